Source: an optimization exercise on an open RTL-to-GDS flow (aim: small area). Production flows keep margins and buffers that such runs may drop.
At most, simulation tests tie the RTL to the original design; equivalence was not proved.
Order is by start time. A run may have started before the one above it ended, and the first run may already hold edits.
Not every run is shown, and edits may drop behaviour that the tests do not exercise.
Only the layout flow was run in run 14; the RTL was not checked for function there.

**flow/design.v**
```verilog
`timescale 1ns / 1ps
module spi_master #(parameter DATA_WIDTH = 16, parameter ADDRESS_WIDTH = 15)
(
    input   wire                                    clock,
    input   wire                                    reset_n,
    input   wire    [DATA_WIDTH-1:0]                data,
    input   wire    [ADDRESS_WIDTH-1:0]             address,
    input   wire                                    read_write,
    input   wire                                    enable,
    input   wire                                    burst_enable,
    input   wire    [15:0]                          burst_count,
    input   wire    [15:0]                          divider,
    input   wire                                    clock_phase,
    input   wire                                    clock_polarity,
    input   wire                                    master_in_slave_out,
    output  logic                                   serial_clock,
    output  reg     [DATA_WIDTH-1:0]                read_data,
    output  reg                                     busy,
    output  reg                                     slave_select,
    output  reg                                     master_out_slave_in,
    output  reg     [DATA_WIDTH+ADDRESS_WIDTH:0]    read_long_data,
    output  reg                                     read_data_valid,
    output  reg                                     burst_data_ready
);
typedef enum
{
    S_IDLE,
    S_SET_SS,
    S_TRANSMIT_ADDRESS,
    S_TRANSMIT_DATA,
    S_UPDATE_TABLE,
    S_READ_DATA,
    S_STOP
} state_type;
state_type                                      _state;
state_type                                      state;
reg                                             internal_serial_clock;
logic                                           _internal_serial_clock;
logic       [DATA_WIDTH-1:0]                    _read_data;
logic                                           _busy;
logic                                           _slave_select;
logic                                           _master_out_slave_in;
logic       [DATA_WIDTH+ADDRESS_WIDTH:0]        _read_long_data;
logic                                           _read_data_valid;
logic                                           _burst_data_ready;
reg         [7:0]                               process_counter;
logic       [7:0]                               _process_counter;
reg         [7:0]                               bit_counter;
logic       [7:0]                               _bit_counter;
reg                                             saved_clock_phase;
logic                                           _saved_clock_phase;
reg                                             saved_clock_polarity;
logic                                           _saved_clock_polarity;
reg                                             saved_read_write;
logic                                           _saved_read_write;
reg         [15:0]                              saved_burst_count;
logic       [15:0]                              _saved_burst_count;
reg         [15:0]                              divider_counter;
logic       [15:0]                              _divider_counter;
logic                                           divider_tick;
reg         [ADDRESS_WIDTH-1:0]                 saved_address;
logic       [ADDRESS_WIDTH-1:0]                 _saved_address;
reg         [DATA_WIDTH-1:0]                    saved_data;
logic       [DATA_WIDTH-1:0]                    _saved_data;
reg                                             saved_burst_enable;
logic                                           _saved_burst_enable;
reg         [DATA_WIDTH+ADDRESS_WIDTH:0]        write_shift_register;
logic       [DATA_WIDTH+ADDRESS_WIDTH:0]        _write_shift_register;
reg         [DATA_WIDTH+ADDRESS_WIDTH:0]        read_shift_register;
logic       [DATA_WIDTH+ADDRESS_WIDTH:0]        _read_shift_register;
reg                                             end_of_burst_word;
logic                                           _end_of_burst_word;
always_comb begin
    _state                  =   state;
    _process_counter        =   process_counter;
    _internal_serial_clock  =   internal_serial_clock;
    _read_data              =   read_data;
    _busy                   =   busy;
    _slave_select           =   slave_select;
    _master_out_slave_in    =   master_out_slave_in;
    _bit_counter            =   bit_counter;
    _saved_clock_phase      =   saved_clock_phase;
    _saved_clock_polarity   =   saved_clock_polarity;
    _saved_read_write       =   saved_read_write;
    _saved_burst_count      =   saved_burst_count;
    _divider_counter        =   divider_counter;
    _saved_address          =   saved_address;
    _saved_data             =   saved_data;
    _saved_burst_enable     =   saved_burst_enable;
    _write_shift_register   =   write_shift_register;
    _read_shift_register    =   read_shift_register;
    _read_long_data         =   read_long_data;
    _burst_data_ready       =   burst_data_ready;
    _end_of_burst_word      =   end_of_burst_word;
    _read_data_valid        =   0;
    if (saved_clock_polarity == 0) begin
        serial_clock    =   internal_serial_clock;
    end
    else begin
        serial_clock    =   !internal_serial_clock;
    end
    if (divider_counter == divider) begin
        _divider_counter    =   0;
        divider_tick        =   1;
    end
    else begin
        _divider_counter    =   divider_counter + 1;
        divider_tick        =   0;
    end
    case (state)
        S_IDLE: begin
            _saved_clock_phase      =   clock_phase;
            _saved_clock_polarity   =   clock_polarity;
            _saved_read_write       =   read_write;
            _saved_burst_count      =   burst_count;
            _saved_burst_enable     =   burst_enable;
            _saved_address          =   address;
            _saved_data             =   data;
            _busy                   =   busy;
            _internal_serial_clock  =   0;
            _bit_counter            =   0;
            _write_shift_register   =   0;
            _read_shift_register    =   0;
            _process_counter        =   0;
            _end_of_burst_word      =   0;
            if (enable) begin
                _busy   =   1;
                _state  =   S_SET_SS;
            end
        end
        S_SET_SS: begin
            if (divider_tick) begin
                _slave_select           =   0;
                _write_shift_register   =   {saved_address, saved_read_write, saved_data};
                _state                  =   S_TRANSMIT_ADDRESS;
                if (saved_clock_phase == 0) begin
                    _master_out_slave_in    =   saved_address[ADDRESS_WIDTH-1];
                    _write_shift_register   =   {saved_address[ADDRESS_WIDTH-2:0], saved_read_write, saved_data, 1'b0};
                end
            end
        end
        S_TRANSMIT_ADDRESS: begin
            if (divider_tick) begin
                case (process_counter)
                    0: begin
                        _process_counter    =   1;
                        if (saved_clock_phase == 1 && bit_counter != 0) begin
                            _read_shift_register  = {read_shift_register[DATA_WIDTH+ADDRESS_WIDTH-1:0],master_in_slave_out};
                        end
                    end
                    1: begin
                        _internal_serial_clock  =   1;
                        _process_counter        =   2;
                        if (saved_clock_phase == 1) begin
                            _master_out_slave_in    =   write_shift_register[DATA_WIDTH+ADDRESS_WIDTH];
                            _write_shift_register   =   {write_shift_register[DATA_WIDTH+ADDRESS_WIDTH-1:0], 1'b0};
                        end
                    end
                    2: begin
                        _process_counter    =   3;
                        if (saved_clock_phase == 0) begin
                            _read_shift_register  = {read_shift_register[DATA_WIDTH+ADDRESS_WIDTH-1:0],master_in_slave_out};
                        end
                    end
                    3: begin
                        _internal_serial_clock  =   0;
                        _process_counter        =   0;
                        if (saved_clock_phase == 0) begin
                            _master_out_slave_in    =   write_shift_register[DATA_WIDTH+ADDRESS_WIDTH];
                            _write_shift_register   =   {write_shift_register[DATA_WIDTH+ADDRESS_WIDTH-1:0], 1'b0};
                        end
                        if (bit_counter == ADDRESS_WIDTH) begin
                            _bit_counter    =   0;
                            if (saved_read_write == 0) begin
                                _state  =   S_TRANSMIT_DATA;
                            end
                            else begin
                                _state  =   S_READ_DATA;
                            end
                        end
                        else begin
                            _bit_counter = bit_counter + 1;
                        end
                    end
                endcase
            end
        end
        S_TRANSMIT_DATA: begin
            if (divider_tick) begin
                case (process_counter)
                    0: begin
                        _process_counter    =   1;
                        if (bit_counter == (DATA_WIDTH - 1) && saved_burst_enable == 1 && saved_burst_count > 1) begin
                            _burst_data_ready = 1;
                        end
                        if (saved_clock_phase == 1) begin
                            _read_shift_register  = {read_shift_register[DATA_WIDTH+ADDRESS_WIDTH-1:0],master_in_slave_out};
                        end
                    end
                    1: begin
                        _process_counter        =   2;
                        _internal_serial_clock  =   1;
                        if (saved_clock_phase == 1) begin
                            _master_out_slave_in    =   write_shift_register[DATA_WIDTH+ADDRESS_WIDTH];
                            _write_shift_register   =   {write_shift_register[DATA_WIDTH+ADDRESS_WIDTH-1:0], 1'b0};
                        end
                    end
                    2: begin
                        _process_counter    =   3;
                        if (saved_clock_phase == 0) begin
                            _read_shift_register  = {read_shift_register[DATA_WIDTH+ADDRESS_WIDTH-1:0],master_in_slave_out};
                        end
                        if (burst_data_ready == 1) begin
                            _burst_data_ready                                                   = 0;
                            _write_shift_register[DATA_WIDTH+ADDRESS_WIDTH:ADDRESS_WIDTH+1]     = data;
                        end
                    end
                    3: begin
                        _process_counter        =   0;
                        _internal_serial_clock  =   0;
                        if (saved_clock_phase == 0) begin
                            _master_out_slave_in    =   write_shift_register[DATA_WIDTH+ADDRESS_WIDTH];
                            _write_shift_register   =   {write_shift_register[DATA_WIDTH+ADDRESS_WIDTH-1:0], 1'b0};
                        end
                        if (bit_counter == (DATA_WIDTH-1)) begin
                            _bit_counter    =   0;
                            if (saved_burst_enable == 1) begin
                                _saved_burst_count = saved_burst_count - 1;
                                if (saved_burst_count <= 1) begin
                                    _state = S_STOP;
                                end
                            end
                            else begin
                                _state = S_STOP;
                            end
                        end
                        else begin
                            _bit_counter = bit_counter + 1;
                        end
                    end
                endcase
            end
        end
        S_READ_DATA: begin
            if (divider_tick) begin
                case (process_counter)
                    0: begin
                        _process_counter    =   1;
                        _burst_data_ready   =   0;
                        if (saved_clock_phase == 1) begin
                            _read_shift_register  = {read_shift_register[DATA_WIDTH+ADDRESS_WIDTH-1:0],master_in_slave_out};
                        end
                    end
                    1: begin
                        _process_counter        =   2;
                        _internal_serial_clock  =   1;
                        if (saved_clock_phase == 1) begin
                            _master_out_slave_in    =   write_shift_register[DATA_WIDTH+ADDRESS_WIDTH];
                            _write_shift_register   =   {write_shift_register[DATA_WIDTH+ADDRESS_WIDTH-1:0], 1'b0};
                        end
                        if (end_of_burst_word) begin
                            _end_of_burst_word = 0;
                            _read_long_data     =   read_shift_register;
                            _read_data          =   read_shift_register[DATA_WIDTH-1:0];
                            _read_data_valid    =   1;
                        end
                    end
                    2: begin
                        _process_counter    =   3;
                        if (saved_clock_phase == 0) begin
                            _read_shift_register  = {read_shift_register[DATA_WIDTH+ADDRESS_WIDTH-1:0],master_in_slave_out};
                        end
                    end
                    3: begin
                        _process_counter        =   0;
                        _internal_serial_clock  =   0;
                        if (saved_clock_phase == 0) begin
                            _master_out_slave_in    =   write_shift_register[DATA_WIDTH+ADDRESS_WIDTH];
                            _write_shift_register   =   {write_shift_register[DATA_WIDTH+ADDRESS_WIDTH-1:0], 1'b0};
                        end
                        if (bit_counter == DATA_WIDTH - 1) begin
                            _bit_counter    =   0;
                            if (saved_burst_enable) begin
                                _saved_burst_count  =   saved_burst_count - 1;
                                if (saved_clock_phase == 0) begin
                                    _read_long_data     =   read_shift_register;
                                    _read_data          =   read_shift_register[DATA_WIDTH-1:0];
                                    _read_data_valid    =   1;
                                end
                                else begin
                                    _end_of_burst_word = 1;
                                end
                                if (saved_burst_count <= 1) begin
                                    _read_data_valid    =   0;
                                    _state              =   S_STOP;
                                end
                            end
                            else begin
                                _state  =   S_STOP;
                            end
                        end
                        else begin
                            _bit_counter    =   bit_counter + 1;
                        end
                    end
                endcase
            end
        end
        S_STOP: begin
            if (divider_tick) begin
                case (process_counter)
                    0: begin
                        _process_counter    =   1;
                        if (saved_clock_phase == 1) begin
                            _read_shift_register  = {read_shift_register[DATA_WIDTH+ADDRESS_WIDTH-1:0],master_in_slave_out};
                        end
                    end
                    1: begin
                        _read_long_data         = read_shift_register;
                        _read_data              = read_shift_register[DATA_WIDTH-1:0];
                        _read_data_valid        = 1;
                        _slave_select           = 1;
                        _master_out_slave_in    = 0;
                        _process_counter        = 2;
                    end
                    2: begin
                        _process_counter        = 3;
                    end
                    3: begin
                        _process_counter        = 0;
                        _busy                   = 0;
                        _state                  = S_IDLE;
                    end
                endcase
            end
        end
    endcase
end
always_ff @(posedge clock or negedge reset_n) begin
    if (!reset_n) begin
        state                           <=  S_IDLE;
        slave_select                    <=  1;
        process_counter                 <=  0;
        internal_serial_clock           <=  0;
        read_data                       <=  0;
        busy                            <=  0;
        master_out_slave_in             <=  0;
        bit_counter                     <=  0;
        saved_clock_phase               <=  0;
        saved_clock_polarity            <=  0;
        divider_counter                 <=  0;
        saved_read_write                <=  0;
        saved_burst_count               <=  0;
        saved_address                   <=  0;
        saved_data                      <=  0;
        read_shift_register             <=  0;
        write_shift_register            <=  0;
        saved_burst_enable              <=  0;
        read_data_valid                 <=  0;
        read_long_data                  <=  0;
        burst_data_ready                <=  0;
        end_of_burst_word               <=  0;
    end
    else begin
        state                           <=  _state;
        process_counter                 <=  _process_counter;
        internal_serial_clock           <=  _internal_serial_clock;
        read_data                       <=  _read_data;
        busy                            <=  _busy;
        slave_select                    <=  _slave_select;
        master_out_slave_in             <=  _master_out_slave_in;
        bit_counter                     <=  _bit_counter;
        saved_clock_phase               <=  _saved_clock_phase;
        saved_clock_polarity            <=  _saved_clock_polarity;
        divider_counter                 <=  _divider_counter;
        saved_read_write                <=  _saved_read_write;
        saved_burst_count               <=  _saved_burst_count;
        saved_address                   <=  _saved_address;
        saved_data                      <=  _saved_data;
        read_shift_register             <=  _read_shift_register;
        write_shift_register            <=  _write_shift_register;
        saved_burst_enable              <=  _saved_burst_enable;
        read_data_valid                 <=  _read_data_valid;
        read_long_data                  <=  _read_long_data;
        burst_data_ready                <=  _burst_data_ready;
        end_of_burst_word               <=  _end_of_burst_word;
    end
end
endmodule
```
**flow/run.sh**
```bash
#!/bin/bash
# synth_recipe.tcl (not shown) runs the flow's synth.tcl, then flattens the netlist and writes it again
# the make line also repeats each setting of config.mk as NAME=value (left out here)
make -C /OpenROAD-flow-scripts/flow DESIGN_CONFIG=/design/flow/config.mk WORK_HOME=/design/flow/orfs CLKGATE_MAP_FILE= SYNTH_SCRIPT=/design/flow/synth_recipe.tcl finish
```
**flow/config.mk**
```make
export PLATFORM = sky130hd
export DESIGN_NAME = spi_master
export DESIGN_NICKNAME = spi_master
export VERILOG_FILES = /design/flow/design.v
export SDC_FILE = /design/flow/constraint.sdc
export NUM_CORES = 4
export LEC_CHECK = 0
export CAP_MARGIN = 20
export CORE_MARGIN = 2
export CORE_UTILIZATION = 40
export SLEW_MARGIN = 20
```
**flow/constraint.sdc**
```tcl
create_clock -name core_clock -period 8.0 [get_ports {clock}]
set_input_delay 1.6000 -clock core_clock [delete_from_list [all_inputs] [get_ports {clock}]]
set_output_delay 1.6000 -clock core_clock [all_outputs]
set_load 0.01 [all_outputs]
```
==> run summary, run 1 <==
* DP Wirelength at 17.47 mm
* Critical Path AT at about 4.7 ns
* Vias in the first global route at between 8000 and 9000
* Starting Density at 40.64%
* H-tree depth at 4
* DIE HEIGHT at 169.5 um
* CTS sink count at 183
* Crit. End Element: flip-flop
* Crit path max fanout at 31
* Area delta synth->final at 17.09%
* Most common cell after layout, fill and taps aside: nand2_1
* Top cell type's share of synthesized area at 41.59%
* Run status: complete, no violations
* Mapped Cells at 1159
* Initial antenna violation count at 0
* Num CTS Buffers at 17
* Ys flop type: dfrtp_1
* Crit Path Class: input port to flip-flop
* Core Region at 0.02695 sq mm
* TritonRoute pass-1 iters at 5
* First-pass GRT wire length at 45.01 mm
* Gpl congestion at 0.7845
* Worst slew pin tran at 1.080 ns
* Rel. slew slack at 28.03%
* Die width at 169.5 um
* Crit path launch type: input port
* Max Cap Viol at 0
* Drt wl/cell at 17.20 um
* RSZ-0062 raised after global routing: false
* Worst Skew at 0.02120 ns
* # setup viols final at 0
* Final hold vios at 0
* GRT Resource Usage Total at 19.21%
* CTS Hold Bufs at 0
* Avg Cell Area, Syn at roughly 9.4 sq um
* Mapped Nets at ~1200
* Ys async rst share at 100.0%
* Hold crit path type: flip-flop to flip-flop
* Nets at approximately 1300
* Vias at 8764
* Worst-skew pair later-pin latency at 0.44 ns
* Synth Register Bits at 183
* Post-CTS setup buffers at 0
* Ports at 125
* Std-Cell Rows at 60
* Min cycle time layout at 4.403 ns
* Synth Cell Area at 0.01095 sq mm
* Fmax at approximately 230 MHz
* Max Root-Sink Buffers at 2
* Resize count post-CTS at 0
* Gr ovfl total at 0
* Max Slew Vio Count at 0
* TNS Setup at 0 ns
* Final ANT Viol Nets at 0
* Number of port buffers at around 120
* Clk slew on worst S/H paths at 0.07 ns
* Commonest non-fill, non-tap cells in the layout: nand2_1 (199), dfrtp_1 (181), clkdlybuf4s50_1 (123)
* Synth warn at 1
* WL final at 26.98 mm
* Initial drt markers at 521
* Die ar. at 0.02872 sq mm
* Fillcell total at 2534
* Share of post-route cells with drive strength above 1 at around an eighth
* Top area cells in the synthesized netlist: dfrtp_1 (42%), nand2_1 (6.8%), mux2i_1 (4.6%)
* Final design utilization at 47.58%
* Synth unique cells at 70
* WP data required at 8.28 ns
* N_diodes at 0
* Clk Tree Root Cell: clkbuf_16
* Vias per cell at 5.589
* CTS tree: done
* Sequential share of the synthesized area at a little over two fifths
* FF-to-FF setup slack at between 4 and 5 ns
* Largest net degree at the start of global routing at just over 80
* EDFF count, synth at 0
* Fin crit share at a little under three fifths
* Post-synth top area cell: dfrtp_1
* DRC viols at 0
layer usage:
layer	share of wire, %	up-vias	GRT usage, %
li1	-	4272	-
met1	50	4271	27.79
met2	45	200	30.13
met3	3.8	21	3.032
met4	1.1	0	4.794
met5	0	-	0
critical path, stage by stage:
cell and delay, ns:
clkdlybuf4s50_1 0.41, xor2_1 0.14, nor4_1 0.41, nand4_1 0.61
o41a_1 1.00, o21bai_1 0.34, o2bb2ai_1 0.17
cells in the mapped netlist, types with 4 or more instances:
cell type / count
a221oi_1: 30
nand2b_1: 7
nor2b_1: 7
nor3_1: 9
o21bai_1: 4
o31ai_1: 6
mux2_4: 30
a22o_1: 21
nand2_1: 199
buf_4: 18
xor2_1: 27
o2bb2ai_1: 33
buf_6: 7
nor4_1: 6
o22a_1: 22
nand3_1: 14
o21ai_0: 91
and2_1: 4
dfrtp_1: 182
ha_1: 9
buf_1: 10
inv_1: 14
clkbuf_1: 46
xnor2_1: 7
a31oi_1: 4
buf_2: 23
mux2_1: 10
mux2_2: 39
and3_1: 11
nor2_1: 74
o21ai_1: 9
mux2i_1: 50
a22oi_1: 33
or3_1: 5
a21oi_1: 48
registers in the layout, summed over array words and instances, names as in the netlist, 8 cells and up:
| register | cells |
|---|---|
| divider_counter | 16 |
| read_long_data | 32 |
| read_shift_register | 32 |
| saved_burst_count | 16 |
| write_shift_register | 32 |
| saved_address | 15 |
| saved_data | 16 |
| bit_counter | 8 |
metrics by stage:
stage          setup slack (ns)  area [sq um]  hold slack (ns)  cells
2_1_floorplan             4.668         10950           0.4481   1159
3_3_place_gp              3.131         12240           0.4673   1536
3_5_place_dp              3.102         12240           0.4836   1536
4_1_cts                   3.570         12820           0.5068   1568
5_1_grt                   3.302         12820           0.5199   1568
6_report                  3.597         12820           0.5013   1568
final cells by class:
| type | count | area (sq um) | area share [%] |
|---|---|---|---|
| clock buffers | 17 | 425.4 | 3.317 |
| clock inverters | 15 | 160.2 | 1.249 |
| inverters | 14 | 52.55 | 0.4098 |
| multi-input cells | 858 | 5809 | 45.30 |
| flip-flops and latches | 183 | 4584 | 35.75 |
| well taps | 341 | 426.7 | 3.327 |
| repair buffers | 140 | 1365 | 10.64 |
cell families after synthesis:
kind of cell | synth area share, %
AO/OA/AOI/OAI | 21.12
XOR/XNOR | 2.868
adder cells (fa/ha/maj) | 1.028
buffers and inverters | 5.404
flip-flops | 41.83
multiplexers | 13.72
AND/OR/NAND/NOR | 14.03
path summary, 6_finish.rpt:
| kind | from | end | depth (start not counted) |
|---|---|---|---|
| setup reg to reg | saved_clock_phase$_DFFE_PN0P_ | read_shift_register[4]$_DFFE_PN0P_ | 7 |
| setup / recovery | divider[12] | saved_burst_count[11]$_DFFE_PN0P_ | 7 |
| max in group asynchronous | reset_n | saved_clock_phase$_DFFE_PN0P_ | 2 |
| hold reg to reg | saved_burst_count[14]$_DFFE_PN0P_ | saved_burst_count[14]$_DFFE_PN0P_ | 1 |
| min in group asynchronous | reset_n | read_long_data[16]$_DFFE_PN0P_ | 1 |
| hold / removal | saved_burst_count[14]$_DFFE_PN0P_ | saved_burst_count[14]$_DFFE_PN0P_ | 1 |
Power of run 1 is not shown: the default activity estimate is doubtful for this run.
==> run 2, diff against run 1 <==
==> flow/design.v (replaced) <==
`timescale 1ns / 1ps
module spi_master #(parameter DATA_WIDTH = 16, parameter ADDRESS_WIDTH = 15)
(
    input   wire                                    clock,
    input   wire                                    reset_n,
    input   wire    [DATA_WIDTH-1:0]                data,
    input   wire    [ADDRESS_WIDTH-1:0]             address,
    input   wire                                    read_write,
    input   wire                                    enable,
    input   wire                                    burst_enable,
    input   wire    [15:0]                          burst_count,
    input   wire    [15:0]                          divider,
    input   wire                                    clock_phase,
    input   wire                                    clock_polarity,
    input   wire                                    master_in_slave_out,
    output  logic                                   serial_clock,
    output  logic   [DATA_WIDTH-1:0]                read_data,
    output  logic                                   busy,
    output  logic                                   slave_select,
    output  reg                                     master_out_slave_in,
    output  reg     [DATA_WIDTH+ADDRESS_WIDTH:0]    read_long_data,
    output  reg                                     read_data_valid,
    output  logic                                   burst_data_ready
);
localparam [2:0] S_IDLE             = 3'b000;
localparam [2:0] S_SET_SS           = 3'b001;
localparam [2:0] S_STOP             = 3'b010;
localparam [2:0] S_TRANSMIT_ADDRESS = 3'b100;
localparam [2:0] S_TRANSMIT_DATA    = 3'b110;
localparam [2:0] S_READ_DATA        = 3'b111;
reg     [2:0]   state;
reg     [1:0]   pc;
reg     [3:0]   bc;
reg     [15:0]  divider_counter;
reg     [15:0]  saved_burst_count;
reg     [15:0]  d_field;             
reg     [31:0]  shift_register;
reg             saved_clock_phase;
reg             saved_clock_polarity;
reg             saved_burst_enable;
reg             later_word;          
logic           tick;
logic           st_idle, st_setss, st_stop, st_addr, st_write, st_read, st_act, st_dr;
logic           pc0, pc1, pc2, pc3, bc0, bc15, end_word;
logic           gt1;
logic           shift_out, shift_in, reload, wrap;
logic           cap_a, cap_b, cap_c;
logic   [3:0]   idx;
logic           out_bit;
logic   [2:0]   next_state;
always_comb begin
    tick     = (divider_counter == divider);
    st_idle  = (state == S_IDLE);
    st_setss = (state == S_SET_SS);
    st_stop  = (state == S_STOP);
    st_addr  = (state == S_TRANSMIT_ADDRESS);
    st_write = (state == S_TRANSMIT_DATA);
    st_read  = (state == S_READ_DATA);
    st_act   = state[2];
    st_dr    = state[2] & state[1];
    pc0      = (pc == 2'd0);
    pc1      = (pc == 2'd1);
    pc2      = (pc == 2'd2);
    pc3      = (pc == 2'd3);
    bc0      = (bc == 4'd0);
    bc15     = (bc == 4'd15);
    end_word = tick & pc3 & bc15;
    gt1      = |saved_burst_count[15:1];
    busy             = !st_idle;
    slave_select     = !(st_act | (st_stop & !pc[1]));
    serial_clock     = (st_act & pc[1]) ^ saved_clock_polarity;
    burst_data_ready = st_write & bc15 & (pc[0] ^ pc[1]) & saved_burst_enable & gt1;
    read_data        = read_long_data[DATA_WIDTH-1:0];
    reload    = tick & pc2 & burst_data_ready;
    shift_out = tick & (saved_clock_phase ? (st_act & pc1) : (pc3 & (st_act | st_setss)));
    shift_in  = tick & (saved_clock_phase ? (pc0 & (st_dr | st_stop | (st_addr & !bc0)))
                                          : (pc2 & st_act));
    wrap  = !saved_clock_phase & bc15 & st_dr;
    idx   = saved_clock_phase ? ~bc : ~(bc + 4'd1);
    if (wrap)
        out_bit = st_write & saved_burst_enable & gt1 & d_field[15];
    else if (st_dr & later_word)
        out_bit = st_write & d_field[idx];
    else
        out_bit = shift_register[31];
    cap_a = tick & st_read & pc1 & bc0 & later_word & saved_burst_enable & saved_clock_phase;
    cap_b = end_word & st_read & saved_burst_enable & !saved_clock_phase;
    cap_c = tick & st_stop & pc1;
    next_state = state;
    case (state)
        S_IDLE:             if (enable) next_state = S_SET_SS;
        S_SET_SS:           if (tick) next_state = S_TRANSMIT_ADDRESS;
        S_TRANSMIT_ADDRESS: if (end_word) next_state = master_out_slave_in ? S_READ_DATA : S_TRANSMIT_DATA;
        S_TRANSMIT_DATA,
        S_READ_DATA:        if (end_word & (!saved_burst_enable | !gt1)) next_state = S_STOP;
        S_STOP:             if (tick & pc3) next_state = S_IDLE;
        default:            next_state = S_IDLE;
    endcase
end
always_ff @(posedge clock or negedge reset_n) begin
    if (!reset_n) begin
        state                   <=  S_IDLE;
        divider_counter         <=  0;
        saved_clock_polarity    <=  0;
        master_out_slave_in     <=  0;
        read_long_data          <=  0;
        read_data_valid         <=  0;
    end
    else begin
        state               <=  next_state;
        divider_counter     <=  tick ? 16'd0 : divider_counter + 16'd1;
        if (st_idle)
            saved_clock_polarity <= clock_polarity;
        if (shift_out)
            master_out_slave_in <= out_bit;
        else if (cap_c)
            master_out_slave_in <= 0;
        if (cap_a | cap_b | cap_c)
            read_long_data  <=  shift_register;
        read_data_valid     <=  cap_a | cap_c | (cap_b & gt1);
    end
end
always_ff @(posedge clock) begin
    if (st_idle) begin
        {bc, pc}            <=  6'd63;
        saved_clock_phase   <=  clock_phase;
        saved_burst_enable  <=  burst_enable;
        saved_burst_count   <=  burst_count;
    end
    else begin
        if (tick)
            {bc, pc}        <=  {bc, pc} + 6'd1;
        if (end_word & st_dr)
            saved_burst_count <= saved_burst_count - 16'd1;
    end
    if (reload)
        d_field             <=  data;
    if (st_idle)
        shift_register      <=  {address, read_write, data};
    else if (shift_in)
        shift_register      <=  {shift_register[30:0], master_in_slave_out};
    later_word              <=  st_dr & (later_word | end_word);
end
endmodule
==> run 2 against run 1 <==
  * Still clean
  * Global-route usage down 1.5 points
  * Register-to-register slack better by 0.36 ns
  * Routed wire length is 49% lower
  * Hold slack worse by 0.040 ns
  * Count of clock-buffer cells in the layout increased by 5
  * Fmax rose by 0.47%
  * Via count shrank 49%
  * Critical path type is now flip-flop to output port
  * Largest cell class is now registers
==> run summary, run 2 <==
* Post-CTS setup buffers at 0
* Num CTS Buffers at 17
* Min cycle time layout at 4.382 ns
* Highest Signal Layer: met4
* N_diodes at 0
* Fillcell total at 1350
* DP Wirelength at 9.722 mm
* TritonRoute pass-1 iters at 5
* Max Cap Viol at 0
* Commonest non-fill, non-tap cells in the layout: nand2_1 (140), clkdlybuf4s50_1 (123), edfxtp_1 (66)
* Std-Cell Rows at 45
* Core Region at 0.01526 sq mm
* Worst Skew at 0.008757 ns
* DIE HEIGHT at 129.0 um
* Ports at 125
* Hold_sp: later_word$_DFF_P_
* Resize count post-CTS at 0
* Avg Cell Area, Syn at approximately 11 sq um
* Crit path launch type: flip-flop
* Largest registers: read_long_data (32), shift_register (32)
* Crit Path Class: flip-flop to output port
* CTS tree: done
* Die ar. at around 0.017 sq mm
* FF-to-FF setup slack at 4.84 ns
* Vias per cell at between 4 and 5
* Fmax at 228.2 MHz
* Max Slew Vio Count at 0
* Min-Delay Path Depth at 2
* Starting Density at 40.96%
* First-pass GRT wire length at 22.65 mm
* Gpl congestion at 0.8188
* Synth Register Bits at 127
* Ys async rst share at 42.52%
* Max Root-Sink Buffers at 2
* Sequential share of the synthesized area at 55.58%
* Crit path cell chain: or4_4 > nor3_4 > nand2_1 > o41ai_4 > nor3_1 > clkdlybuf4s50_1
* Critical-path top delay cell: or4_4
* List of most frequent post-synthesis cells: nand2_1 (140), edfxtp_1 (66), dfrtp_1 (54), xnor2_1 (37), mux2_1 (32)
* Hold crit path type: flip-flop to flip-flop
* Synth warn at 1
* Final hold vios at 0
* Worst slew pin tran at around 0.73 ns
* CTS sink count at about 130
* Critical Path AT at about 2.8 ns
* Slowest stage delay, CP at 0.58 ns
* Synth unique cells at 52
* Most frequent cell after synthesis: nand2_1
* Vias in the first global route at approximately 4600
* Mapped Cells at 571
* Largest net degree at the start of global routing at 55
* RSZ-0062 raised after global routing: false
* Crit. End Element: output port
* TNS Setup at 0 ns
* Clk slew on worst S/H paths at roughly 0.06 ns
* R2R cell count at 6
* R2R Path Start: state[2]$_DFFE_PN0P_
* Vias at 4450
* Gr ovfl total at 0
* DRC viols at 0
* Multi-input gate area at ~0.0025 sq mm
* Post-synth top area cell: edfxtp_1
* Hold EP: later_word$_DFF_P_
* Worst-skew pair later-pin latency at 0.41 ns
* Synth Cell Area at about 0.0062 sq mm
* Drt wl/cell at between 15 and 20 um
* Initial drt markers at 210
* H-tree depth at 4
* WP data required at about 6.4 ns
* GRT Resource Usage Total at 17.73%
* Ys flop type: edfxtp_1
* CTS Hold Bufs at 0
* Clk Tree Root Cell: clkbuf_16
* Run status: complete, no violations
* Post-route cell area at 0.008159 sq mm
* Rel. slew slack at between 50% and 60%
* Cell Area, Placed at 0.007599 sq mm
* Share of post-route cells with drive strength above 1 at 6.936%
* Final ANT Viol Nets at 0
* Fin crit share at between 50% and 60%
* Mapped Nets at 650
* Most common cell after layout, fill and taps aside: nand2_1
* Nets at 758
* # setup viols final at 0
* Reg2reg end: saved_burst_count[2]$_DFFE_PP_
* Met1 Wirelength at 6.257 mm
* Top cell type's share of synthesized area at 31.71%
* Sequential cell area at 0.003473 sq mm
* Initial antenna violation count at 0
* Met3 wire len at 769 um
* Final design utilization at a little over half
* WL final at 13.83 mm
* Area delta synth->final at 30.55%
* Metal2 WL at about 6.6 mm
* WHS at 0.4617 ns
* Die width at 129.0 um
* Top area cells in the synthesized netlist: edfxtp_1 (32%), dfrtp_1 (22%), nand2_1 (8.4%)
* EDFF count, synth at 66
* Crit path max fanout at 4
* Number of port buffers at 124
run 2: changes by cell type after synthesis, moves of 38 or more:
cell	previous run	this run
nand2_1	199	140
edfxtp_1	0	66
dfrtp_1	182	54
a21oi_1	48	10
nor2_1	74	29
mux2_2	39	1
o21ai_0	91	19
mux2i_1	50	9
run 2: cell families (layout without fill, tap and decap cells):
group / count (synthesis) / after routing / synth area share [%]
AO/OA/AOI/OAI: 49 / 49 / 4.985
AND/OR/NAND/NOR: 235 / 235 / 17.02
flip-flops: 127 / 127 / 55.58
buffers and inverters: 55 / 176 / 4.504
XOR/XNOR: 50 / 50 / 7.127
multiplexers: 47 / 47 / 9.189
adder cells (fa/ha/maj): 8 / 8 / 1.602
run 2: layer usage:
layer	global-route usage, %	vias up
met2	28.38	109
li1	-	2171
met4	6.714	0
met1	22.85	2152
met3	5.281	18
met5	0	-
run 2: final cells by class:
class / count / share of cell area [%]
sequential: 127 / 42.57
multi-input combinational: 389 / 30.69
timing repair buffer: 131 / 16.04
clock buffer: 22 / 5.444
tap: 211 / 3.236
clock inverter: 10 / 1.426
inverter: 13 / 0.5981
run 2: worst max path at each step:
stage                                    from                              to  slack (ns)  depth (start not counted)
6_report       saved_burst_count[6]$_DFFE_PP_                burst_data_ready        3.62                          6
5_1_grt        saved_burst_count[6]$_DFFE_PP_                burst_data_ready        3.49                          6
4_1_cts        saved_burst_count[6]$_DFFE_PP_                burst_data_ready        3.60                          6
3_5_place_dp                       divider[3]   read_long_data[2]$_DFFE_PN0P_        3.60                          8
3_3_place_gp                       divider[5]   read_long_data[3]$_DFFE_PN0P_        3.47                          7
2_1_floorplan                     divider[10]  saved_burst_count[0]$_DFFE_PP_        3.91                          5
run 2: metrics by stage:
step,instances,worst slack (ns)
5_1_grt,903,3.490
4_1_cts,903,3.603
6_report,903,3.618
2_1_floorplan,571,3.907
3_5_place_dp,871,3.598
3_3_place_gp,870,3.467
run 2: worst max-delay path: cells and delay by family (launching register included):
kind	cells	cell delay, ns
compound gates	1	0.34
flops	1	0.45
buf+inv	1	0.51
simple gates	4	1.07
Power of run 2 is not shown: the default activity estimate is doubtful for this run.
==> run 3, diff against run 2 <==
--- a/flow/design.v
+++ b/flow/design.v
@@ -33,7 +33,7 @@
 reg     [3:0]   bc;
 reg     [15:0]  divider_counter;
 reg     [15:0]  saved_burst_count;
-reg     [15:0]  d_field;             
+reg             shifted_out;
 reg     [31:0]  shift_register;
 reg             saved_clock_phase;
 reg             saved_clock_polarity;
@@ -45,7 +45,6 @@
 logic           gt1;
 logic           shift_out, shift_in, reload, wrap;
 logic           cap_a, cap_b, cap_c;
-logic   [3:0]   idx;
 logic           out_bit;
 logic   [2:0]   next_state;
 always_comb begin
@@ -76,11 +75,12 @@
     shift_in  = tick & (saved_clock_phase ? (pc0 & (st_dr | st_stop | (st_addr & !bc0)))
                                           : (pc2 & st_act));
     wrap  = !saved_clock_phase & bc15 & st_dr;
-    idx   = saved_clock_phase ? ~bc : ~(bc + 4'd1);
     if (wrap)
-        out_bit = st_write & saved_burst_enable & gt1 & d_field[15];
-    else if (st_dr & later_word)
-        out_bit = st_write & d_field[idx];
+        out_bit = st_write & saved_burst_enable & gt1 & shift_register[31];
+    else if (st_read & later_word)
+        out_bit = 1'b0;
+    else if (st_write & later_word & saved_clock_phase)
+        out_bit = shifted_out;
     else
         out_bit = shift_register[31];
     cap_a = tick & st_read & pc1 & bc0 & later_word & saved_burst_enable & saved_clock_phase;
@@ -133,12 +133,18 @@
         if (end_word & st_dr)
             saved_burst_count <= saved_burst_count - 16'd1;
     end
-    if (reload)
-        d_field             <=  data;
     if (st_idle)
-        shift_register      <=  {address, read_write, data};
+        shift_register[31:16] <=  {address, read_write};
+    else if (reload)
+        shift_register[31:16] <=  data;
     else if (shift_in)
-        shift_register      <=  {shift_register[30:0], master_in_slave_out};
+        shift_register[31:16] <=  shift_register[30:15];
+    if (st_idle)
+        shift_register[15:0]  <=  data;
+    else if (shift_in)
+        shift_register[15:0]  <=  {shift_register[14:0], master_in_slave_out};
+    if (shift_in)
+        shifted_out         <=  shift_register[31];
     later_word              <=  st_dr & (later_word | end_word);
 end
 endmodule
==> flow/flow/run.sh (new file) <==
#!/bin/bash
set -euo pipefail
export BUFFER_PORTS_ARGS="-buffer_cell sky130_fd_sc_hd__buf_1"
export CTS_ARGS="-sink_clustering_enable -repair_clock_nets -dont_use_dummy_load -buf_list sky130_fd_sc_hd__clkbuf_8"
bash standard.sh > standard.log 2>&1
==> flow/standard.sh (new file) <==
#!/bin/bash
# synth_recipe.tcl (not shown) runs the flow's synth.tcl, then flattens the netlist and writes it again
# the make line also repeats each setting of config.mk as NAME=value (left out here)
make -C /OpenROAD-flow-scripts/flow DESIGN_CONFIG=/design/flow/config.mk WORK_HOME=/design/flow/orfs CLKGATE_MAP_FILE= SYNTH_SCRIPT=/design/flow/synth_recipe.tcl "${@:-finish}"
removed: flow/run.sh
==> run 3 against run 2 <==
  * Clock skew rose by 0.028 ns
  * Final cell count fell by 7.9%
  * Count of clock-buffer cells in the layout fell by 13
  * Non-clock buffer count fell by 1
  * Sequential share of layout area rose by 4.2 points
  * Hold slack improved by 0.023 ns
  * Critical path depth did not move
  * Area after synthesis fell by 6.1%
  * Highest routed layer unchanged
  * Synthesized cell count fell by 2.1%
==> run summary, run 3 <==
* Max Cap Viol at 0
* Nets at 727
* Clk slew on worst S/H paths at between 0.1 and 0.15 ns
* Worst Skew at 0.03630 ns
* Vias at about 4500
* Crit Path Class: input port to flip-flop
* Fmax at ~240 MHz
* Die width at ~130 um
* Critical Path AT at 4.11 ns
* Core Region at about 0.014 sq mm
* Commonest non-fill, non-tap cells in the layout: buf_1 (123), nand2_1 (90), dfrtp_1 (54)
* Gr ovfl total at 0
* EDFF count, synth at between 50 and 60
* N_diodes at 0
* Worst slew pin tran at approximately 0.84 ns
* R2R cell count at 5
* Largest registers: read_long_data (32), shift_register (32)
* Synth unique cells at between 50 and 60
* Std-Cell Rows at 44
* Resize count post-CTS at 0
* Ys async rst share at 48.21%
* Mapped Nets at 636
* Fin crit share at 51.25%
* WL final at 13.33 mm
* Largest net degree at the start of global routing at 70
* List of most frequent post-synthesis cells: nand2_1 (90), dfrtp_1 (54), edfxtp_1 (51), mux2_1 (30), xor2_1 (27)
* Final worst slack at 3.900 ns
* CTS tree: done
* Multiplexer share of the synthesized area at roughly 6.3%
* Most common cell after layout, fill and taps aside: buf_1
* XOR/XNOR Fraction of Synth Area at 6.270%
* Num CTS Buffers at 9
* Max Root-Sink Buffers at 2
* Top cell type's share of synthesized area at 26.10%
* WP data required at 8.01 ns
* R2R Path Start: state[2]$_DFFE_PN0P_
* Vias in the first global route at 4146
* Starting Density at 40.67%
* TritonRoute pass-1 iters at 4
* FF-to-FF setup slack at 4.40 ns
* Number of port buffers at 124
* Initial antenna violation count at 0
* DP Wirelength at around 9.3 mm
* Ys flop type: dfrtp_1
* CTS Hold Bufs at 0
* Share of post-route cells with drive strength above 1 at 4.321%
* Clk Tree Root Cell: clkbuf_8
* Sequential share of the synthesized area at 51.52%
* # setup viols final at 0
* Final hold vios at 0
* Initial drt markers at 442
* Worst-skew pair later-pin latency at 0.38 ns
* Synth warn at 1
* Post-CTS setup buffers at 0
* CP Capture Point: shift_register[20]$_DFFE_PP_
* Post-Synth Simple-Gate Area at 15.40%
* Rel. slew slack at 43.95%
* Ports at around 130
* Crit path launch type: input port
* Post-synth top area cell: edfxtp_1
* Mapped Cells at about 560
* Min cycle time layout at about 4.1 ns
* Max Slew Vio Count at 0
* Largest family of logic cells by synthesized area: simple AND/OR/NAND/NOR gates
* Area delta synth->final at 10.11%
* Synth Area in Compound Gates at approximately 13%
* Most frequent cell after synthesis: nand2_1
* Crit path launch: divider[5]
* Final ANT Viol Nets at 0
* Adder-cell share of the synthesized area at 1.280%
* Reg2reg end: shift_register[20]$_DFFE_PP_
* CTS sink count at 112
* Synth Cell Area at about 0.0059 sq mm
* Pre-CTS setup slack at 3.504 ns
* First-pass GRT wire length at 21.98 mm
* Run status: complete, no violations
* H-tree depth at 3
* Drt wl/cell at 16.02 um
* Crit path max fanout at 17
* Hold crit path type: flip-flop to flip-flop
* Fillcell total at about 1400
* RSZ-0062 raised after global routing: false
* Vias per cell at 5.353
* Top area cells in the synthesized netlist: edfxtp_1 (26%), dfrtp_1 (23%), mux2_1 (5.8%)
* Synth Register Bits at between 100 and 150
* GRT Resource Usage Total at 17.36%
* TNS Setup at 0 ns
* Crit. End Element: flip-flop
* Gpl congestion at 0.8694
* DRC viols at 0
* Avg Cell Area, Syn at 10.50 sq um
* DIE HEIGHT at 125.1 um
* Die ar. at 0.01565 sq mm
## run 3: stage by stage
step	util [%]	instance area [sq um]	cells	hold WS, ns
after floorplan	-	5867	559	0.4595
after global placement	43.90	6332	823	0.4748
after detailed placement	43.90	6332	823	0.4749
after CTS	44.76	6456	832	0.4849
after global routing	44.79	6460	832	0.5189
final	44.79	6460	832	0.4849
## run 3: critical path: stages
cell and delay, ns:
buf_1 0.08, xor2_1 0.16, nor4_2 0.35, nand4_1 0.61, a311oi_1 0.64, or3_1 0.65
## run 3: final cells by class
cell class	count	area [sq um]	share of cell area, %
Timing Repair Buffer	130	511.7	7.922
Tap cell	184	230.2	3.564
Multi-Input combinational cell	372	2476	38.33
Sequential cell	112	3023	46.79
Inverter	25	95.09	1.472
Clock buffer	9	123.9	1.917
## run 3: cells by family after synthesis
family / after synthesis
XOR/XNOR: 42
multiplexers: 33
buffers and inverters: 75
AND/OR/NAND/NOR: 189
AO/OA/AOI/OAI: 102
adder cells (fa/ha/maj): 6
flip-flops: 112
## run 3: worst min-delay path by stage
stage                                         from                              to  slack (ns)  cells after the start
floorplan             shift_register[10]$_DFFE_PP_  read_long_data[10]$_DFFE_PN0P_        0.46                      1
global placement    read_long_data[21]$_DFFE_PN0P_  read_long_data[21]$_DFFE_PN0P_        0.47                      1
detailed placement    shift_register[16]$_DFFE_PP_  read_long_data[16]$_DFFE_PN0P_        0.47                      1
CTS                   shift_register[16]$_DFFE_PP_  read_long_data[16]$_DFFE_PN0P_        0.48                      1
global route          shift_register[18]$_DFFE_PP_  read_long_data[18]$_DFFE_PN0P_        0.52                      1
finish                shift_register[16]$_DFFE_PP_  read_long_data[16]$_DFFE_PN0P_        0.48                      1
## run 3: layer usage
layer / track usage [%] / vias up / wire [um]
met5: 0 / - / 0
met4: 5.098 / 0 / 195
met3: 2.867 / 13 / 849
met2: 26.21 / 146 / 5996
met1: 25.81 / 2124 / 6289
li1: - / 2171 / -
Power of run 3 is not shown: the default activity estimate is doubtful for this run.
==> run 4, diff against run 3 <==
==> flow/flow/run.sh (replaced) <==
#!/bin/bash
# The standard layout (standard.sh), with these changes:
#  - synthesis maps the logic with an area-oriented ABC script (flow/area.abc);
#    flow/my_synth.tcl is synth_recipe.tcl with only the ABC script swapped
#  - the port buffers are the smallest buffer (buf_1) instead of the resizer's pick
#  - clock tree synthesis without dummy loads and with clkbuf_8 clock buffers
set -euo pipefail
HERE=$(pwd)
sed "s#SYNTH_SCRIPT=[^ ]*#SYNTH_SCRIPT=$HERE/flow/my_synth.tcl#" standard.sh > my_standard.sh
export MY_ABC_SCRIPT=$HERE/flow/area.abc
export BUFFER_PORTS_ARGS="-buffer_cell sky130_fd_sc_hd__buf_1"
export CTS_ARGS="-sink_clustering_enable -repair_clock_nets -dont_use_dummy_load -buf_list sky130_fd_sc_hd__clkbuf_8"
bash my_standard.sh > standard.log 2>&1
==> flow/flow/area.abc (new file) <==
strash
dch -f
amap
topo
==> flow/flow/my_synth.tcl (new file) <==
proc synth {args} { yosys synth -nofsm -noshare {*}$args }
proc abc {args} {
  set i [lsearch -exact $args -script]
  if {$i >= 0} { lset args [expr {$i + 1}] $::env(MY_ABC_SCRIPT) }
  yosys abc {*}$args
}
source $::env(SCRIPTS_DIR)/synth.tcl
# left out here: clear keep_hierarchy, flatten, clean up, hide names made inside functions, write 1_2_yosys.v
==> run 4 against run 3 <==
  * Final area is 7.3% lower
  * Critical path type unchanged
  * Fmax shrank 24%
  * Non-clock buffer count is 2 lower
  * Still clean on timing, DRC and antenna
  * Core utilization grew 2.3 points
  * Critical endpoint is now shift_register[30]$_DFFE_PP_
  * Hold slack better by 0.014 ns
  * Critical path depth up 3
  * First-iteration DRC count decreased by 58%
  * Synthesized cell count fell by 14%
  * Global-route usage up 0.91 points
  * Routed wire length fell by 4.5%
==> run summary, run 4 <==
* Drt wl/cell at 16.45 um
* Die width at around 120 um
* Core Region at about 0.013 sq mm
* DRC viols at 0
* Clk Tree Root Cell: clkbuf_8
* Worst Skew at 0.03588 ns
* Vias in the first global route at between 4000 and 5000
* N_diodes at 0
* Crit. End Element: flip-flop
* H-tree depth at 3
* Crit Path Class: input port to flip-flop
* Crit path launch type: input port
* Gpl congestion at 0.8529
* Avg Cell Area, Syn at 10.93 sq um
* DIE HEIGHT at approximately 120 um
* Most common cell after layout, fill and taps aside: buf_1
* Mapped Nets at 558
* List of most frequent post-synthesis cells: o22a_1 (86), dfrtp_1 (54), nor2_1 (52), edfxtp_1 (51), clkinv_1 (46)
* CTS tree: done
* Post-CTS setup buffers at 0
* Commonest non-fill, non-tap cells in the layout: buf_1 (123), o22a_1 (86), dfrtp_1 (54)
* # setup viols final at 0
* Resize count post-CTS at 0
* Crit path max fanout at 19
* WP depth at 9
* Die ar. at 0.01408 sq mm
* Most frequent cell after synthesis: o22a_1
* Vias at 4176
* Ys async rst share at 48.21%
* Initial drt markers at 185
* First-pass GRT wire length at 20.22 mm
* Rel. slew slack at 34.61%
* Starting Density at 41.34%
* EDFF count, synth at 51
* Synth Cell Area at roughly 0.0053 sq mm
* Ys flop type: dfrtp_1
* Largest registers: read_long_data (32), shift_register (32)
* Area delta synth->final at 13.82%
* Post-synth top area cell: edfxtp_1
* Ports at around 130
* TritonRoute pass-1 iters at 5
* WP data required at 7.99 ns
* DP Wirelength at 8.638 mm
* R2R cell count at 10
* Max Root-Sink Buffers at 2
* GRT Resource Usage Total at ~18%
* Top area cells in the synthesized netlist: edfxtp_1 (29%), dfrtp_1 (26%), o22a_1 (14%)
* Fmax at 186.1 MHz
* Std-Cell Rows at 41
* Worst-skew pair later-pin latency at approximately 0.39 ns
* RSZ-0062 raised after global routing: false
* Crit path cell chain: buf_1 > clkinv_1 > o221ai_1 > a2111oi_0 > nand4_1 > clkinv_1 > nand3_1 > clkinv_1 > or3_1
* CP bufs+invs at 4
* Vias per cell at 5.395
* WL final at 12.73 mm
* Synth warn at 1
* Top cell type's share of synthesized area at 29.12%
* Num CTS Buffers at 9
* Final hold vios at 0
* Max Slew Vio Count at 0
* Top delay family on crit path: simple AND/OR/NAND/NOR gates
* Run status: complete, no violations
* Hold crit path type: flip-flop to flip-flop
* Sequential share of the synthesized area at 57.48%
* Gr ovfl total at 0
* CP dominant cell by count: clkinv_1
* Number of port buffers at approximately 120
* CTS Hold Bufs at 0
* TNS Setup at 0 ns
* Share of post-route cells with drive strength above 1 at 2.658%
* Clk slew on worst S/H paths at 0.12 ns
* Critical Path AT at 5.37 ns
* Min cycle time layout at roughly 5.4 ns
* Min-Delay Path Depth at 0
* Fin crit share at 67.17%
* Synth Register Bits at between 100 and 150
* Initial antenna violation count at 0
* Slowest stage delay, CP at 0.86 ns
* Critical-path top delay cell: or3_1
* CTS sink count at 112
* Synth unique cells at 37
* Largest net degree at the start of global routing at 59
* Final ANT Viol Nets at 0
* Mapped Cells at 481
* Nets at 681
* Worst slew pin tran at 0.9807 ns
* Max Cap Viol at 0
-- run 4: cell count changes in the layout (fill, tap and decap cells not counted), moves of 24 or more --
| cell | before | now |
|---|---|---|
| nor2_1 | 25 | 51 |
| xor2_1 | 27 | 2 |
| nand2_1 | 90 | 36 |
| clkinv_1 | 0 | 46 |
| mux2_1 | 30 | 0 |
| o22a_1 | 16 | 86 |
| inv_1 | 24 | 0 |
-- run 4: routing by layer --
layer / GRT usage [%] / share of wire [%]
met5: 0 / 0
met4: 6.845 / 1.4
met3: 3.861 / 5.2
met2: 29.09 / 46
met1: 24.52 / 47
-- run 4: cell families after synthesis --
logic type / Yosys count / synth area share [%]
flip-flops: 112 / 57.48
buffers and inverters: 62 / 5.568
AO/OA/AOI/OAI: 169 / 24.05
adder cells (fa/ha/maj): 6 / 1.428
AND/OR/NAND/NOR: 128 / 10.80
XOR/XNOR: 4 / 0.6663
-- run 4: final cells by class --
type / instances / area [sq um]
Clock buffer: 9 / 123.9
Sequential cell: 112 / 3023
Timing Repair Buffer: 128 / 496.7
Multi-Input combinational cell: 307 / 1954
Fill cell: 1305 / 6736
Inverter: 46 / 172.7
Tap cell: 172 / 215.2
-- run 4: worst reg2reg max path, cell delays in order, from the launching register on --
cell,delay [ns]
edfxtp_1,0.43
or2_0,0.26
or3_1,0.34
nor3_1,0.14
nor4b_1,0.43
nand2b_1,0.20
or3_1,0.14
nor3b_1,0.09
nand3_1,0.57
clkinv_1,0.75
or3_1,0.86
-- run 4: worst paths after layout --
path                                                       from                              to  slack, ns
worst max-delay path                                 divider[3]    shift_register[30]$_DFFE_PP_       2.63
worst min-delay path               shift_register[31]$_DFFE_PP_           shifted_out$_DFFE_PP_       0.50
worst max register to register  saved_burst_count[11]$_DFFE_PP_    shift_register[30]$_DFFE_PP_       3.41
worst min register to register     shift_register[31]$_DFFE_PP_           shifted_out$_DFFE_PP_       0.50
max in group asynchronous                               reset_n  read_long_data[17]$_DFFE_PN0P_       6.18
min in group asynchronous                               reset_n    divider_counter[7]$_DFF_PN0_       1.34
-- run 4: per-stage QoR --
step	setup slack [ns]	std cells	hold slack [ns]	cell area (sq um)	util, %
floorplan	2.266	481	0.4349	5259	-
global placement	2.366	765	0.4548	5862	46.08
detailed placement	2.292	765	0.4502	5862	46.08
CTS	2.645	774	0.4938	5986	47.05
global route	2.261	774	0.5039	5986	47.05
finish	2.626	774	0.4992	5986	47.05
Power of run 4 is not shown: the default activity estimate is doubtful for this run.
==> run 5, diff against run 4 <==
--- a/flow/design.v
+++ b/flow/design.v
@@ -38,11 +38,12 @@
 reg             saved_clock_phase;
 reg             saved_clock_polarity;
 reg             saved_burst_enable;
+reg             borrow;
 reg             later_word;          
 logic           tick;
 logic           st_idle, st_setss, st_stop, st_addr, st_write, st_read, st_act, st_dr;
 logic           pc0, pc1, pc2, pc3, bc0, bc15, end_word;
-logic           gt1;
+logic           gt1, rotate, borrow_in;
 logic           shift_out, shift_in, reload, wrap;
 logic           cap_a, cap_b, cap_c;
 logic           out_bit;
@@ -65,6 +66,8 @@
     bc15     = (bc == 4'd15);
     end_word = tick & pc3 & bc15;
     gt1      = |saved_burst_count[15:1];
+    rotate   = tick & pc3 & st_act;
+    borrow_in = (st_dr & bc15) | borrow;
     busy             = !st_idle;
     slave_select     = !(st_act | (st_stop & !pc[1]));
     serial_clock     = (st_act & pc[1]) ^ saved_clock_polarity;
@@ -125,14 +128,18 @@
         {bc, pc}            <=  6'd63;
         saved_clock_phase   <=  clock_phase;
         saved_burst_enable  <=  burst_enable;
-        saved_burst_count   <=  burst_count;
+        saved_burst_count   <=  {burst_count[0], burst_count[15:1]};
     end
     else begin
         if (tick)
             {bc, pc}        <=  {bc, pc} + 6'd1;
-        if (end_word & st_dr)
-            saved_burst_count <= saved_burst_count - 16'd1;
+        if (rotate)
+            saved_burst_count <= {saved_burst_count[0] ^ borrow_in, saved_burst_count[15:1]};
     end
+    if (st_idle)
+        borrow              <=  1'b0;
+    else if (rotate)
+        borrow              <=  borrow_in & !saved_burst_count[0];
     if (st_idle)
         shift_register[31:16] <=  {address, read_write};
     else if (reload)
==> run 5 against run 4 <==
  * Sequential cell count is 1 higher
  * Global-route usage grew 0.80 points
  * Non-clock buffer count grew 1
  * Core utilization increased by 1.3 points
  * Fmax is 5.1% higher
  * Count of clock-buffer cells in the layout is 8 higher
  * Via count shrank 5.6%
  * First-iteration DRC count rose by 19%
  * Hold slack got worse by 0.033 ns
  * Die area is 4.5% lower
  * Critical path type unchanged
==> run summary, run 5 <==
* Run status: complete, no violations
* Fillcell total at 1178
* WL final at between 10 and 15 mm
* H-tree depth at 4
* Die ar. at 0.01345 sq mm
* Crit path launch type: input port
* Crit Path Class: input port to flip-flop
* Critical Path AT at 5.39 ns
* Crit path max fanout at 34
* Post-synth top area cell: edfxtp_1
* Initial antenna violation count at 0
* Final worst slack at 2.889 ns
* Post-route cell area at 0.005856 sq mm
* Top area cells in the synthesized netlist: edfxtp_1 (31%), dfrtp_1 (27%), o22a_1 (11%)
* Die width at 116.0 um
* Post-Synth Simple-Gate Area at roughly a tenth
* Ports at roughly 130
* First-pass GRT wire length at 19.61 mm
* Mapped Cells at 440
* Fin crit share at 63.89%
* Resize count post-CTS at 0
* List of most frequent post-synthesis cells: o22a_1 (63), dfrtp_1 (54), edfxtp_1 (51), nor2_1 (37), clkinv_1 (35)
* TNS Setup at 0 ns
* Drt wl/cell at 16.24 um
* Avg Cell Area, Syn at 11.40 sq um
* Initial drt markers at ~220
* Worst Skew at a little under 0.03 ns
* Number of port buffers at between 100 and 150
* Crit. End Element: flip-flop
* Max Cap Viol at 0
* Synth Register Bits at 113
* Synth Area in Compound Gates at 21.60%
* Multiplexer share of the synthesized area at 0%
* Adder-cell share of the synthesized area at 1.497%
* Largest registers: read_long_data (32), shift_register (32)
* Mapped Nets at 517
* Pre-CTS setup slack at 2.461 ns
* Final hold vios at 0
* WP data required at 8.28 ns
* # setup viols final at 0
* Most frequent cell after synthesis: o22a_1
* Ys async rst share at 47.79%
* Slowest stage delay, CP at 0.85 ns
* Vias in the first global route at 4002
* Share of post-route cells with drive strength above 1 at 4.386%
* Crit path cell chain: buf_1 > nor2_1 > a21oi_1 > o221ai_1 > a2111oi_0 > nand4_1 > or3_1 > nand4b_1 > nand2_1 > buf_4 > clkinv_1 > o22a_1
* Gr ovfl total at 0
* Commonest non-fill, non-tap cells in the layout: buf_1 (123), o22a_1 (63), dfrtp_1 (54)
* DRC viols at 0
* Area delta synth->final at 16.74%
* RSZ-0062 raised after global routing: false
* CTS tree: done
* Top delay family on crit path: simple AND/OR/NAND/NOR gates
* Worst slew pin tran at 1.025 ns
* Largest net degree at the start of global routing at 72
* Ys flop type: dfrtp_1
* Std-Cell Rows at 40
* Critical-path top delay cell: clkinv_1
* Synth warn at 1
* DP Wirelength at 8.101 mm
* Gpl congestion at 0.8787
* Synth Cell Area at 0.005016 sq mm
* N_diodes at 0
* TritonRoute pass-1 iters at 4
* Top cell type's share of synthesized area at between 30% and 40%
* Synth unique cells at 33
* Final ANT Viol Nets at 0
* Max Slew Vio Count at 0
* Num CTS Buffers at 17
* Vias per cell at 5.344
* Clk slew on worst S/H paths at 0.06 ns
* Fmax at 195.6 MHz
* Hold crit path type: flip-flop to flip-flop
* Most common cell after layout, fill and taps aside: buf_1
* Vias at 3944
* CTS sink count at between 100 and 150
* DIE HEIGHT at 116.0 um
* Sequential share of the synthesized area at 60.66%
* CP bufs+invs at 3
* XOR/XNOR Fraction of Synth Area at 1.222%
* Cell Area, Placed at between 0.005 and 0.006 sq mm
* Clk Tree Root Cell: clkbuf_8
* CTS Hold Bufs at 0
* Post-CTS setup buffers at 0
* Min cycle time layout at between 5 and 6 ns
* Worst-skew pair later-pin latency at 0.42 ns
* EDFF count, synth at 51
* WHS at 0.4662 ns
* Starting Density at 41.42%
* Max Root-Sink Buffers at 2
* Largest family of logic cells by synthesized area: compound AO/OA/AOI/OAI gates
* Rel. slew slack at 31.65%
* Core Region at 0.01211 sq mm
* GRT Resource Usage Total at 19.07%
* Nets at ~650
[run 5: area by class of cell]
cell class / count / area (sq um) / share of cell area, %
Clock buffer: 17 / 234.0 / 3.996
Multi-Input combinational cell: 276 / 1733 / 29.59
Timing Repair Buffer: 129 / 504.2 / 8.611
Sequential cell: 113 / 3043 / 51.97
Inverter: 35 / 131.4 / 2.244
Tap cell: 168 / 210.2 / 3.590
[run 5: final timing paths]
kind / from / endpoint / cells after the start / slack [ns]
max in group asynchronous: reset_n / divider_counter[6]$_DFF_PN0_ / 2 / 6.20
min: borrow$_SDFFE_PP0P_ / borrow$_SDFFE_PP0P_ / 2 / 0.47
max: divider[14] / read_long_data[21]$_DFFE_PN0P_ / 12 / 2.89
min in group asynchronous: reset_n / divider_counter[2]$_DFF_PN0_ / 2 / 1.32
max reg2reg: divider_counter[14]$_DFF_PN0_ / read_long_data[21]$_DFFE_PN0P_ / 12 / 3.74
min reg2reg: borrow$_SDFFE_PP0P_ / borrow$_SDFFE_PP0P_ / 2 / 0.47
[run 5: stage by stage]
stage	util (%)	instances
finish	48.35	738
global route	48.35	738
global placement	46.42	721
floorplan	-	440
CTS	48.35	738
detailed placement	46.42	721
[run 5: kinds of logic after synthesis]
group | Yosys count
AO/OA/AOI/OAI | 151
XOR/XNOR | 7
adder cells (fa/ha/maj) | 6
buffers and inverters | 51
flip-flops | 113
AND/OR/NAND/NOR | 112
[run 5: tightest hold or removal path, stage by stage, from the launching register on]
cell and delay (ns):
dfxtp_1 0.30, clkinv_1 0.04, o21ai_0 0.07
[run 5: metal layers]
metal	vias up	global-route usage (%)	part of all wire, %
li1	1927	-	-
met1	1901	25.16	47
met2	108	29.86	47
met3	8	5.439	5.5
met4	0	7.619	0.91
met5	-	0	0
Power of run 5 is not shown: the default activity estimate is doubtful for this run.
==> run 6, diff against run 5 <==
--- a/flow/flow/run.sh
+++ b/flow/flow/run.sh
@@ -9,5 +9,5 @@
 sed "s#SYNTH_SCRIPT=[^ ]*#SYNTH_SCRIPT=$HERE/flow/my_synth.tcl#" standard.sh > my_standard.sh
 export MY_ABC_SCRIPT=$HERE/flow/area.abc
 export BUFFER_PORTS_ARGS="-buffer_cell sky130_fd_sc_hd__buf_1"
-export CTS_ARGS="-sink_clustering_enable -repair_clock_nets -dont_use_dummy_load -buf_list sky130_fd_sc_hd__clkbuf_8"
+export CTS_ARGS="-sink_clustering_enable -repair_clock_nets -dont_use_dummy_load -buf_list sky130_fd_sc_hd__clkbuf_8 -sink_clustering_size 20 -sink_clustering_max_diameter 100"
 bash my_standard.sh > standard.log 2>&1
==> run 6 against run 5 <==
  * Final cell count unchanged
  * Die area unchanged
  * Setup slack unchanged
  * Count of clock-buffer cells in the layout unchanged
  * Critical path type unchanged
  * Global-route usage unchanged
  * First-iteration DRC count unchanged
  * Non-clock buffer count unchanged
  * Via count unchanged
  * Area after synthesis unchanged
  * Still clean
  * Hold slack unchanged
==> run summary, run 6 <==
* Run status: complete, no violations
* Reg2reg end: read_long_data[21]$_DFFE_PN0P_
* Fin crit share at about 64%
* Mapped Cells at 440
* FF-to-FF setup slack at 3.74 ns
* DRC viols at 0
* Vias in the first global route at 4002
* Synth unique cells at 33
* List of most frequent post-synthesis cells: o22a_1 (63), dfrtp_1 (54), edfxtp_1 (51), nor2_1 (37), clkinv_1 (35)
* Worst Skew at 0.02949 ns
* First-pass GRT wire length at 19.61 mm
* Resize count post-CTS at 0
* Die width at 116.0 um
* WP data required at 8.28 ns
* R2R cell count at 12
* N_diodes at 0
* Most frequent cell after synthesis: o22a_1
* Sequential share of the synthesized area at 60.66%
* Fmax at 195.6 MHz
* Num CTS Buffers at 17
* Largest family of logic cells by synthesized area: compound AO/OA/AOI/OAI gates
* Ys flop type: dfrtp_1
* Std-Cell Rows at 40
* Min-Delay Path Depth at 2
* Initial drt markers at ~220
* Nets at 649
* Number of port buffers at 124
* XOR/XNOR Fraction of Synth Area at 1.222%
* Worst slew pin tran at slightly above 1 ns
* Slowest stage delay, CP at 0.85 ns
* Max Cap Viol at 0
* Crit path launch type: input port
* Top area cells in the synthesized netlist: edfxtp_1 (31%), dfrtp_1 (27%), o22a_1 (11%)
* Multiplexer share of the synthesized area at 0%
* Starting Density at 41.42%
* Most common cell after layout, fill and taps aside: buf_1
* Hold crit path type: flip-flop to flip-flop
* Synth Register Bits at between 100 and 150
* Vias per cell at 5.344
* WL final at roughly 12 mm
* H-tree depth at 4
* EDFF count, synth at 51
* Ports at 125
* Hold_sp: borrow$_SDFFE_PP0P_
* Gpl congestion at between 0.8 and 0.9
* CTS sink count at 113
* Crit path cell chain: buf_1 > nor2_1 > a21oi_1 > o221ai_1 > a2111oi_0 > nand4_1 > or3_1 > nand4b_1 > nand2_1 > buf_4 > clkinv_1 > o22a_1
* Crit path max fanout at 34
* Clk slew on worst S/H paths at 0.06 ns
* Vias at 3944
* Clk Tree Root Cell: clkbuf_8
* Crit. End Element: flip-flop
* Top delay family on crit path: simple AND/OR/NAND/NOR gates
* R2R Path Start: divider_counter[14]$_DFF_PN0_
* DIE HEIGHT at 116.0 um
* CP bufs+invs at 3
* Die ar. at 0.01345 sq mm
* Critical Path AT at 5.39 ns
* Synth Area in Compound Gates at 21.60%
* RSZ-0062 raised after global routing: false
* Hold EP: borrow$_SDFFE_PP0P_
* Mapped Nets at 517
* Crit Path Class: input port to flip-flop
* Core Region at 0.01211 sq mm
* Ys async rst share at 47.79%
* Commonest non-fill, non-tap cells in the layout: buf_1 (123), o22a_1 (63), dfrtp_1 (54)
* TNS Setup at 0 ns
* Area delta synth->final at 16.74%
* CTS tree: done
* Critical-path top delay cell: clkinv_1
* DP Wirelength at 8.101 mm
* Max Root-Sink Buffers at 2
* Worst-skew pair later-pin latency at 0.42 ns
* Avg Cell Area, Syn at 11.40 sq um
* Synth Cell Area at around 0.005 sq mm
* # setup viols final at 0
* Max Slew Vio Count at 0
* Min cycle time layout at a little over 5 ns
* Gr ovfl total at 0
* Top cell type's share of synthesized area at a little under a third
* Initial antenna violation count at 0
* CTS Hold Bufs at 0
* Post-CTS setup buffers at 0
* Post-synth top area cell: edfxtp_1
* Largest registers: read_long_data (32), shift_register (32)
* Final ANT Viol Nets at 0
* Share of post-route cells with drive strength above 1 at 4.386%
* Fillcell total at ~1200
* Post-Synth Simple-Gate Area at about a tenth
* Drt wl/cell at 16.24 um
* TritonRoute pass-1 iters at 4
* WP depth at 12
* GRT Resource Usage Total at 19.07%
* Final hold vios at 0
* Rel. slew slack at 31.65%
* Largest net degree at the start of global routing at between 70 and 80
* Synth warn at 1
* Adder-cell share of the synthesized area at under 10%
run 6: cell counts in the layout (fill, tap and decap cells not counted):
No cell type changed its count.
run 6: cell families (layout without fill, tap and decap cells):
| group | after synthesis | after routing |
|---|---|---|
| and+or+nand+nor | 112 | 112 |
| DFF | 113 | 113 |
| AOI/OAI and AO/OA | 151 | 151 |
| adders and majority gates | 6 | 6 |
| buffers and inverters | 51 | 181 |
| xor gates and xnor gates | 7 | 7 |
run 6: final cells by class:
cell class	instances	area [sq um]	share of cell area (%)
clock buffer	17	234.0	3.996
tap	168	210.2	3.590
inverter	35	131.4	2.244
timing repair buffer	129	504.2	8.611
sequential	113	3043	51.97
multi-input combinational	276	1733	29.59
run 6: worst reg2reg max path, stage by stage (launching register included):
cell and delay [ns]:
dfrtp_1 0.38, clkinv_1 0.07, nor2_1 0.04, a21oi_1 0.10, o221ai_1 0.14, a2111oi_0 0.35, nand4_1 0.51, or3_1 0.56
nand4b_1 0.20, nand2_1 0.08, buf_4 0.37, clkinv_1 0.85, o22a_1 0.46
run 6: worst max-delay path by stage:
stage,from,endpoint,slack [ns]
after global routing,divider[14],read_long_data[16]$_DFFE_PN0P_,2.55
after floorplan,state[0]$_DFFE_PN0P_,busy,2.05
after global placement,divider[14],read_long_data[0]$_DFFE_PN0P_,2.70
after CTS,divider[14],read_long_data[21]$_DFFE_PN0P_,2.92
final,divider[14],read_long_data[21]$_DFFE_PN0P_,2.89
after detailed placement,divider[14],read_long_data[21]$_DFFE_PN0P_,2.46
run 6: per-layer routing:
layer,global-route usage [%],wire length (um)
met3,5.439,661
met4,7.619,109
met2,29.86,5635
met1,25.16,5576
met5,0,0
run 6: stage by stage:
stage	setup slack, ns	std cells	hold slack, ns	instance area (sq um)	utilization (%)
after floorplan	2.049	440	0.4341	5016	-
after global placement	2.702	721	0.4435	5622	46.42
after detailed placement	2.461	721	0.4516	5622	46.42
after CTS	2.919	738	0.4661	5856	48.35
after global routing	2.548	738	0.4861	5856	48.35
final	2.889	738	0.4662	5856	48.35
Power of run 6 is not shown: the default activity estimate is doubtful for this run.
==> run 7, diff against run 6 <==
--- a/flow/flow/run.sh
+++ b/flow/flow/run.sh
@@ -9,5 +9,5 @@
 sed "s#SYNTH_SCRIPT=[^ ]*#SYNTH_SCRIPT=$HERE/flow/my_synth.tcl#" standard.sh > my_standard.sh
 export MY_ABC_SCRIPT=$HERE/flow/area.abc
 export BUFFER_PORTS_ARGS="-buffer_cell sky130_fd_sc_hd__buf_1"
-export CTS_ARGS="-sink_clustering_enable -repair_clock_nets -dont_use_dummy_load -buf_list sky130_fd_sc_hd__clkbuf_8 -sink_clustering_size 20 -sink_clustering_max_diameter 100"
+export CTS_ARGS="-sink_clustering_enable -repair_clock_nets -dont_use_dummy_load -buf_list sky130_fd_sc_hd__clkbuf_8 -sink_buffer_max_cap_derate 1.0"
 bash my_standard.sh > standard.log 2>&1
==> run 7 against run 6 <==
  * Still clean on timing, DRC and antenna
  * Critical path depth stayed put
  * Final cell count unchanged
  * Via count did not move
  * Register-to-register slack about the same
  * Hold slack unchanged
  * Core utilization unchanged
  * Sequential share of layout area stayed put
  * Clock skew is the same
  * Critical endpoint unchanged
==> run summary, run 7 <==
* Synth Cell Area at roughly 0.0050 sq mm
* Crit path max fanout at 34
* Pre-CTS setup slack at roughly 2.5 ns
* Worst-skew pair later-pin latency at 0.42 ns
* Worst Skew at 0.02949 ns
* Commonest non-fill, non-tap cells in the layout: buf_1 (123), o22a_1 (63), dfrtp_1 (54)
* Final worst slack at 2.889 ns
* Sequential share of the synthesized area at 60.66%
* Clk slew on worst S/H paths at roughly 0.060 ns
* Final hold vios at 0
* Synth unique cells at 33
* Top area cells in the synthesized netlist: edfxtp_1 (31%), dfrtp_1 (27%), o22a_1 (11%)
* Std-Cell Rows at 40
* Number of port buffers at about 120
* Crit Path Class: input port to flip-flop
* Top delay family on crit path: simple AND/OR/NAND/NOR gates
* Hold crit path type: flip-flop to flip-flop
* Critical-path top delay cell: clkinv_1
* Initial antenna violation count at 0
* DIE HEIGHT at 116.0 um
* Ys async rst share at 47.79%
* CTS Hold Bufs at 0
* FF-to-FF setup slack at between 3 and 4 ns
* Die width at 116.0 um
* Clk Tree Root Cell: clkbuf_8
* Share of post-route cells with drive strength above 1 at approximately 4.4%
* Gpl congestion at 0.8787
* Initial drt markers at about 220
* EDFF count, synth at 51
* Crit path cell chain: buf_1 > nor2_1 > a21oi_1 > o221ai_1 > a2111oi_0 > nand4_1 > or3_1 > nand4b_1 > nand2_1 > buf_4 > clkinv_1 > o22a_1
* Post-synth top area cell: edfxtp_1
* # setup viols final at 0
* Ys flop type: dfrtp_1
* H-tree depth at 4
* CTS tree: done
* Crit path launch type: input port
* Slowest stage delay, CP at 0.85 ns
* N_diodes at 0
* Max Cap Viol at 0
* Mapped Cells at 440
* TritonRoute pass-1 iters at 4
* Reg2reg end: read_long_data[21]$_DFFE_PN0P_
* Largest net degree at the start of global routing at just over 70
* Ports at between 100 and 150
* Starting Density at between 40% and 50%
* Run status: complete, no violations
* CP bufs+invs at 3
* Max Root-Sink Buffers at 2
* Vias per cell at about 5.3
* Max Slew Vio Count at 0
* Vias in the first global route at 4002
* Fmax at 195.6 MHz
* Synth warn at 1
* Rel. slew slack at 31.65%
* R2R cell count at 12
* Fillcell total at 1178
* Gr ovfl total at 0
* Fin crit share at between 60% and 70%
* RSZ-0062 raised after global routing: false
* Area delta synth->final at 16.74%
* Critical Path AT at 5.39 ns
* Num CTS Buffers at 17
* Most common cell after layout, fill and taps aside: buf_1
* Largest registers: read_long_data (32), shift_register (32)
* CTS sink count at 113
* Avg Cell Area, Syn at 11.40 sq um
* First-pass GRT wire length at between 15 and 20 mm
* WL final at 11.98 mm
* Post-CTS setup buffers at 0
* WP depth at 12
* Nets at 649
* Final design utilization at 48.35%
* Core Region at approximately 0.012 sq mm
* Mapped Nets at 517
* Synth Register Bits at around 110
* DRC viols at 0
* Top cell type's share of synthesized area at around 31%
* DP Wirelength at roughly 8.1 mm
* Min cycle time layout at just over 5 ns
* TNS Setup at 0 ns
* Vias at 3944
* Crit. End Element: flip-flop
* CP Capture Point: read_long_data[21]$_DFFE_PN0P_
* List of most frequent post-synthesis cells: o22a_1 (63), dfrtp_1 (54), edfxtp_1 (51), nor2_1 (37), clkinv_1 (35)
* Resize count post-CTS at 0
* Drt wl/cell at 16.24 um
* Crit path launch: divider[14]
* R2R Path Start: divider_counter[14]$_DFF_PN0_
* Final ANT Viol Nets at 0
* Most frequent cell after synthesis: o22a_1
* GRT Resource Usage Total at 19.07%
* Worst slew pin tran at 1.025 ns
* WP data required at approximately 8.3 ns
* Die ar. at between 0.01 and 0.015 sq mm
run 7: cell counts after synthesis:
Identical to the previous run, type by type.
run 7: per-stage QoR:
step | hold WS [ns] | cells | instance area (sq um)
floorplan | 0.4341 | 440 | 5016
global placement | 0.4435 | 721 | 5622
detailed placement | 0.4516 | 721 | 5622
CTS | 0.4661 | 738 | 5856
global route | 0.4861 | 738 | 5856
finish | 0.4662 | 738 | 5856
run 7: area by class of cell:
class,count,area (sq um),share of cell area [%]
Multi-Input combinational cell,276,1733,29.59
Clock buffer,17,234.0,3.996
Tap cell,168,210.2,3.590
Timing Repair Buffer,129,504.2,8.611
Sequential cell,113,3043,51.97
Inverter,35,131.4,2.244
run 7: tightest hold or removal path, stage by stage (launching register included):
cell	delay, ns
dfxtp_1	0.30
clkinv_1	0.04
o21ai_0	0.07
run 7: worst min-delay path by stage:
stage                                       from                    end  depth (start not counted)
floorplan                     later_word$_DFF_P_     later_word$_DFF_P_                          2
global placement    shift_register[31]$_DFFE_PP_  shifted_out$_DFFE_PP_                          0
detailed placement  shift_register[31]$_DFFE_PP_  shifted_out$_DFFE_PP_                          0
CTS                 shift_register[31]$_DFFE_PP_  shifted_out$_DFFE_PP_                          0
global route                  later_word$_DFF_P_     later_word$_DFF_P_                          2
finish                       borrow$_SDFFE_PP0P_    borrow$_SDFFE_PP0P_                          2
run 7: per-layer routing:
metal / part of all wire, % / track usage (%) / vias up
met1: 47 / 25.16 / 1901
li1: - / - / 1927
met2: 47 / 29.86 / 108
met4: 0.91 / 7.619 / 0
met3: 5.5 / 5.439 / 8
met5: 0 / 0 / -
run 7: cell families after synthesis:
logic type / synth area share, %
buffers and inverters: 5.014
xor gates and xnor gates: 1.222
AOI/OAI and AO/OA: 21.60
adders and majority gates: 1.497
DFF: 60.66
and+or+nand+nor: 10.00
Power of run 7 is not shown: the default activity estimate is doubtful for this run.
==> run 8, diff against run 7 <==
--- a/flow/design.v
+++ b/flow/design.v
@@ -25,9 +25,11 @@
 localparam [2:0] S_IDLE             = 3'b000;
 localparam [2:0] S_SET_SS           = 3'b001;
 localparam [2:0] S_STOP             = 3'b010;
-localparam [2:0] S_TRANSMIT_ADDRESS = 3'b100;
-localparam [2:0] S_TRANSMIT_DATA    = 3'b110;
-localparam [2:0] S_READ_DATA        = 3'b111;
+localparam [2:0] S_TRANSMIT_ADDRESS = 3'b011;
+localparam [2:0] S_TRANSMIT_DATA    = 3'b100;
+localparam [2:0] S_TRANSMIT_DATA_L  = 3'b101;
+localparam [2:0] S_READ_DATA        = 3'b110;
+localparam [2:0] S_READ_DATA_L      = 3'b111;
 reg     [2:0]   state;
 reg     [1:0]   pc;
 reg     [3:0]   bc;
@@ -39,8 +41,7 @@
 reg             saved_clock_polarity;
 reg             saved_burst_enable;
 reg             borrow;
-reg             later_word;          
-logic           tick;
+logic           tick, later_word;
 logic           st_idle, st_setss, st_stop, st_addr, st_write, st_read, st_act, st_dr;
 logic           pc0, pc1, pc2, pc3, bc0, bc15, end_word;
 logic           gt1, rotate, borrow_in;
@@ -54,10 +55,11 @@
     st_setss = (state == S_SET_SS);
     st_stop  = (state == S_STOP);
     st_addr  = (state == S_TRANSMIT_ADDRESS);
-    st_write = (state == S_TRANSMIT_DATA);
-    st_read  = (state == S_READ_DATA);
-    st_act   = state[2];
-    st_dr    = state[2] & state[1];
+    st_write = state[2] & !state[1];
+    st_read  = state[2] & state[1];
+    st_act   = state[2] | (state[1] & state[0]);
+    st_dr    = state[2];
+    later_word = state[2] & state[0];    
     pc0      = (pc == 2'd0);
     pc1      = (pc == 2'd1);
     pc2      = (pc == 2'd2);
@@ -95,7 +97,9 @@
         S_SET_SS:           if (tick) next_state = S_TRANSMIT_ADDRESS;
         S_TRANSMIT_ADDRESS: if (end_word) next_state = master_out_slave_in ? S_READ_DATA : S_TRANSMIT_DATA;
         S_TRANSMIT_DATA,
-        S_READ_DATA:        if (end_word & (!saved_burst_enable | !gt1)) next_state = S_STOP;
+        S_TRANSMIT_DATA_L,
+        S_READ_DATA,
+        S_READ_DATA_L:      if (end_word) next_state = (!saved_burst_enable | !gt1) ? S_STOP : {state[2:1], 1'b1};
         S_STOP:             if (tick & pc3) next_state = S_IDLE;
         default:            next_state = S_IDLE;
     endcase
@@ -152,6 +156,5 @@
         shift_register[15:0]  <=  {shift_register[14:0], master_in_slave_out};
     if (shift_in)
         shifted_out         <=  shift_register[31];
-    later_word              <=  st_dr & (later_word | end_word);
 end
 endmodule
--- a/flow/flow/run.sh
+++ b/flow/flow/run.sh
@@ -9,5 +9,5 @@
 sed "s#SYNTH_SCRIPT=[^ ]*#SYNTH_SCRIPT=$HERE/flow/my_synth.tcl#" standard.sh > my_standard.sh
 export MY_ABC_SCRIPT=$HERE/flow/area.abc
 export BUFFER_PORTS_ARGS="-buffer_cell sky130_fd_sc_hd__buf_1"
-export CTS_ARGS="-sink_clustering_enable -repair_clock_nets -dont_use_dummy_load -buf_list sky130_fd_sc_hd__clkbuf_8 -sink_buffer_max_cap_derate 1.0"
+export CTS_ARGS="-sink_clustering_enable -repair_clock_nets -dont_use_dummy_load -buf_list sky130_fd_sc_hd__clkbuf_8"
 bash my_standard.sh > standard.log 2>&1
==> run 8 against run 7 <==
  * Final area shrank 2.8%
  * Core utilization fell by 1.1 points
  * Sequential share of layout area increased by 1.1 points
  * Area after synthesis down 0.82%
  * Final cell count shrank 1.8%
  * Hold slack improved by 0.029 ns
  * Via count down 2.4%
  * Register-to-register slack worse by 0.07 ns
  * Critical path depth fell by 3
  * Highest routed layer unchanged
==> run summary, run 8 <==
* Gr ovfl total at 0
* Most common cell after layout, fill and taps aside: buf_1
* Worst slew pin tran at about 0.93 ns
* Most frequent cell after synthesis: o22a_1
* Max Root-Sink Buffers at 2
* Area delta synth->final at 14.44%
* Vias at 3851
* Post-CTS setup buffers at 0
* WL final at approximately 12 mm
* Rel. slew slack at 37.91%
* H-tree depth at 3
* Non-Filler Instances at between 700 and 800
* Synth warn at 1
* Cell Area, Placed at 0.005569 sq mm
* N_diodes at 0
* Std-Cell Rows at 40
* Post-synth top area cell: edfxtp_1
* Ports at around 130
* Mapped Nets at 512
* CTS tree: done
* First-pass GRT wire length at 19.04 mm
* Crit path max fanout at 21
* Largest registers: read_long_data (32), shift_register (32)
* List of most frequent post-synthesis cells: o22a_1 (63), dfrtp_1 (54), edfxtp_1 (51), nand2_1 (39), nor2_1 (35)
* Drt wl/cell at 16.00 um
* Initial antenna violation count at 0
* Met1 Wirelength at 5.555 mm
* Gpl congestion at between 0.7 and 0.8
* # setup viols final at 0
* TritonRoute pass-1 iters at 8
* Vias per cell at roughly 5.3
* EDFF count, synth at 51
* CTS Hold Bufs at 0
* Crit path launch type: input port
* Largest net degree at the start of global routing at 55
* Die width at 115.5 um
* Hold crit path type: flip-flop to flip-flop
* Fin crit share at roughly two thirds
* Nets at 636
* Crit. End Element: flip-flop
* Metal2 WL at between 5 and 6 mm
* Final ANT Viol Nets at 0
* Starting Density at 41.24%
* Post-route cell area at ~0.0057 sq mm
* Max Cap Viol at 0
* Avg Cell Area, Syn at 11.44 sq um
* Commonest non-fill, non-tap cells in the layout: buf_1 (123), o22a_1 (63), dfrtp_1 (54)
* Worst-skew pair later-pin latency at 0.37 ns
* Initial drt markers at 240
* Run status: complete, no violations
* Clk slew on worst S/H paths at 0.10 ns
* Vias in the first global route at 3739
* DP Wirelength at just over 8 mm
* Ys async rst share at 48.21%
* RSZ-0062 raised after global routing: false
* Clk Tree Root Cell: clkbuf_8
* Max Slew Vio Count at 0
* Core Region at ~0.012 sq mm
* Synth unique cells at 35
* Top cell type's share of synthesized area at 30.78%
* Final hold vios at 0
* Synth Cell Area at 0.004975 sq mm
* Min cycle time layout at approximately 5.2 ns
* Share of post-route cells with drive strength above 1 at under 10%
* Crit Path Class: input port to flip-flop
* Num CTS Buffers at 9
* Worst Skew at roughly 0.032 ns
* CTS sink count at 112
* GRT Resource Usage Total at 18.25%
* Placed insts at 716
* WP data required at around 8.0 ns
* TNS Setup at 0 ns
* Highest Signal Layer: met4
* Sequential share of the synthesized area at 60.76%
* DIE HEIGHT at 115.5 um
* Top area cells in the synthesized netlist: edfxtp_1 (31%), dfrtp_1 (27%), o22a_1 (11%)
* DRC viols at 0
* Met3 wire len at 678 um
* Synth Register Bits at 112
* Number of port buffers at 124
* Mapped Cells at 435
* Fmax at 190.9 MHz
* Resize count post-CTS at 0
* Critical Path AT at 5.25 ns
* WHS at a little under 0.5 ns
* Die ar. at 0.01334 sq mm
* Fillcell total at 1186
* Ys flop type: dfrtp_1
==> run 8: changes by cell type after synthesis, moves of 3 or more <==
cell	before	now
a21oi_1	17	14
nand2_1	33	39
nand3_1	9	5
nor4_1	6	3
==> run 8: layout make-up <==
type / instances / area (sq um) / share of cell area (%)
inverters: 34 / 127.6 / 2.242
repair buffers: 129 / 504.2 / 8.857
well taps: 168 / 210.2 / 3.692
flip-flops and latches: 112 / 3023 / 53.10
clock buffers: 9 / 123.9 / 2.176
multi-input cells: 273 / 1704 / 29.93
==> run 8: metrics by stage <==
step	setup slack, ns	util, %
2_1_floorplan	3.236	-
3_3_place_gp	2.579	46.17
3_5_place_dp	2.368	46.17
4_1_cts	2.766	47.20
5_1_grt	2.375	47.20
6_report	2.761	47.20
==> run 8: metal layers <==
layer	GRT usage (%)	vias up
met5	0	-
met4	5.141	0
met3	3.556	10
met2	27.76	117
met1	26.76	1835
li1	-	1889
==> run 8: critical path, stage by stage <==
cell and delay (ns):
buf_1 0.10, clkinv_1 0.06, o221ai_1 0.19, a2111oi_0 0.08, nand4_1 0.36, clkinv_1 0.62, nand3_1 0.78, clkinv_1 0.65
or3_1 0.80
==> run 8: path summary, 6_finish.rpt <==
| check | slack (ns) | endpoint | cells past startpoint | start |
|---|---|---|---|---|
| setup / recovery | 2.76 | shift_register[21]$_DFFE_PP_ | 9 | divider[15] |
| hold / removal | 0.49 | borrow$_SDFFE_PP0P_ | 2 | borrow$_SDFFE_PP0P_ |
| setup reg to reg | 3.67 | shift_register[21]$_DFFE_PP_ | 10 | divider_counter[14]$_DFF_PN0_ |
| hold reg to reg | 0.49 | borrow$_SDFFE_PP0P_ | 2 | borrow$_SDFFE_PP0P_ |
| max in group asynchronous | 6.15 | divider_counter[9]$_DFF_PN0_ | 2 | reset_n |
| min in group asynchronous | 1.35 | read_long_data[9]$_DFFE_PN0P_ | 2 | reset_n |
==> run 8: logic make-up after synthesis <==
kind of cell	Yosys count	share of synthesized area (%)
buf+inv	50	4.980
compound gates	149	21.66
simple gates	111	9.859
flops	112	60.76
xor+xnor	7	1.232
fa+ha+maj	6	1.509
Power of run 8 is not shown: the default activity estimate is doubtful for this run.
==> run 9, diff against run 8 <==
--- a/flow/config.mk
+++ b/flow/config.mk
@@ -5,7 +5,7 @@
 export SDC_FILE = /design/flow/constraint.sdc
 export NUM_CORES = 4
 export LEC_CHECK = 0
-export CAP_MARGIN = 20
+export CAP_MARGIN = 0
 export CORE_MARGIN = 2
 export CORE_UTILIZATION = 40
-export SLEW_MARGIN = 20
+export SLEW_MARGIN = 0
==> run 9 against run 8 <==
  * Still clean on timing, DRC and antenna
  * Setup slack unchanged
  * Area after synthesis stayed put
  * Fmax unchanged
  * Sequential cell count unchanged
  * Count of clock-buffer cells in the layout unchanged
  * Critical path depth is the same
  * Final cell count did not move
  * Global-route usage did not move
  * Die area unchanged
  * Critical path type unchanged
==> run summary, run 9 <==
* Run status: complete, no violations
* EDFF count, synth at 51
* WP data required at about 8 ns
* Final hold vios at 0
* Mapped Nets at slightly above 500
* Reg2reg end: shift_register[21]$_DFFE_PP_
* Worst slew pin tran at ~0.93 ns
* H-tree depth at 3
* Top delay family on crit path: simple AND/OR/NAND/NOR gates
* Synth Cell Area at 0.004975 sq mm
* Global-route track usage on met2 at 27.76%
* Starting Density at about two fifths
* Avg Cell Area, Syn at 11.44 sq um
* Hold EP: borrow$_SDFFE_PP0P_
* Area delta synth->final at 14.44%
* Max Root-Sink Buffers at 2
* Post-CTS setup buffers at 0
* Vias per cell at 5.312
* Rel. slew slack at 37.91%
* Die width at ~120 um
* Fillcell total at 1186
* Ys async rst share at 48.21%
* Final ANT Viol Nets at 0
* Synth unique cells at 35
* Top area cells in the synthesized netlist: edfxtp_1 (31%), dfrtp_1 (27%), o22a_1 (11%)
* TritonRoute pass-1 iters at 8
* Fin crit share at roughly two thirds
* Met1 usage at around 27%
* Nets at 636
* Top cell type's share of synthesized area at 30.78%
* Num CTS Buffers at 9
* DP Wirelength at just over 8 mm
* Crit. End Element: flip-flop
* Clk slew on worst S/H paths at ~0.1 ns
* DRC viols at 0
* Largest registers: read_long_data (32), shift_register (32)
* Commonest non-fill, non-tap cells in the layout: buf_1 (123), o22a_1 (63), dfrtp_1 (54)
* Hold_sp: borrow$_SDFFE_PP0P_
* Worst Skew at 0.03236 ns
* Fmax at between 150 and 200 MHz
* FF-to-FF setup slack at between 3 and 4 ns
* Ys flop type: dfrtp_1
* Critical Path AT at between 5 and 6 ns
* R2R Path Start: divider_counter[14]$_DFF_PN0_
* RSZ-0062 raised after global routing: false
* TNS Setup at 0 ns
* Gpl congestion at 0.7985
* Largest net degree at the start of global routing at 55
* # setup viols final at 0
* DIE HEIGHT at 115.5 um
* Ports at between 100 and 150
* Max Slew Vio Count at 0
* Sequential share of the synthesized area at 60.76%
* Synth Register Bits at 112
* N_diodes at 0
* CTS tree: done
* Crit path max fanout at 21
* Met3 GRT Util at under 10%
* Crit Path Class: input port to flip-flop
* Crit path cell chain: buf_1 > clkinv_1 > o221ai_1 > a2111oi_0 > nand4_1 > clkinv_1 > nand3_1 > clkinv_1 > or3_1
* Slowest stage delay, CP at 0.80 ns
* First-pass GRT wire length at 19.04 mm
* Layer with the highest usage: met2
* Vias at 3851
* CP bufs+invs at 4
* Hold crit path type: flip-flop to flip-flop
* Number of port buffers at 124
* Crit path launch type: input port
* GRT Resource Usage Total at 18.25%
* Post-synth top area cell: edfxtp_1
* Min-Delay Path Depth at 2
* Synth warn at 1
* List of most frequent post-synthesis cells: o22a_1 (63), dfrtp_1 (54), edfxtp_1 (51), nand2_1 (39), nor2_1 (35)
* CP dominant cell by count: clkinv_1
* Critical-path top delay cell: or3_1
* Initial drt markers at 240
* Die ar. at 0.01334 sq mm
* Worst-skew pair later-pin latency at 0.37 ns
* WL final at 11.60 mm
* Resize count post-CTS at 0
* Share of post-route cells with drive strength above 1 at 2.873%
* Core Region at 0.01206 sq mm
* Gr ovfl total at 0
* Min cycle time layout at 5.239 ns
* Clk Tree Root Cell: clkbuf_8
* Initial antenna violation count at 0
* CTS Hold Bufs at 0
* Mapped Cells at 435
* Drt wl/cell at 16.00 um
* CTS sink count at 112
* Most frequent cell after synthesis: o22a_1
* Max Cap Viol at 0
* Vias in the first global route at approximately 3700
* Std-Cell Rows at 40
* Most common cell after layout, fill and taps aside: buf_1
* R2R cell count at 10
run 9: cell counts after synthesis:
No cell type changed its count.
run 9: area by class of cell:
type	instances	area [sq um]	share of cell area, %
Sequential cell	112	3023	53.10
Multi-Input combinational cell	273	1704	29.93
Timing Repair Buffer	129	504.2	8.857
Tap cell	168	210.2	3.692
Inverter	34	127.6	2.242
Clock buffer	9	123.9	2.176
run 9: how the worst max path moves through the flow:
stage                           start                        endpoint  slack (ns)  depth (start not counted)
after floorplan           divider[14]  read_long_data[20]$_DFFE_PN0P_        3.24                         12
after global placement    divider[15]    shift_register[18]$_DFFE_PP_        2.58                          9
after detailed placement  divider[15]    shift_register[19]$_DFFE_PP_        2.37                          9
after CTS                 divider[15]    shift_register[24]$_DFFE_PP_        2.77                          9
after global routing      divider[15]    shift_register[16]$_DFFE_PP_        2.38                          9
final                     divider[15]    shift_register[21]$_DFFE_PP_        2.76                          9
run 9: per-stage QoR:
stage	setup slack (ns)	instances	hold WS, ns	utilization (%)	area (sq um)
6_report	2.761	725	0.4948	47.20	5693
5_1_grt	2.375	725	0.5212	47.20	5693
4_1_cts	2.766	725	0.5011	47.20	5693
3_5_place_dp	2.368	716	0.4551	46.17	5569
3_3_place_gp	2.579	716	0.4548	46.17	5569
2_1_floorplan	3.236	435	0.4349	-	4975
run 9: logic make-up after synthesis:
| family | share of synthesized area, % |
|---|---|
| XOR/XNOR | 1.232 |
| AO/OA/AOI/OAI | 21.66 |
| AND/OR/NAND/NOR | 9.859 |
| adder cells (fa/ha/maj) | 1.509 |
| flip-flops | 60.76 |
| buffers and inverters | 4.980 |
run 9: worst min-delay path, stage by stage, from the launching register on:
cell     delay, ns
dfxtp_1       0.33
a22oi_1       0.06
nor2_1        0.08
run 9: routing by layer:
layer  vias up  share of wire, %
met5         -                 0
met4         0              0.96
met3        10               5.8
met2       117                45
met1      1835                48
li1       1889                 -
Power of run 9 is not shown: the default activity estimate is doubtful for this run.
==> run 10, diff against run 9 <==
==> flow/config.mk (replaced) <==
export PLATFORM = sky130hd
export DESIGN_NAME = spi_master
export DESIGN_NICKNAME = spi_master
export VERILOG_FILES = /design/flow/design.v
export SDC_FILE = /design/flow/constraint.sdc
export NUM_CORES = 4
export LEC_CHECK = 0
export CAP_MARGIN = 20
export CORE_MARGIN = 2
export CORE_UTILIZATION = 60
export SLEW_MARGIN = 20
==> run 10 against run 9 <==
  * First-iteration DRC count decreased by 20%
  * Core utilization up 22 points
  * Critical path type unchanged
  * Clock skew up 0.0038 ns
  * Sequential share of layout area is 0.75 points higher
  * Still clean on timing, DRC and antenna
  * Routed wire length shrank 4.5%
  * Area after synthesis unchanged
  * Non-clock buffer count stayed put
==> run summary, run 10 <==
* Drt wl/cell at 16.74 um
* N_diodes at 0
* Ys flop type: dfrtp_1
* Run status: complete, no violations
* Most common cell after layout, fill and taps aside: buf_1
* Multi-input gate area at 0.001704 sq mm
* R2R Path Start: divider_counter[14]$_DFF_PN0_
* Hold_sp: shift_register[31]$_DFFE_PP_
* Crit. End Element: flip-flop
* First-pass GRT wire length at between 15 and 20 mm
* Post-synth top area cell: edfxtp_1
* Sequential share of the synthesized area at 60.76%
* DIE HEIGHT at 95.06 um
* # setup viols final at 0
* Clk slew on worst S/H paths at 0.09 ns
* Mapped Nets at roughly 500
* Worst Skew at approximately 0.036 ns
* Ports at 125
* Rel. slew slack at 39.07%
* Max Slew Vio Count at 0
* Number of port buffers at 124
* RSZ-0062 raised after global routing: false
* TNS Setup at 0 ns
* CTS tree: done
* Vias in the first global route at around 3800
* Hold crit path type: flip-flop to flip-flop
* CP dominant cell by count: clkinv_1
* Top area cells in the synthesized netlist: edfxtp_1 (31%), dfrtp_1 (27%), o22a_1 (11%)
* Synth Register Bits at 112
* Most frequent cell after synthesis: o22a_1
* Crit path launch type: input port
* Max Root-Sink Buffers at 2
* H-tree depth at 3
* DRC viols at 0
* Crit Path Class: input port to flip-flop
* Core Region at 0.008134 sq mm
* List of most frequent post-synthesis cells: o22a_1 (63), dfrtp_1 (54), edfxtp_1 (51), nand2_1 (39), nor2_1 (35)
* Synth unique cells at 35
* Initial antenna violation count at 0
* DP Wirelength at 7.631 mm
* Crit path cell chain: buf_1 > clkinv_1 > o221ai_1 > a2111oi_0 > nand4_1 > clkinv_1 > nand3_1 > clkinv_1 > or3_1
* Max Cap Viol at 0
* Avg Cell Area, Syn at about 11 sq um
* Synth warn at 1
* CTS Hold Bufs at 0
* Top cell type's share of synthesized area at 30.78%
* Synth Cell Area at around 0.005 sq mm
* Gr ovfl total at 0
* Worst slew pin tran at 0.9083 ns
* Post-CTS setup buffers at 0
* TritonRoute pass-1 iters at 5
* Starting Density at between 60% and 70%
* Clk Tree Root Cell: clkbuf_8
* Vias at 3939
* Share of post-route cells with drive strength above 1 at 2.873%
* Final ANT Viol Nets at 0
* Largest net degree at the start of global routing at 72
* EDFF count, synth at 51
* Largest registers: read_long_data (32), shift_register (32)
* WP data required at roughly 8 ns
* R2R cell count at 10
* Mapped Cells at between 400 and 500
* Critical Path AT at 5.31 ns
* Vias per cell at 5.950
* CTS sink count at ~110
* Initial drt markers at 192
* FF-to-FF setup slack at 3.62 ns
* Min cycle time layout at 5.303 ns
* Die ar. at approximately 0.009 sq mm
* Sequential cell area at 0.003023 sq mm
* Std-Cell Rows at 33
* Resize count post-CTS at 0
* Gpl congestion at slightly above 0.9
* Critical-path top delay cell: nand3_1
* GRT Resource Usage Total at 25.24%
* Worst-skew pair later-pin latency at approximately 0.36 ns
* Hold EP: shifted_out$_DFFE_PP_
* Reg2reg end: shift_register[16]$_DFFE_PP_
* Commonest non-fill, non-tap cells in the layout: buf_1 (123), o22a_1 (63), dfrtp_1 (54)
* Fillcell total at roughly 650
* Die width at 95.06 um
* Nets at between 600 and 700
* Num CTS Buffers at 9
* Final hold vios at 0
* Fmax at 188.6 MHz
* Fin crit share at 66.29%
* WL final at about 11 mm
* Slowest stage delay, CP at 0.82 ns
* Ys async rst share at 48.21%
* Crit path max fanout at 21
* Min-Delay Path Depth at 0
* Area delta synth->final at 12.85%
run 10: critical path: cells and delay by family:
kind                   cells  cell delay [ns]
buffers and inverters      4             1.45
AND/OR/NAND/NOR            3             1.98
AO/OA/AOI/OAI              2             0.28
run 10: worst max path at each step:
| stage | slack, ns | to | startpoint | depth (start not counted) |
|---|---|---|---|---|
| global placement | 2.61 | shift_register[19]$_DFFE_PP_ | divider[15] | 9 |
| global route | 2.18 | shift_register[31]$_DFFE_PP_ | divider[15] | 9 |
| finish | 2.70 | shift_register[16]$_DFFE_PP_ | divider[15] | 9 |
| CTS | 2.74 | shift_register[30]$_DFFE_PP_ | divider[15] | 9 |
| detailed placement | 2.38 | shift_register[19]$_DFFE_PP_ | divider[15] | 9 |
| floorplan | 3.24 | read_long_data[20]$_DFFE_PN0P_ | divider[14] | 12 |
run 10: layout make-up:
type,instances,share of cell area [%]
Timing Repair Buffer,129,8.982
Multi-Input combinational cell,273,30.35
Tap cell,105,2.340
Inverter,34,2.273
Clock buffer,9,2.206
Sequential cell,112,53.84
run 10: logic make-up after synthesis:
group	share of synthesized area [%]
compound gates	21.66
simple gates	9.859
flops	60.76
xor+xnor	1.232
buf+inv	4.980
fa+ha+maj	1.509
run 10: metrics by stage:
stage	setup slack (ns)	area, sq um	instances	util (%)	hold slack [ns]
floorplan	3.236	4975	435	-	0.4349
global placement	2.611	5490	653	67.50	0.4537
detailed placement	2.376	5490	653	67.50	0.4556
CTS	2.742	5614	662	69.02	0.4760
global route	2.178	5614	662	69.02	0.4955
finish	2.697	5614	662	69.02	0.4823
run 10: routing by layer:
metal	wire (um)	track usage [%]
met2	5375	41.67
met5	0	0
met3	542	3.320
met4	167	9.662
met1	4992	34.39
Power of run 10 is not shown: the default activity estimate is doubtful for this run.
==> run 11, diff against run 10 <==
--- a/flow/flow/run.sh
+++ b/flow/flow/run.sh
@@ -9,5 +9,5 @@
 sed "s#SYNTH_SCRIPT=[^ ]*#SYNTH_SCRIPT=$HERE/flow/my_synth.tcl#" standard.sh > my_standard.sh
 export MY_ABC_SCRIPT=$HERE/flow/area.abc
 export BUFFER_PORTS_ARGS="-buffer_cell sky130_fd_sc_hd__buf_1"
-export CTS_ARGS="-sink_clustering_enable -repair_clock_nets -dont_use_dummy_load -buf_list sky130_fd_sc_hd__clkbuf_8"
+export CTS_ARGS="-sink_clustering_enable -repair_clock_nets -dont_use_dummy_load -buf_list sky130_fd_sc_hd__clkbuf_16"
 bash my_standard.sh > standard.log 2>&1
--- a/flow/config.mk
+++ b/flow/config.mk
@@ -7,5 +7,5 @@
 export LEC_CHECK = 0
 export CAP_MARGIN = 20
 export CORE_MARGIN = 2
-export CORE_UTILIZATION = 60
+export CORE_UTILIZATION = 40
 export SLEW_MARGIN = 20
==> run 11 against run 10 <==
  * Global-route usage decreased by 6.7 points
  * Routed wire length increased by 5.7%
  * Die area is 48% higher
  * Final area grew 3.2%
  * Critical path depth is the same
  * Clock skew down 0.017 ns
  * Register-to-register slack improved by 0.05 ns
  * Via count fell by 2.3%
  * Core utilization shrank 21 points
  * Area after synthesis is the same
  * Count of clock-buffer cells in the layout unchanged
  * First-iteration DRC count grew 39%
==> run summary, run 11 <==
* Fmax at 190.1 MHz
* Worst-skew pair later-pin latency at 0.35 ns
* Worst Skew at 0.01946 ns
* Clk Tree Root Cell: clkbuf_16
* Area delta synth->final at 16.47%
* First-pass GRT wire length at 19.15 mm
* GRT Resource Usage Total at 18.55%
* # setup viols final at 0
* Max Root-Sink Buffers at 2
* Worst slew pin tran at 0.9397 ns
* H-tree depth at 3
* Fin crit share at 65.74%
* WP data required at 7.99 ns
* Fillcell total at 1176
* Ports at approximately 130
* DRC viols at 0
* FF-to-FF setup slack at 3.67 ns
* Run status: complete, no violations
* Post-synth top area cell: edfxtp_1
* Largest registers: read_long_data (32), shift_register (32)
* Std-Cell Rows at 40
* Largest net degree at the start of global routing at 55
* CTS sink count at about 110
* Mapped Cells at about 440
* CTS Hold Bufs at 0
* Core Region at 0.01206 sq mm
* Ys async rst share at 48.21%
* R2R cell count at 10
* Post-CTS setup buffers at 0
* Initial drt markers at 267
* Vias in the first global route at 3776
* Synth Cell Area at 0.004975 sq mm
* Max Slew Vio Count at 0
* Mapped Nets at 512
* Ys flop type: dfrtp_1
* Reg2reg end: shift_register[24]$_DFFE_PP_
* Hold_sp: shift_register[31]$_DFFE_PP_
* Starting Density at 41.24%
* DIE HEIGHT at 115.5 um
* Vias per cell at approximately 5.3
* Die ar. at 0.01334 sq mm
* R2R Path Start: divider_counter[14]$_DFF_PN0_
* Final ANT Viol Nets at 0
* Critical Path AT at 5.25 ns
* Synth unique cells at 35
* Initial antenna violation count at 0
* Num CTS Buffers at 9
* Hold EP: shifted_out$_DFFE_PP_
* Top area cells in the synthesized netlist: edfxtp_1 (31%), dfrtp_1 (27%), o22a_1 (11%)
* Clk slew on worst S/H paths at ~0.07 ns
* Die width at 115.5 um
* WL final at 11.71 mm
* Synth warn at 1
* Crit path max fanout at 21
* Min-Delay Path Depth at 0
* Drt wl/cell at roughly 16 um
* CTS tree: done
* Top cell type's share of synthesized area at 30.78%
* List of most frequent post-synthesis cells: o22a_1 (63), dfrtp_1 (54), edfxtp_1 (51), nand2_1 (39), nor2_1 (35)
* EDFF count, synth at 51
* Most common cell after layout, fill and taps aside: buf_1
* Commonest non-fill, non-tap cells in the layout: buf_1 (123), o22a_1 (63), dfrtp_1 (54)
* Rel. slew slack at between 30 and 40%
* Number of port buffers at around 120
* Gr ovfl total at 0
* RSZ-0062 raised after global routing: false
* Max Cap Viol at 0
* TNS Setup at 0 ns
* Share of post-route cells with drive strength above 1 at 2.873%
* DP Wirelength at ~8.0 mm
* Sequential share of the synthesized area at 60.76%
* N_diodes at 0
* TritonRoute pass-1 iters at 4
* Min cycle time layout at roughly 5.3 ns
* Nets at between 600 and 700
* Synth Register Bits at roughly 110
* Gpl congestion at 0.7985
* Crit path launch type: input port
* Crit Path Class: input port to flip-flop
* Vias at 3848
* Final hold vios at 0
* Hold crit path type: flip-flop to flip-flop
* Crit. End Element: flip-flop
* Avg Cell Area, Syn at 11.44 sq um
* Most frequent cell after synthesis: o22a_1
* Resize count post-CTS at 0
[run 11: cell counts after synthesis]
No cell type changed its count.
[run 11: kinds of logic (layout without fill, tap and decap cells)]
kind of cell | count (synthesis) | count (layout) | share of synthesized area (%)
buffers and inverters | 50 | 172 | 4.980
XOR/XNOR | 7 | 7 | 1.232
adder cells (fa/ha/maj) | 6 | 6 | 1.509
AND/OR/NAND/NOR | 111 | 111 | 9.859
flip-flops | 112 | 112 | 60.76
AO/OA/AOI/OAI | 149 | 149 | 21.66
[run 11: critical path: stages]
cell,delay (ns)
buf_1,0.10
clkinv_1,0.06
o221ai_1,0.19
a2111oi_0,0.08
nand4_1,0.36
clkinv_1,0.61
nand3_1,0.78
clkinv_1,0.65
or3_1,0.81
[run 11: worst max-delay path by stage]
stage / startpoint / end / cells after the start
final: divider[15] / shift_register[24]$_DFFE_PP_ / 9
after global routing: divider[15] / shift_register[21]$_DFFE_PP_ / 9
after CTS: divider[15] / shift_register[24]$_DFFE_PP_ / 9
after detailed placement: divider[15] / shift_register[19]$_DFFE_PP_ / 9
after global placement: divider[15] / shift_register[18]$_DFFE_PP_ / 9
after floorplan: divider[14] / read_long_data[20]$_DFFE_PN0P_ / 12
[run 11: stage by stage]
| stage | hold slack, ns | worst slack [ns] | instance area (sq um) | std cells | util (%) |
|---|---|---|---|---|---|
| after global routing | 0.4979 | 2.339 | 5794 | 725 | 48.04 |
| final | 0.4855 | 2.741 | 5794 | 725 | 48.04 |
| after floorplan | 0.4349 | 3.236 | 4975 | 435 | - |
| after CTS | 0.4876 | 2.735 | 5794 | 725 | 48.04 |
| after global placement | 0.4548 | 2.579 | 5569 | 716 | 46.17 |
| after detailed placement | 0.4551 | 2.368 | 5569 | 716 | 46.17 |
[run 11: final cells by class]
class                   instances  area, sq um  area share [%]
multi-input cells             273         1704           29.41
well taps                     168        210.2           3.628
flip-flops and latches        112         3023           52.17
repair buffers                129        504.2           8.702
clock buffers                   9        225.2           3.887
inverters                      34        127.6           2.203
[run 11: layer usage]
layer  global-route usage [%]  share of wire, %
met5                        0                 0
met4                    6.586               1.3
met3                    4.393               5.5
met2                    28.23                45
met1                    26.10                48
Power of run 11 is not shown: the default activity estimate is doubtful for this run.
==> run 12, diff against run 11 <==
--- a/flow/flow/run.sh
+++ b/flow/flow/run.sh
@@ -9,5 +9,5 @@
 sed "s#SYNTH_SCRIPT=[^ ]*#SYNTH_SCRIPT=$HERE/flow/my_synth.tcl#" standard.sh > my_standard.sh
 export MY_ABC_SCRIPT=$HERE/flow/area.abc
 export BUFFER_PORTS_ARGS="-buffer_cell sky130_fd_sc_hd__buf_1"
-export CTS_ARGS="-sink_clustering_enable -repair_clock_nets -dont_use_dummy_load -buf_list sky130_fd_sc_hd__clkbuf_16"
+export CTS_ARGS="-repair_clock_nets -dont_use_dummy_load -buf_list sky130_fd_sc_hd__clkbuf_8"
 bash my_standard.sh > standard.log 2>&1
==> run 12 against run 11 <==
  * Still clean
  * Core utilization fell by 0.84 points
  * First-iteration DRC count down 10%
  * Setup slack better by 0.021 ns
  * Sequential share of layout area rose by 0.93 points
  * Global-route usage down 0.30 points
  * Count of clock-buffer cells in the layout is the same
  * Sequential cell count stayed put
  * Critical path depth did not move
  * Final area decreased by 1.7%
  * Fmax up 0.39%
==> run summary, run 12 <==
* Core Region at 0.01206 sq mm
* Die ar. at 0.01334 sq mm
* CP Capture Point: shift_register[21]$_DFFE_PP_
* DIE HEIGHT at 115.5 um
* Post-CTS setup buffers at 0
* Adder-cell share of the synthesized area at 1.509%
* Fmax at around 190 MHz
* Multiplexer share of the synthesized area at 0%
* First-pass GRT wire length at 19.04 mm
* Critical-path top delay cell: or3_1
* Most common cell after layout, fill and taps aside: buf_1
* Clk slew on worst S/H paths at 0.10 ns
* Final ANT Viol Nets at 0
* WL final at 11.60 mm
* FF-to-FF setup slack at 3.67 ns
* Avg Cell Area, Syn at 11.44 sq um
* Gr ovfl total at 0
* Nets at 636
* CP bufs+invs at 4
* Cell Area, Placed at 0.005569 sq mm
* Fin crit share at 65.48%
* Worst Skew at 0.03236 ns
* CP dominant cell by count: clkinv_1
* Worst slew pin tran at 0.9256 ns
* Worst-skew pair later-pin latency at 0.37 ns
* Sequential share of the synthesized area at about three fifths
* Starting Density at just over 40%
* Crit path launch type: input port
* Fillcell total at 1186
* List of most frequent post-synthesis cells: o22a_1 (63), dfrtp_1 (54), edfxtp_1 (51), nand2_1 (39), nor2_1 (35)
* Post-synth top area cell: edfxtp_1
* Ys async rst share at 48.21%
* Most frequent cell after synthesis: o22a_1
* Rel. slew slack at 37.91%
* Ports at roughly 130
* Vias at 3851
* # setup viols final at 0
* DP Wirelength at approximately 8.0 mm
* Ys flop type: dfrtp_1
* WP depth at 9
* Std-Cell Rows at 40
* Largest registers: read_long_data (32), shift_register (32)
* Number of port buffers at 124
* Crit Path Class: input port to flip-flop
* Vias in the first global route at ~3700
* Largest family of logic cells by synthesized area: compound AO/OA/AOI/OAI gates
* Drt wl/cell at about 16 um
* Share of post-route cells with drive strength above 1 at 2.873%
* Synth warn at 1
* Hold crit path type: flip-flop to flip-flop
* Max Slew Vio Count at 0
* Multi-input gate area at roughly 0.0017 sq mm
* Top area cells in the synthesized netlist: edfxtp_1 (31%), dfrtp_1 (27%), o22a_1 (11%)
* Post-Synth Simple-Gate Area at 9.859%
* GRT Resource Usage Total at a little under a fifth
* Mapped Nets at between 500 and 600
* Crit path max fanout at 21
* Synth Area in Compound Gates at 21.65%
* Mapped Cells at roughly 440
* Num CTS Buffers at 9
* Slowest stage delay, CP at 0.80 ns
* Run status: complete, no violations
* Critical Path AT at around 5.3 ns
* Die width at roughly 120 um
* Synth unique cells at 35
* TNS Setup at 0 ns
* Initial antenna violation count at 0
* Area delta synth->final at 14.44%
* Max Cap Viol at 0
* Max Root-Sink Buffers at 2
* Crit path launch: divider[15]
* EDFF count, synth at 51
* Top delay family on crit path: simple AND/OR/NAND/NOR gates
* CTS sink count at 112
* WP data required at 8.01 ns
* R2R cell count at 10
* Commonest non-fill, non-tap cells in the layout: buf_1 (123), o22a_1 (63), dfrtp_1 (54)
* Initial drt markers at 240
* Final hold vios at 0
* Clk Tree Root Cell: clkbuf_8
* R2R Path Start: divider_counter[14]$_DFF_PN0_
* Post-route cell area at 0.005693 sq mm
* Synth Register Bits at 112
* CTS tree: done
* Top cell type's share of synthesized area at 30.78%
* Gpl congestion at 0.7985
* TritonRoute pass-1 iters at 8
* CTS Hold Bufs at 0
* H-tree depth at 3
* Crit path cell chain: buf_1 > clkinv_1 > o221ai_1 > a2111oi_0 > nand4_1 > clkinv_1 > nand3_1 > clkinv_1 > or3_1
* Reg2reg end: shift_register[21]$_DFFE_PP_
* Vias per cell at roughly 5.3
* Sequential cell area at 0.003023 sq mm
* RSZ-0062 raised after global routing: false
* Resize count post-CTS at 0
* Min cycle time layout at 5.239 ns
* Synth Cell Area at ~0.0050 sq mm
* DRC viols at 0
* N_diodes at 0
* Crit. End Element: flip-flop
* XOR/XNOR Fraction of Synth Area at under 10%
* Largest net degree at the start of global routing at 55
[run 12: tightest hold or removal path, cell delays in order, from the launching register on]
cell and delay [ns]:
dfxtp_1 0.33, a22oi_1 0.06, nor2_1 0.08
[run 12: how the worst min path moves through the flow]
stage,endpoint,depth (start not counted),start
floorplan,shifted_out$_DFFE_PP_,0,shift_register[31]$_DFFE_PP_
global placement,shifted_out$_DFFE_PP_,0,shift_register[31]$_DFFE_PP_
detailed placement,shifted_out$_DFFE_PP_,0,shift_register[31]$_DFFE_PP_
CTS,borrow$_SDFFE_PP0P_,2,borrow$_SDFFE_PP0P_
global route,shifted_out$_DFFE_PP_,0,shift_register[31]$_DFFE_PP_
finish,borrow$_SDFFE_PP0P_,2,borrow$_SDFFE_PP0P_
[run 12: metal layers]
| metal | up-vias | routed length [um] | global-route usage [%] |
|---|---|---|---|
| met3 | 10 | 678 | 3.556 |
| met5 | - | 0 | 0 |
| met4 | 0 | 111 | 5.141 |
| met2 | 117 | 5256 | 27.76 |
| li1 | 1889 | - | - |
| met1 | 1835 | 5555 | 26.76 |
[run 12: layout make-up]
cell class              count  area share (%)
flip-flops and latches    112           53.10
clock buffers               9           2.176
inverters                  34           2.242
multi-input cells         273           29.93
repair buffers            129           8.857
well taps                 168           3.692
[run 12: cells by family after synthesis]
family | Yosys count
adder cells (fa/ha/maj) | 6
AND/OR/NAND/NOR | 111
XOR/XNOR | 7
buffers and inverters | 50
flip-flops | 112
AO/OA/AOI/OAI | 149
[run 12: metrics by stage]
stage                     instances  hold slack [ns]  setup WS, ns  utilization (%)
after floorplan                 435           0.4349         3.236                -
after global placement          716           0.4548         2.579            46.17
after detailed placement        716           0.4551         2.368            46.17
after CTS                       725           0.5011         2.766            47.20
after global routing            725           0.5212         2.375            47.20
final                           725           0.4948         2.761            47.20
Power of run 12 is not shown: the default activity estimate is doubtful for this run.
==> run 13, diff against run 12 <==
--- a/flow/design.v
+++ b/flow/design.v
@@ -31,7 +31,7 @@
 localparam [2:0] S_READ_DATA        = 3'b110;
 localparam [2:0] S_READ_DATA_L      = 3'b111;
 reg     [2:0]   state;
-reg     [1:0]   pc;
+reg     [1:0]   pc;                  
 reg     [3:0]   bc;
 reg     [15:0]  divider_counter;
 reg     [15:0]  saved_burst_count;
@@ -60,10 +60,10 @@
     st_act   = state[2] | (state[1] & state[0]);
     st_dr    = state[2];
     later_word = state[2] & state[0];    
-    pc0      = (pc == 2'd0);
-    pc1      = (pc == 2'd1);
-    pc2      = (pc == 2'd2);
-    pc3      = (pc == 2'd3);
+    pc0      = (pc == 2'b00);
+    pc1      = (pc == 2'b01);
+    pc2      = (pc == 2'b11);
+    pc3      = (pc == 2'b10);
     bc0      = (bc == 4'd0);
     bc15     = (bc == 4'd15);
     end_word = tick & pc3 & bc15;
@@ -73,7 +73,7 @@
     busy             = !st_idle;
     slave_select     = !(st_act | (st_stop & !pc[1]));
     serial_clock     = (st_act & pc[1]) ^ saved_clock_polarity;
-    burst_data_ready = st_write & bc15 & (pc[0] ^ pc[1]) & saved_burst_enable & gt1;
+    burst_data_ready = st_write & bc15 & pc[0] & saved_burst_enable & gt1;
     read_data        = read_long_data[DATA_WIDTH-1:0];
     reload    = tick & pc2 & burst_data_ready;
     shift_out = tick & (saved_clock_phase ? (st_act & pc1) : (pc3 & (st_act | st_setss)));
@@ -129,14 +129,18 @@
 end
 always_ff @(posedge clock) begin
     if (st_idle) begin
-        {bc, pc}            <=  6'd63;
+        bc                  <=  4'd15;
+        pc                  <=  2'b10;
         saved_clock_phase   <=  clock_phase;
         saved_burst_enable  <=  burst_enable;
         saved_burst_count   <=  {burst_count[0], burst_count[15:1]};
     end
     else begin
-        if (tick)
-            {bc, pc}        <=  {bc, pc} + 6'd1;
+        if (tick) begin
+            pc              <=  {pc[0], !pc[1]};
+            if (pc3)
+                bc          <=  bc + 4'd1;
+        end
         if (rotate)
             saved_burst_count <= {saved_burst_count[0] ^ borrow_in, saved_burst_count[15:1]};
     end
--- a/flow/flow/run.sh
+++ b/flow/flow/run.sh
@@ -9,5 +9,5 @@
 sed "s#SYNTH_SCRIPT=[^ ]*#SYNTH_SCRIPT=$HERE/flow/my_synth.tcl#" standard.sh > my_standard.sh
 export MY_ABC_SCRIPT=$HERE/flow/area.abc
 export BUFFER_PORTS_ARGS="-buffer_cell sky130_fd_sc_hd__buf_1"
-export CTS_ARGS="-repair_clock_nets -dont_use_dummy_load -buf_list sky130_fd_sc_hd__clkbuf_8"
+export CTS_ARGS="-sink_clustering_enable -repair_clock_nets -dont_use_dummy_load -buf_list sky130_fd_sc_hd__clkbuf_8"
 bash my_standard.sh > standard.log 2>&1
==> run 13 against run 12 <==
  * Still clean
  * Clock skew is 0.0052 ns lower
  * Non-clock buffer count is 1 lower
  * Via count is 1.6% higher
  * Count of clock-buffer cells in the layout stayed put
  * Register-to-register slack worse by 0.16 ns
  * Synthesized cell count is 1.1% lower
  * Critical endpoint is now shift_register[31]$_DFFE_PP_
==> run summary, run 13 <==
* Largest registers: read_long_data (32), shift_register (32)
* Min cycle time layout at 5.416 ns
* Nets at 628
* DP Wirelength at 8.241 mm
* N_diodes at 0
* CTS tree: done
* Most frequent cell after synthesis: o22a_1
* List of most frequent post-synthesis cells: o22a_1 (64), dfrtp_1 (54), edfxtp_1 (51), nand2_1 (41), nor2_1 (39)
* Clk Tree Root Cell: clkbuf_8
* Hold crit path type: flip-flop to flip-flop
* Critical-path top delay cell: nand4_1
* Pre-CTS setup slack at 2.168 ns
* Gpl congestion at ~0.88
* Initial drt markers at 181
* Top cell type's share of synthesized area at 30.98%
* CP dominant cell by count: clkinv_1
* Fmax at 184.6 MHz
* Max Root-Sink Buffers at 2
* Max Cap Viol at 0
* Slowest stage delay, CP at about 0.88 ns
* Critical Path AT at 5.42 ns
* TNS Setup at 0 ns
* Largest net degree at the start of global routing at 73
* Gr ovfl total at 0
* Sequential share of the synthesized area at 61.15%
* CTS Hold Bufs at 0
* GRT Resource Usage Total at about a fifth
* Number of port buffers at 124
* Die width at 115.2 um
* Avg Cell Area, Syn at 11.50 sq um
* Rel. slew slack at 34.92%
* Run status: complete, no violations
* Synth warn at 1
* Vias in the first global route at 3765
* H-tree depth at 3
* Final ANT Viol Nets at 0
* Ys async rst share at around half
* Clk slew on worst S/H paths at 0.09 ns
* Crit path cell chain: buf_1 > clkinv_1 > o221ai_1 > a2111oi_0 > nand4_1 > clkinv_1 > nand4_1 > clkinv_1 > or3_1
* Synth Cell Area at 0.004943 sq mm
* Std-Cell Rows at 40
* Worst Skew at 0.02712 ns
* Mapped Nets at 505
* Crit Path Class: input port to flip-flop
* Commonest non-fill, non-tap cells in the layout: buf_1 (123), o22a_1 (64), dfrtp_1 (54)
* Final worst slack at 2.584 ns
* Core Region at between 0.01 and 0.015 sq mm
* CP bufs+invs at 4
* Post-CTS setup buffers at 0
* First-pass GRT wire length at between 15 and 20 mm
* EDFF count, synth at 51
* Drt wl/cell at 16.71 um
* DRC viols at 0
* Top area cells in the synthesized netlist: edfxtp_1 (31%), dfrtp_1 (27%), o22a_1 (11%)
* Crit path max fanout at 20
* Max Slew Vio Count at 0
* Most common cell after layout, fill and taps aside: buf_1
* DIE HEIGHT at 115.2 um
* Final hold vios at 0
* Synth unique cells at 34
* FF-to-FF setup slack at around 3.5 ns
* WP data required at 8.00 ns
* WL final at about 12 mm
* Resize count post-CTS at 0
* Crit path launch type: input port
* Top delay family on crit path: simple AND/OR/NAND/NOR gates
* Num CTS Buffers at 9
* Ports at 125
* Vias per cell at 5.439
* # setup viols final at 0
* Die ar. at 0.01326 sq mm
* CTS sink count at ~110
* Area delta synth->final at 14.40%
* Fin crit share at 67.70%
* Worst-skew pair later-pin latency at 0.38 ns
* Synth Register Bits at 112
* Starting Density at about two fifths
* Initial antenna violation count at 0
* Crit. End Element: flip-flop
* Mapped Cells at 430
* TritonRoute pass-1 iters at 6
* RSZ-0062 raised after global routing: false
* Share of post-route cells with drive strength above 1 at 2.722%
* Ys flop type: dfrtp_1
* Vias at 3911
* Worst slew pin tran at about 0.97 ns
* Post-synth top area cell: edfxtp_1
==> run 13: cell count changes after synthesis, sizes merged, moves of 2 or more <==
| cell | change |
|---|---|
| o32ai | +2 |
| clkinv | -3 |
| and2 | -2 |
| ha | -2 |
| or3 | +2 |
| a31oi | -2 |
| o21a | +2 |
| nor3 | -2 |
| nor2 | +4 |
| nand2 | +2 |
| o21ai | -5 |
==> run 13: worst paths after layout <==
| kind | cells past startpoint | end | startpoint |
|---|---|---|---|
| max | 9 | shift_register[31]$_DFFE_PP_ | divider[3] |
| min | 1 | divider_counter[15]$_DFF_PN0_ | divider_counter[15]$_DFF_PN0_ |
| max reg2reg | 8 | shift_register[31]$_DFFE_PP_ | divider_counter[3]$_DFF_PN0_ |
| min reg2reg | 1 | divider_counter[15]$_DFF_PN0_ | divider_counter[15]$_DFF_PN0_ |
| max in group asynchronous | 2 | divider_counter[14]$_DFF_PN0_ | reset_n |
| min in group asynchronous | 2 | divider_counter[3]$_DFF_PN0_ | reset_n |
==> run 13: worst reg2reg max path, cell delays in order (launching register included) <==
cell	delay, ns
dfrtp_1	0.36
clkinv_1	0.11
o221ai_1	0.21
a2111oi_0	0.09
nand4_1	0.27
clkinv_1	0.56
nand4_1	0.88
clkinv_1	0.74
or3_1	0.88
==> run 13: through the flow <==
stage                     cell area, sq um  hold slack (ns)  instances  util, %
after global routing                  5655           0.5356        719    46.89
final                                 5655           0.5114        719    46.89
after detailed placement              5530           0.4936        710    45.85
after CTS                             5654           0.5173        719    46.88
after global placement                5530           0.4683        710    45.85
after floorplan                       4943           0.4514        430        -
==> run 13: cells by family after synthesis <==
group | Yosys count | share of synthesized area, %
compound gates | 146 | 21.87
xor+xnor | 6 | 1.063
fa+ha+maj | 4 | 1.012
buf+inv | 47 | 4.784
flops | 112 | 61.15
simple gates | 115 | 10.12
==> run 13: layout make-up <==
class | count | area, sq um
fillers | 1173 | 6406
flip-flops and latches | 112 | 3023
multi-input cells | 271 | 1684
repair buffers | 128 | 496.7
well taps | 168 | 210.2
clock buffers | 9 | 123.9
inverters | 31 | 117.6
==> run 13: per-layer routing <==
layer / vias to the layer above / wire length, um / track usage [%]
met1: 1897 / 5418 / 25.46
li1: 1874 / - / -
met2: 123 / 5753 / 30.63
met5: - / 0 / 0
met3: 17 / 573 / 3.163
met4: 0 / 273 / 8.112
Power of run 13 is not shown: the default activity estimate is doubtful for this run.
==> run 14, diff against run 13 <==
--- a/flow/design.v
+++ b/flow/design.v
@@ -45,7 +45,7 @@
 logic           st_idle, st_setss, st_stop, st_addr, st_write, st_read, st_act, st_dr;
 logic           pc0, pc1, pc2, pc3, bc0, bc15, end_word;
 logic           gt1, rotate, borrow_in;
-logic           shift_out, shift_in, reload, wrap;
+logic           shift_out, shift_in, shift_top, reload, wrap;
 logic           cap_a, cap_b, cap_c;
 logic           out_bit;
 logic   [2:0]   next_state;
@@ -76,15 +76,20 @@
     burst_data_ready = st_write & bc15 & pc[0] & saved_burst_enable & gt1;
     read_data        = read_long_data[DATA_WIDTH-1:0];
     reload    = tick & pc2 & burst_data_ready;
+    shift_top = shift_in & !st_addr;
     shift_out = tick & (saved_clock_phase ? (st_act & pc1) : (pc3 & (st_act | st_setss)));
     shift_in  = tick & (saved_clock_phase ? (pc0 & (st_dr | st_stop | (st_addr & !bc0)))
                                           : (pc2 & st_act));
-    wrap  = !saved_clock_phase & bc15 & st_dr;
-    if (wrap)
+    wrap  = !saved_clock_phase & bc15;
+    if (st_setss | (st_addr & !wrap))
+        out_bit = shift_register[15];
+    else if (st_addr)
+        out_bit = shift_register[31];
+    else if (wrap)
         out_bit = st_write & saved_burst_enable & gt1 & shift_register[31];
     else if (st_read & later_word)
         out_bit = 1'b0;
-    else if (st_write & later_word & saved_clock_phase)
+    else if (saved_clock_phase)
         out_bit = shifted_out;
     else
         out_bit = shift_register[31];
@@ -148,14 +153,12 @@
         borrow              <=  1'b0;
     else if (rotate)
         borrow              <=  borrow_in & !saved_burst_count[0];
-    if (st_idle)
-        shift_register[31:16] <=  {address, read_write};
-    else if (reload)
+    if (st_idle | reload)
         shift_register[31:16] <=  data;
-    else if (shift_in)
+    else if (shift_top)
         shift_register[31:16] <=  shift_register[30:15];
     if (st_idle)
-        shift_register[15:0]  <=  data;
+        shift_register[15:0]  <=  {address, read_write};
     else if (shift_in)
         shift_register[15:0]  <=  {shift_register[14:0], master_in_slave_out};
     if (shift_in)
==> run 14 against run 13 <==
  * Non-clock buffer count unchanged
  * Global-route usage shrank 1.8 points
  * Hold slack lost 0.029 ns
  * Sequential cell count unchanged
  * Die area shrank 1.5%
  * Area after synthesis is 1.5% lower
  * Sequential share of layout area grew 0.88 points
  * Fmax up 2.8%
  * Largest cell class unchanged
==> run summary, run 14 <==
* Run status: complete, no violations
* Largest registers: read_long_data (32), shift_register (32)
* Fmax at 189.8 MHz
* Die ar. at 0.01307 sq mm
* Synth Register Bits at around 110
* R2R cell count at 12
* Post-CTS setup buffers at 0
* TNS Setup at 0 ns
* Critical-path top delay cell: clkinv_1
* Pre-CTS setup slack at roughly 2.3 ns
* Final worst slack at between 2 and 3 ns
* Final design utilization at 46.52%
* Clk slew on worst S/H paths at ~0.10 ns
* Final hold vios at 0
* Most frequent cell after synthesis: o22a_1
* Crit path launch type: input port
* # setup viols final at 0
* Rel. slew slack at approximately a third
* Max Cap Viol at 0
* CP dominant cell by count: clkinv_1
* Share of post-route cells with drive strength above 1 at roughly 3.2%
* Crit. End Element: flip-flop
* Mapped Cells at 406
* Mapped Nets at slightly below 500
* CTS sink count at roughly 110
* N_diodes at 0
* Synth unique cells at 36
* Worst Skew at approximately 0.024 ns
* DP Wirelength at 7.422 mm
* Worst slew pin tran at 0.9759 ns
* CP bufs+invs at 4
* Clk Tree Root Cell: clkbuf_8
* Top area cells in the synthesized netlist: edfxtp_1 (31%), dfrtp_1 (28%), o22a_1 (14%)
* WP data required at between 8 and 9 ns
* Initial antenna violation count at 0
* Vias at ~3600
* Slowest stage delay, CP at 0.84 ns
* CTS tree: done
* Commonest non-fill, non-tap cells in the layout: buf_1 (123), o22a_1 (79), dfrtp_1 (54)
* Synth warn at 1
* Num CTS Buffers at 9
* Top cell type's share of synthesized area at 31.47%
* List of most frequent post-synthesis cells: o22a_1 (79), dfrtp_1 (54), edfxtp_1 (51), nor2_1 (45), clkinv_1 (34)
* Ys async rst share at 48.21%
* Final ANT Viol Nets at 0
* DRC viols at 0
* Max Slew Vio Count at 0
* WP depth at 13
* FF-to-FF setup slack at 3.59 ns
* CP Capture Point: read_long_data[26]$_DFFE_PN0P_
* Largest net degree at the start of global routing at 55
* RSZ-0062 raised after global routing: false
* Ys flop type: dfrtp_1
* Crit path cell chain: buf_1 > nor2_1 > a21oi_1 > o221ai_1 > a2111oi_0 > nand4_1 > nor3_1 > clkinv_1 > or3_1 > nand2_1 > buf_4 > clkinv_1 > o22a_1
* Ports at 125
* Synth Cell Area at 0.004867 sq mm
* Resize count post-CTS at 0
* Crit path launch: divider[14]
* Fin crit share at between 60% and 70%
* Sequential share of the synthesized area at 62.11%
* Reg2reg end: read_long_data[26]$_DFFE_PN0P_
* Critical Path AT at ~5.5 ns
* DIE HEIGHT at between 100 and 150 um
* Area delta synth->final at 14.32%
* Hold crit path type: flip-flop to flip-flop
* Crit Path Class: input port to flip-flop
* Gr ovfl total at 0
* Crit path max fanout at 34
* First-pass GRT wire length at 17.50 mm
* H-tree depth at 3
* WL final at 10.77 mm
* Max Root-Sink Buffers at 2
* Starting Density at between 40% and 50%
* Vias in the first global route at 3566
* Initial drt markers at 163
* R2R Path Start: divider_counter[14]$_DFF_PN0_
* GRT Resource Usage Total at 17.17%
* EDFF count, synth at 51
* Number of port buffers at 124
* Min cycle time layout at 5.268 ns
* TritonRoute pass-1 iters at 4
* Post-synth top area cell: edfxtp_1
* Gpl congestion at 0.8827
* Vias per cell at 5.381
* Core Region at 0.01196 sq mm
* Std-Cell Rows at 40
* WHS at 0.4821 ns
* CTS Hold Bufs at 0
* Die width at ~110 um
* Most common cell after layout, fill and taps aside: buf_1
* Worst-skew pair later-pin latency at 0.37 ns
* Top delay family on crit path: buffers and inverters
* Drt wl/cell at 15.98 um
* Nets at 604
* Fillcell total at 1160
* Avg Cell Area, Syn at 11.99 sq um
==> run 14: cell types whose count changed after synthesis, sizes merged, moves of 3 or more <==
cell and delta:
o22ai -15, o22a +15, nand2 -19, o211ai +3
clkinv +3, nor2 +6, o21ai -12
==> run 14: cells by family (layout without fill, tap and decap cells) <==
group	after synthesis	count (layout)	synth area share [%]
compound gates	133	133	21.54
flops	112	112	62.11
simple gates	101	101	9.152
buf+inv	50	171	5.090
xor+xnor	6	6	1.080
fa+ha+maj	4	4	1.028
==> run 14: layer usage <==
| layer | share of wire (%) | up-vias | wire length, um | GRT usage (%) |
|---|---|---|---|---|
| met1 | 47 | 1717 | 5112 | 23.36 |
| met2 | 44 | 119 | 4774 | 26.47 |
| met5 | 0 | - | 0 | 0 |
| met3 | 6.2 | 15 | 667 | 4.076 |
| met4 | 2.0 | 0 | 213 | 7.317 |
| li1 | - | 1776 | - | - |
==> run 14: layout make-up <==
cell class	instances	area [sq um]	area share (%)
sequential	112	3023	54.33
multi-input combinational	244	1609	28.92
timing repair buffer	128	496.7	8.927
tap	147	183.9	3.306
inverter	34	127.6	2.294
clock buffer	9	123.9	2.226
==> run 14: worst min-delay path by stage <==
stage                                            start                    end  slack [ns]  cells past startpoint
after floorplan           shift_register[31]$_DFFE_PP_  shifted_out$_DFFE_PP_        0.43                      0
after global placement    shift_register[31]$_DFFE_PP_  shifted_out$_DFFE_PP_        0.45                      0
after detailed placement  shift_register[31]$_DFFE_PP_  shifted_out$_DFFE_PP_        0.47                      0
after CTS                 shift_register[31]$_DFFE_PP_  shifted_out$_DFFE_PP_        0.48                      0
after global routing      shift_register[31]$_DFFE_PP_  shifted_out$_DFFE_PP_        0.51                      0
final                     shift_register[31]$_DFFE_PP_  shifted_out$_DFFE_PP_        0.48                      0
==> run 14: metrics by stage <==
stage               cells  area (sq um)
CTS                   674          5564
finish                674          5564
floorplan             406          4867
detailed placement    665          5440
global placement      665          5440
global route          674          5564
Power of run 14 is not shown: the default activity estimate is doubtful for this run.
==> run 15, diff against run 14 <==
--- a/flow/design.v
+++ b/flow/design.v
@@ -76,10 +76,10 @@
     burst_data_ready = st_write & bc15 & pc[0] & saved_burst_enable & gt1;
     read_data        = read_long_data[DATA_WIDTH-1:0];
     reload    = tick & pc2 & burst_data_ready;
-    shift_top = shift_in & !st_addr;
     shift_out = tick & (saved_clock_phase ? (st_act & pc1) : (pc3 & (st_act | st_setss)));
     shift_in  = tick & (saved_clock_phase ? (pc0 & (st_dr | st_stop | (st_addr & !bc0)))
                                           : (pc2 & st_act));
+    shift_top = shift_in & !st_addr;
     wrap  = !saved_clock_phase & bc15;
     if (st_setss | (st_addr & !wrap))
         out_bit = shift_register[15];
==> run 15 against run 14 <==
  * Fmax unchanged
  * Hold slack is the same
  * First-iteration DRC count is the same
  * Clock skew did not move
  * Area after synthesis unchanged
  * Die area did not move
  * Via count unchanged
  * Setup slack did not move
  * Critical path depth is the same
  * Largest cell class unchanged
==> run summary, run 15 <==
* Initial antenna violation count at 0
* Hold EP: shifted_out$_DFFE_PP_
* Multi-input gate area at between 0.0015 and 0.002 sq mm
* Final hold vios at 0
* Critical Path AT at about 5.5 ns
* H-tree depth at 3
* TNS Setup at 0 ns
* EDFF count, synth at 51
* Ys async rst share at 48.21%
* TritonRoute pass-1 iters at 4
* Share of post-route cells with drive strength above 1 at 3.226%
* Most frequent cell after synthesis: o22a_1
* Vias in the first global route at roughly 3600
* Hold_sp: shift_register[31]$_DFFE_PP_
* CTS sink count at roughly 110
* R2R Path Start: divider_counter[14]$_DFF_PN0_
* Min-Delay Path Depth at 0
* Ys flop type: dfrtp_1
* Ports at 125
* Resize count post-CTS at 0
* Initial drt markers at 163
* Std-Cell Rows at 40
* Top cell type's share of synthesized area at 31.47%
* First-pass GRT wire length at 17.50 mm
* Drt wl/cell at 15.98 um
* Clk Tree Root Cell: clkbuf_8
* Commonest non-fill, non-tap cells in the layout: buf_1 (123), o22a_1 (79), dfrtp_1 (54)
* Gr ovfl total at 0
* Top area cells in the synthesized netlist: edfxtp_1 (31%), dfrtp_1 (28%), o22a_1 (14%)
* Hold crit path type: flip-flop to flip-flop
* Max Root-Sink Buffers at 2
* WHS at 0.4821 ns
* Worst slew pin tran at slightly below 1 ns
* N_diodes at 0
* Nets at 604
* Crit Path Class: input port to flip-flop
* Synth unique cells at 36
* Largest net degree at the start of global routing at 55
* Worst-skew pair later-pin latency at approximately 0.37 ns
* DRC viols at 0
* GRT Resource Usage Total at between 15 and 20%
* Fmax at 189.8 MHz
* Gpl congestion at 0.8827
* Max Slew Vio Count at 0
* WP data required at 8.27 ns
* R2R cell count at 12
* Clk slew on worst S/H paths at 0.10 ns
* Crit. End Element: flip-flop
* DIE HEIGHT at around 110 um
* Number of port buffers at 124
* Crit path launch type: input port
* Run status: complete, no violations
* CTS tree: done
* Worst Skew at ~0.024 ns
* Rel. slew slack at a little over a third
* Die ar. at 0.01307 sq mm
* Max Cap Viol at 0
* DP Wirelength at approximately 7.4 mm
* Die width at 114.3 um
* Avg Cell Area, Syn at 11.99 sq um
* Vias at between 3000 and 4000
* List of most frequent post-synthesis cells: o22a_1 (79), dfrtp_1 (54), edfxtp_1 (51), nor2_1 (45), clkinv_1 (34)
* FF-to-FF setup slack at 3.59 ns
* Final worst slack at 2.732 ns
* Sequential share of the synthesized area at 62.11%
* Synth Cell Area at around 0.0049 sq mm
* Mapped Cells at 406
* Synth warn at 1
* Final ANT Viol Nets at 0
* Post-synth top area cell: edfxtp_1
* Pre-CTS setup slack at 2.254 ns
* Reg2reg end: read_long_data[26]$_DFFE_PN0P_
* Largest registers: read_long_data (32), shift_register (32)
* Core Region at roughly 0.012 sq mm
* RSZ-0062 raised after global routing: false
* WL final at between 10 and 15 mm
* Area delta synth->final at 14.32%
* Sequential cell area at 0.003023 sq mm
* Num CTS Buffers at 9
* Fin crit share at 65.85%
* Post-CTS setup buffers at 0
* Vias per cell at ~5.4
* Post-route cell area at 0.005564 sq mm
* Synth Register Bits at between 100 and 150
* Mapped Nets at around 480
* Crit path max fanout at 34
* Fillcell total at 1160
* Most common cell after layout, fill and taps aside: buf_1
* CTS Hold Bufs at 0
* Starting Density at 40.69%
* Cell Area, Placed at between 0.005 and 0.006 sq mm
* Min cycle time layout at between 5 and 6 ns
* # setup viols final at 0
[run 15: cells by family after synthesis]
kind of cell	Yosys count	synth area share, %
compound gates	133	21.54
xor+xnor	6	1.080
fa+ha+maj	4	1.028
buf+inv	50	5.090
flops	112	62.11
simple gates	101	9.152
[run 15: layout make-up]
type | instances | area share (%)
Timing Repair Buffer | 128 | 8.927
Multi-Input combinational cell | 244 | 28.92
Clock buffer | 9 | 2.226
Inverter | 34 | 2.294
Sequential cell | 112 | 54.33
Tap cell | 147 | 3.306
[run 15: metal layers]
metal | up-vias | GRT usage, % | wire (um) | share of wire [%]
met5 | - | 0 | 0 | 0
met4 | 0 | 7.317 | 213 | 2.0
met3 | 15 | 4.076 | 667 | 6.2
met2 | 119 | 26.47 | 4774 | 44
met1 | 1717 | 23.36 | 5112 | 47
li1 | 1776 | - | - | -
[run 15: worst max-delay path by stage]
stage	startpoint	end	slack, ns
floorplan	divider[14]	read_long_data[26]$_DFFE_PN0P_	2.88
global placement	divider[14]	read_long_data[26]$_DFFE_PN0P_	2.43
detailed placement	divider[14]	read_long_data[26]$_DFFE_PN0P_	2.25
CTS	divider[14]	read_long_data[26]$_DFFE_PN0P_	2.69
global route	divider[2]	read_long_data[26]$_DFFE_PN0P_	2.13
finish	divider[14]	read_long_data[26]$_DFFE_PN0P_	2.73
[run 15: worst max-delay path, cell delays in order]
cell and delay, ns:
buf_1 0.10, nor2_1 0.06, a21oi_1 0.11, o221ai_1 0.11, a2111oi_0 0.32, nand4_1 0.39, nor3_1 0.37, clkinv_1 0.32
or3_1 0.40, nand2_1 0.08, buf_4 0.35, clkinv_1 0.84, o22a_1 0.50
[run 15: stage by stage]
step	utilization (%)	cells
after floorplan	-	406
after global placement	45.48	665
after detailed placement	45.48	665
after CTS	46.52	674
after global routing	46.52	674
final	46.52	674
Power of run 15 is not shown: the default activity estimate is doubtful for this run.

## port drivers added, routing unchanged
Ports are ideal in the flow. The routed layouts listed here were re-timed in OpenROAD. Step 1: set_driving_cell puts a clkbuf_16 on clock and a buf_2 on each other input, an assumption about the parent block. Step 2, shift: input delay + t, output delay - t, t = (earliest + latest rising clock arrival at the registers) / 2. This alone moves slack from input paths to output paths. Three values: no drivers, after step 1, after step 2; two values: the first two.
run | shift t [ns] | setup slack, ns | worst register clock-pin slew, ns
run 1 | 0.477 | 3.597 / 3.620 / 3.143 | 0.09 / 0.09
run 2 | 0.449 | 3.618 / 3.579 / 3.618 | 0.06 / 0.06
run 3 | 0.398 | 3.900 / 3.916 / 3.518 | 0.11 / 0.11
run 4 | 0.409 | 2.626 / 2.638 / 2.229 | 0.12 / 0.12
run 5 | 0.440 | 2.889 / 2.898 / 2.458 | 0.07 / 0.07
run 6 | 0.440 | 2.889 / 2.898 / 2.458 | 0.07 / 0.07
run 7 | 0.440 | 2.889 / 2.898 / 2.458 | 0.07 / 0.07
run 8 | 0.386 | 2.761 / 2.765 / 2.379 | 0.10 / 0.10
run 9 | 0.386 | 2.761 / 2.765 / 2.379 | 0.10 / 0.10
run 10 | 0.379 | 2.697 / 2.707 / 2.328 | 0.11 / 0.11
run 11 | 0.377 | 2.741 / 2.748 / 2.371 | 0.07 / 0.07
run 12 | 0.386 | 2.761 / 2.765 / 2.379 | 0.10 / 0.10
run 13 | 0.403 | 2.584 / 2.593 / 2.190 | 0.10 / 0.10
run 14 | 0.396 | 2.732 / 2.740 / 2.344 | 0.10 / 0.10
run 15 | 0.396 | 2.732 / 2.740 / 2.344 | 0.10 / 0.10
After both steps setup and hold are still met in every run listed. The setup slack of run 1, which loses most, moves by +0.023 ns with the drivers and by -0.454 ns with both steps.
